Context: an optimization exercise on an open-source flow, tuned for small area, a short achievable clock period and few clock cycles. The choices shown serve that exercise and are no tape-out recipe. Function was checked by simulation only, so behaviour that the tests miss may differ from the original. Order is by start time. A run may have started before the one above it ended, and the first run may already hold edits. Some runs may be left out. An edit can pass the tests and still lose a function that they never use. No activity file was given, so power comes from the tool's default toggle rates.

[design/flow/run.sh]
#!/bin/bash
# synth_recipe.tcl (not shown) runs the flow's synth.tcl, then flattens the netlist and writes it again
# the make line also repeats each setting of config.mk as NAME=value (left out here)
make -C /OpenROAD-flow-scripts/flow DESIGN_CONFIG=/design/flow/config.mk WORK_HOME=/design/flow/orfs CLKGATE_MAP_FILE= SYNTH_SCRIPT=/design/flow/synth_recipe.tcl finish
[design/flow/config.mk]
export PLATFORM = sky130hd
export DESIGN_NAME = mips
export DESIGN_NICKNAME = mips
export VERILOG_FILES = /design/flow/design.v
export SDC_FILE = /design/flow/constraint.sdc
export NUM_CORES = 4
export LEC_CHECK = 0
export CAP_MARGIN = 20
export CORE_MARGIN = 2
export CORE_UTILIZATION = 30
export PLACE_DENSITY = 0.5
export SLEW_MARGIN = 20
[design/flow/constraint.sdc]
create_clock -name core_clock -period 9.0 [get_ports {clk}]
set_input_delay 1.8000 -clock core_clock [delete_from_list [all_inputs] [get_ports {clk}]]
set_output_delay 1.8000 -clock core_clock [all_outputs]
set_load 0.01 [all_outputs]
[design/flow/design.v]
`timescale 1ns / 1ps
module ctrl(
	 input [5:0] Func, Op,
	 output RegDst,
	 output Branch,   
	 output MtoR,
	 output MW, MR,
	 output [3:0] ALUOp,
	 output Alusel,
	 output RW,
	 output J, Jal, Jr, Jalr,
	 output LB,
	 output addu, subu, ori, lw, sw, beq, lui, j, jal, jr, lb, jalr, rotrv, rotr, blez, bltzal,   clz
    );
	assign addu = (Op == 6'b000000 && Func == 6'b100001),
			 subu = (Op == 6'b000000 && Func == 6'b100011),
			 ori  = (Op == 6'b001101),
			 lw   = (Op == 6'b100011),
			 sw   = (Op == 6'b101011),
			 beq  = (Op == 6'b000100),
			 lui  = (Op == 6'b001111),
			 j    = (Op == 6'b000010),
			 jal  = (Op == 6'b000011),
			 jr   = (Op == 6'b000000 && Func == 6'b001000),
			 jalr = (Op == 6'b000000 && Func == 6'b001001),
			 lb   = (Op == 6'b100000),
			 blez = (Op == 6'b000110),
			 rotrv = (Op == 6'b000000 && Func == 6'b000110),
			 bltzal =(Op == 6'b000001),
			 rotr = (Op == 6'b000000 && Func == 6'b000010),  
			 clz  = (Op == 6'b011100 && Func == 6'b100000);
	assign RegDst = (addu || subu || rotrv || clz),  
			 Branch = beq,
			 MtoR   = lw,
			 MW     = sw,
			 MR     = (lw || lb),
			 ALUOp  = (addu || lw || sw || lb) ? 4'b0001 :
			{
				subu ? 4'b0010 :
				{
					ori ? 4'b0100 :
					{
						lui ? 4'b1000 :
						rotrv ? 4'b1001 : 
						clz ? 4'b1010 : 4'b0000 
					}
				}
			},
			 Alusel = (ori || lw || sw || lui || lb),
			 RW     = (addu || subu || ori || lw || lui || jal || lb || rotrv || bltzal || clz), 
			 J      = j,
			 Jal    = jal,
			 Jalr   = jalr,
			 Jr     = jr,
			 LB     = lb;
endmodule
`timescale 1ns / 1ps
module hazard(
	 output stall_F, stall_D,
	 output [2:0] f_Rs_D, f_Rt_D,
	 output reset_E, 
	 output [2:0] f_jr_D, f_A_E, f_B_E,
	 output [1:0] f_Data_M, f_RD1_D, f_RD2_D,
	 input [31:0] Instr_D, Instr_E, Instr_M, Instr_W
    );
	 wire stall_b, stall_cal_r, stall_cal_i, stall_load, stall_store, stall_jr;
	 reg [5:0] op_D, op_E, op_M, op_W,
				  fun_D, fun_E, fun_M, fun_W;
	 reg [4:0] Rs_D, Rs_E, Rs_M, Rs_W,
				  Rt_D, Rt_E, Rt_M, Rt_W,
				  Rd_D, Rd_E, Rd_M, Rd_W;
	 wire addu_D, addu_E, addu_M, addu_W,
			subu_D, subu_E, subu_M, subu_W,
			ori_D, ori_E, ori_M, ori_W,
			lw_D, lw_E, lw_M, lw_W,
			sw_D, sw_E, sw_M, sw_W,
			beq_D, beq_E, beq_M, beq_W,
			lui_D, lui_E, lui_M, lui_W,
			jr_D, jr_E, jr_M, jr_W,
			jal_D, jal_E, jal_M, jal_W,
			lb_D, lb_E, lb_M, lb_W,
			blez_D, blez_E, blez_M, blez_W,
			rotrv_D, rotrv_E, rotrv_M, rotrv_W,
			bltzal_D, bltzal_E, bltzal_M, bltzal_W,
			clz_D, clz_E, clz_M, clz_W;
ctrl CTRL_D(
	 .Func(fun_D), .Op(op_D), .addu(addu_D), .subu(subu_D), .ori(ori_D), .lw(lw_D), .sw(sw_D), .beq(beq_D), .lui(lui_D), .jr(jr_D), .jal(jal_D), .lb(lb_D), .blez(blez_D), .rotrv(rotrv_D), .bltzal(bltzal_D), .clz(clz_D)
    );
ctrl CTRL_E(
	 .Func(fun_E), .Op(op_E), .addu(addu_E), .subu(subu_E), .ori(ori_E), .lw(lw_E), .sw(sw_E), .beq(beq_E), .lui(lui_E), .jr(jr_E), .jal(jal_E), .lb(lb_E), .blez(blez_E), .rotrv(rotrv_E), .bltzal(bltzal_E), .clz(clz_E)
    );
ctrl CTRL_M(
	 .Func(fun_M), .Op(op_M), .addu(addu_M), .subu(subu_M), .ori(ori_M), .lw(lw_M), .sw(sw_M), .beq(beq_M), .lui(lui_M), .jr(jr_M), .jal(jal_M), .lb(lb_M), .blez(blez_M), .rotrv(rotrv_M), .bltzal(bltzal_M), .clz(clz_M)
    );
ctrl CTRL_W(
	 .Func(fun_W), .Op(op_W), .addu(addu_W), .subu(subu_W), .ori(ori_W), .lw(lw_W), .sw(sw_W), .beq(beq_W), .lui(lui_W), .jr(jr_W), .jal(jal_W), .lb(lb_W), .blez(blez_W), .rotrv(rotrv_W), .bltzal(bltzal_W), .clz(clz_W)
    );
	 wire cal_r_D = addu_D || subu_D || rotrv_D || clz_D, cal_r_E = addu_E || subu_E || rotrv_E || clz_E,
			cal_r_M = addu_M || subu_M || rotrv_M || clz_M, cal_r_W = addu_W || subu_W || rotrv_W || clz_W,
			cal_i_D = lui_D || ori_D, cal_i_E = lui_E || ori_E,
			cal_i_M = lui_M || ori_M, cal_i_W = lui_W || ori_W,
			load_D  = lw_D || lb_D, load_E  = lw_E || lb_E,
			load_M  = lw_M || lb_M, load_W  = lw_W || lb_W,
			store_D = sw_D, store_E = sw_E, store_M = sw_M, store_W = sw_W;
	always @(*) begin
		op_D <= Instr_D[31:26]; op_E <= Instr_E[31:26]; op_M <= Instr_M[31:26]; op_W <= Instr_W[31:26];
		fun_D <= Instr_D[5:0]; fun_E <= Instr_E[5:0]; fun_M <= Instr_M[5:0]; fun_W <= Instr_W[5:0];
	   Rs_D <= Instr_D[25:21]; Rs_E <= Instr_E[25:21]; Rs_M <= Instr_M[25:21]; Rs_W <= Instr_W[25:21];
		Rt_D <= Instr_D[20:16]; Rt_E <= Instr_E[20:16]; Rt_M <= Instr_M[20:16]; Rt_W <= Instr_W[20:16];
		Rd_D <= Instr_D[15:11]; Rd_E <= Instr_E[15:11]; Rd_M <= Instr_M[15:11]; Rd_W <= Instr_W[15:11];
	end
	 assign stall_F = stall_b || stall_cal_r || stall_cal_i || stall_load || stall_store || stall_jr,
			  stall_D = stall_F,
			  reset_E = stall_F,
			  stall_b = beq_D && (
				 (cal_r_E && ((Rd_E == Rs_D && Rs_D != 0) || (Rd_E == Rt_D && Rt_D != 0))) ||
				 (cal_i_E && ((Rt_E == Rs_D && Rs_D != 0) || (Rt_E == Rt_D && Rt_D != 0))) ||
				 (load_E && ((Rt_E == Rt_D && Rt_D != 0) || (Rt_E == Rs_D && Rs_D != 0))) ||
				 (load_M && ((Rt_M == Rt_D && Rt_D != 0) || (Rt_M == Rs_D && Rs_D != 0)))) ||
				 (blez_D || bltzal_D) && (
				 (cal_r_E && Rd_E == Rs_D && Rs_D != 0) ||
				 (cal_i_E && Rt_E == Rs_D && Rs_D != 0) ||
				 (load_E && Rt_E == Rs_D && Rs_D != 0) ||
				 (load_M && Rt_M == Rs_D && Rs_D != 0)),
			  stall_cal_r = load_E && cal_r_D && ((Rt_E == Rs_D && Rs_D != 0) || (Rt_E == Rt_D && Rt_D != 0)),
			  stall_cal_i = load_E && cal_i_D && Rt_E == Rs_D && Rs_D != 0,
			  stall_load = load_E && load_D && Rt_E == Rs_D && Rs_D != 0,
			  stall_store = load_E && store_D && Rt_E == Rs_D && Rs_D != 0,
			  stall_jr = jr_D && Rs_D != 0 && (
					(cal_r_E && Rd_E == Rs_D) ||
					(cal_i_E && Rt_E ==Rs_D) ||
					(load_E && Rt_E == Rs_D) ||
					(load_M && Rt_M == Rs_D)
					),
			  f_RD1_D = (cal_r_D || cal_i_D || load_D || store_D) && cal_r_W && Rs_D == Rd_W && Rd_W != 0 ? 2'b01 :
							(cal_r_D || cal_i_D || load_D || store_D) && cal_i_W && Rs_D == Rt_W && Rt_W != 0 ? 2'b01 :
							(cal_r_D || cal_i_D || load_D || store_D) && load_W && Rs_D == Rt_W && Rt_W != 0 ? 2'b01 :
							(cal_r_D || cal_i_D || load_D || store_D) && (jal_W || bltzal_W) && Rs_D == 5'h1f ? 2'b10 : 2'b00,
			  f_RD2_D = (cal_r_D || store_D) && cal_r_W && Rt_D == Rd_W && Rd_W != 0 ? 2'b01 :
							(cal_r_D || store_D) && cal_i_W && Rt_D == Rt_W && Rt_W != 0 ? 2'b01 :
							(cal_r_D || store_D) && load_W && Rt_D == Rt_W && Rt_W != 0 ? 2'b01 :
							(cal_r_D || store_D) && (jal_W || bltzal_W) && Rt_D == 5'h1f ? 2'b10: 2'b00,
			  f_Rs_D = (beq_D || blez_D || bltzal_D) && (jal_E || bltzal_E) && Rs_D == 5'h1f ? 3'b100 :
						  (beq_D || blez_D || bltzal_D) && (jal_M || bltzal_M) && Rs_D == 5'h1f ? 3'b101 :
						  (beq_D || blez_D || bltzal_D) && cal_r_M && Rs_D == Rd_M && Rd_M != 0 ? 3'b001 :
						  (beq_D || blez_D || bltzal_D) && cal_i_M && Rs_D == Rt_M && Rt_M != 0 ? 3'b001 :
						  (beq_D || blez_D || bltzal_D) && cal_r_W && Rs_D == Rd_W && Rd_W != 0 ? 3'b010 :
						  (beq_D || blez_D || bltzal_D) && cal_i_W && Rs_D == Rt_W && Rt_W != 0 ? 3'b010 :
						  (beq_D || blez_D || bltzal_D) && load_W && Rs_D == Rt_W && Rt_W != 0 ? 3'b011 :
						  (beq_D || blez_D || bltzal_D) && (jal_W || bltzal_W) && Rs_D == 5'h1f ? 3'b110 : 3'b000,
			  f_Rt_D =  beq_D && (jal_E || bltzal_E) && Rt_D == 5'h1f ? 3'b100 :
							beq_D && (jal_M || bltzal_M) && Rt_D == 5'h1f ? 3'b101 :
							beq_D && cal_r_M && Rt_D == Rd_M && Rd_M != 0 ? 3'b001 :
						   beq_D && cal_i_M && Rt_D == Rt_M && Rt_M != 0 ? 3'b001 :
						   beq_D && cal_r_W && Rt_D == Rd_W && Rd_W != 0 ? 3'b010 :
						   beq_D && cal_i_W && Rt_D == Rt_W && Rt_W != 0 ? 3'b010 :
						   beq_D && load_W && Rt_D == Rt_W && Rt_W != 0 ? 3'b011 :
							beq_D && (jal_W || bltzal_W) && Rt_D == 5'h1f ? 3'b110 : 3'b000,
			  f_jr_D = jr_D && (jal_E || bltzal_E) && Rs_D == 5'h1f ? 3'b100 :
						  jr_D && cal_r_M && Rs_D == Rd_M && Rd_M != 0 ? 3'b001 :
						  jr_D && cal_i_M && Rs_D == Rt_M && Rt_M != 0 ? 3'b001 :
						  jr_D && (jal_M || bltzal_M) && Rs_D == 5'h1f ? 3'b101 :
						  jr_D && cal_r_W && Rs_D == Rd_W && Rd_W != 0 ? 3'b010 :
						  jr_D && cal_i_W && Rs_D == Rt_W && Rt_W != 0 ? 3'b010 :
						  jr_D && load_W && Rs_D == Rt_W && Rt_W != 0 ? 3'b011 :
						  jr_D && (jal_W || bltzal_W) && Rs_D == 5'h1f ? 3'b110 : 3'b000,  
			  f_A_E = (cal_r_E || cal_i_E || load_E || store_E) && cal_r_M && Rs_E == Rd_M && Rd_M != 0 ? 3'b010 :
					  	 (cal_r_E || cal_i_E || load_E || store_E) && cal_i_M && Rs_E == Rt_M && Rt_M != 0 ? 3'b010 :
						 (cal_r_E || cal_i_E || load_E || store_E) && (jal_M || bltzal_M) && Rs_E == 5'h1f ? 3'b100 :
					  	 (cal_r_E || cal_i_E || load_E || store_E) && cal_r_W && Rs_E == Rd_W && Rd_W != 0 ? 3'b001 :
						 (cal_r_E || cal_i_E || load_E || store_E) && cal_i_W && Rs_E == Rt_W && Rt_W != 0 ? 3'b001 :
						 (cal_r_E || cal_i_E || load_E || store_E) && load_W && Rs_E == Rt_W && Rt_W != 0 ? 3'b011 :
						 (cal_r_E || cal_i_E || load_E || store_E) && (jal_W || bltzal_W) && Rs_E == 5'h1f ? 3'b101 : 3'b000,
			  f_B_E = (cal_r_E || store_E) && cal_r_M && Rt_E == Rd_M && Rd_M != 0 ? 3'b010 :
						 (cal_r_E || store_E) && cal_i_M && Rt_E == Rt_M && Rt_M != 0 ? 3'b010 :
						 (cal_r_E || store_E) && (jal_M || bltzal_M) && Rt_E == 5'h1f ? 3'b100 :
						 (cal_r_E || store_E) && cal_r_W && Rt_E == Rd_W && Rd_W != 0 ? 3'b001 :
						 (cal_r_E || store_E) && cal_i_W && Rt_E == Rt_W && Rt_W != 0 ? 3'b001 :
						 (cal_r_E || store_E) && load_W && Rt_E == Rt_W && Rt_W != 0 ? 3'b011 :
						 (cal_r_E || store_E) && (jal_W || bltzal_W) && Rt_E == 5'h1f ? 3'b101 :	3'b000,
			  f_Data_M = store_M && load_W && Rt_M == Rt_W && Rt_W !=0 ? 2'b01 :
							 store_M && (jal_W || bltzal_W) && Rt_M == 5'h1f ? 2'b10 : 2'b00;
endmodule
`timescale 1ns / 1ps
module IFU(
    input CLK,
	 input RESET,
	 input PCsrc_D,  
	 input [31:0] IM_D,  
	 input [31:0] NPC, 
	 output [31:0]Instr,
	 output [31:0] PC, PC_,  
	 output reg [31:0] Instr_D,
	 output reg [31:0] PC_D,
	 input stall_D, stall_F
	 );
	always @(posedge CLK) begin  
		if(RESET) begin
			Instr_D <= 0; PC_D <= 0;
		end
		else if(!stall_D) begin
			Instr_D <= Instr; PC_D <= PC;
		end
	end
	reg [31:0] rgt; 
	always @(posedge CLK) begin  
		if(RESET) rgt <= 32'h00003000;  
		else if(!stall_F) rgt <= PC_; 
	end
	assign PC = rgt;
	assign Instr = IM_D;
	assign PC_ = PCsrc_D ? NPC : (PC + 32'h4);
endmodule
`timescale 1ns / 1ps
module GRF(
	 input CLK,
	 input RESET,
	 output PCsrc_D,  
	 input [31:0] PC_D, Instr_D,
	 output reg [31:0] Instr_E,
	 output reg [31:0] PC_E,
	 output reg [31:0] RD1_E, RD2_E,
	 output reg [4:0] Rs_E, Rt_E, Rd_E,
	 output reg [31:0] EXT_E,
	 output [31:0] NPC,
	 input [2:0] f_Rs_D, f_Rt_D, f_jr_D,
	 input [1:0] f_RD1_D ,f_RD2_D,
	 input reset_E,  
	 input [31:0] ALUOut_M, PC_M,
	 input [31:0] RD_W, ALUOut_W, PC_W, RF_WD, Instr_W,
	 input [4:0] WReg_W,
	 output TR_WE,
	 output [4:0] TR_WA,
	 output [31:0] TR_WD, TR_PC
    );
	 wire [3:0] ALUOp_D;
	 wire Branch_D, MtoR_D, MW_D, MR_D, Alusel_D, RW_D, J, Jal, Jr, LB_D, blez_D, rotrv_D, bltzal_D;
	 wire RW_W, LB_W, Jal_W, bltzal_W;
ctrl D_CTRL(
	 .Func(Instr_D[5:0]), .Op(Instr_D[31:26]), .Branch(Branch_D), .MtoR(MtoR_D),
    .MW(MW_D), .MR(MR_D), .RW(RW_D),
    .J(J), .Jal(Jal), .Jr(Jr), .LB(LB_D), .blez(blez_D), .rotrv(rotrv_D), .bltzal(bltzal_D)
    );
ctrl WB_CTRL(
	 .Func(Instr_W[5:0]), .Op(Instr_W[31:26]),
    .RW(RW_W), .Jal(Jal_W), .LB(LB_W), .bltzal(bltzal_W)
    );
	always @(posedge CLK) begin  
		if(RESET || reset_E) begin
			Instr_E <= 32'b0; PC_E <= 32'b0; RD1_E <= 32'b0; RD2_E <= 32'b0;
			Rs_E <= 5'b0; Rt_E <= 5'b0; Rd_E <= 5'b0; EXT_E <= 32'b0;
		end
		else begin
			Instr_E <= Instr_D;
			PC_E <= PC_D;
			RD1_E <= RegRD1;
			RD2_E <= RegRD2;
			Rs_E <= Instr_D[25:21];
			Rt_E <= Instr_D[20:16];
			Rd_E <= Instr_D[15:11];
			EXT_E <= {{16{imm[15]}}, imm};
		end
	end
	wire WE; 
	wire [31:0] WD;
	wire [4:0] WA; 
	wire [4:0] Rs = Instr_D[25:21], Rt = Instr_D[20:16], Rd = Instr_D[15:11];
	wire [4:0] A1 = Rs, A2 = Rt;
	wire [25:0] index = Instr_D[25:0];
	wire [31:0] index_s;
	wire [31:0] WPC;
	wire [31:0] RegRD1 = f_RD1_D == 2'b01 ? RF_WD : f_RD1_D == 2'b10 ? (PC_W + 32'h8) : grf[A1]; 
	wire [31:0] RegRD2 = f_RD2_D == 2'b01 ? RF_WD : f_RD2_D == 2'b10 ? (PC_W + 32'h8) : grf[A2];
	wire [31:0] ext = {{14{imm[15]}}, imm, 2'b0};
	wire [15:0] imm = Instr_D[15:0];
	reg [31:0] grf[0:31];  
	integer i;
	always @(posedge CLK) begin 
		if(RESET)  
			for(i = 0; i <= 31; i = i + 1) grf[i] <= 32'h0;
		else if(WE) begin 
			if(WA != 32'h0) begin
				grf[WA] <= WD;  
			end
		end
	end
	wire [31:0] RD1, RD2;
   reg [2:0] PCsel;
	assign RD1 = f_Rs_D == 3'b001 ? ALUOut_M :
					 f_Rs_D == 3'b010 ? ALUOut_W :
					 f_Rs_D == 3'b011 ? RF_WD :
					 f_Rs_D == 3'b100 ? (PC_E + 32'h8) :
					 f_Rs_D == 3'b101 ? (PC_M + 32'h8) :
					 f_Rs_D == 3'b110 ? (PC_W + 32'h8) : RegRD1,  
			 RD2 = f_Rt_D == 3'b001 ? ALUOut_M :
					 f_Rt_D == 3'b010 ? ALUOut_W :
					 f_Rt_D == 3'b011 ? RF_WD :
					 f_Rt_D == 3'b100 ? (PC_E + 32'h8) :
					 f_Rt_D == 3'b101 ? (PC_M + 32'h8) :
					 f_Rt_D == 3'b110 ? (PC_W + 32'h8) : RegRD2;  
	always @(*) begin
		if($signed(RD1) < 0 && bltzal_D) PCsel <= 3'b000;  
		else if($signed(RD1) == $signed(RD2) && Branch_D) PCsel <= 3'b000;  
		else if($signed(RD1) <= 0 && blez_D) PCsel <= 3'b000;  
		else if(J) PCsel <= 3'b010;
		else if(Jal) PCsel <= 3'b011;
		else if(Jr) PCsel <= 3'b100;
		else PCsel <= 3'b111;
	end
	assign NPC = PCsel == 3'b000 ? (ext + PC_D + 32'h4) :  
					 PCsel == 3'b010 ? index_s :  
					 PCsel == 3'b011 ? index_s :
					 PCsel == 3'b100 ? ra : 0,  
			 PCsrc_D = !(PCsel == 3'b111);
	wire [31:0] ra = f_jr_D == 3'b001 ? ALUOut_M : 
						  f_jr_D == 3'b010 ? ALUOut_W :
						  f_jr_D == 3'b011 ? RF_WD :
						  f_jr_D == 3'b100 ? (PC_E + 32'h8) :
						  f_jr_D == 3'b101 ? (PC_M + 32'h8) :
						  f_jr_D == 3'b110 ? (PC_W + 32'h8) : RegRD1;  
	 assign index_s = {PC_D[31:28], index, 2'b0},  
			  WE = RW_W,
			  WA = (Jal_W || bltzal_W) ? 5'h1f : WReg_W,  
			  WD = (Jal_W || bltzal_W)? (PC_W + 32'h8) : RF_WD,  
			  WPC = PC_W, 
			  TR_WE = WE && (WA != 5'h0),
			  TR_WA = WA,
			  TR_WD = WD,
			  TR_PC = WPC;
endmodule
`timescale 1ns / 1ps
module ALU(
	 input CLK, RESET,
	 input [31:0] Instr_E,
	 input [31:0] PC_E,
	 input [31:0] RD1_E, RD2_E,
	 input [4:0] Rs_E, Rt_E, Rd_E,
	 input [31:0] EXT_E,
	 output reg [31:0] Instr_M, ALUOut_M,
	 output reg [31:0] WData_M,
	 output reg [4:0] WReg_M,
	 output reg [31:0] PC_M,
	 input [2:0] f_A_E, f_B_E,
	 input [1:0] f_Data_M,
	 input [31:0] RF_WD, RD_W, ALUOut_W, PC_W
    );
	 wire RegDst_E, Alusel_E, clz_E;
	 wire [3:0] ALUOp_E;
ctrl E_CTRL(
	 .Func(Instr_E[5:0]), .Op(Instr_E[31:26]), .RegDst(RegDst_E), .ALUOp(ALUOp_E), .Alusel(Alusel_E), .clz(clz_E)
    );
	 always @(posedge CLK) begin
		if(RESET) begin
			Instr_M <= 0;ALUOut_M <= 0;WReg_M <= 0; WData_M <= 0; PC_M <= 0;
		end
		else begin
			Instr_M <= Instr_E;
			ALUOut_M <= Result;
			WReg_M <= RegDst_E ? Rd_E : Rt_E; 
			WData_M <= (f_B_E == 3'b000) ? RD2_E :
						  (f_B_E == 3'b001) ? ALUOut_W :
						  (f_B_E == 3'b010) ? ALUOut_M :
						  (f_B_E == 3'b100) ? (PC_M + 32'h8) :
						  (f_B_E == 3'b101) ? (PC_W + 32'h8) : RF_WD; 
			PC_M <= PC_E;
		end
	 end
	wire [31:0] A, B, HI, OR; 
	wire [31:0] Result;
	assign HI = {B[15:0], 16'b0},  
			 OR = {16'b0, B[15:0]},  
			 A = (f_A_E == 3'b000) ? RD1_E :
				  (f_A_E == 3'b001) ? ALUOut_W :
				  (f_A_E == 3'b010) ? ALUOut_M :
				  (f_A_E == 3'b100) ? (PC_M + 32'h8) :
				  (f_A_E == 3'b101) ? (PC_W + 32'h8) : RF_WD,
			 B = Alusel_E ? EXT_E :
				  (f_B_E == 3'b000) ? RD2_E :
				  (f_B_E == 3'b001) ? ALUOut_W :
				  (f_B_E == 3'b010) ? ALUOut_M :
				  (f_B_E == 3'b100) ? (PC_M + 32'h8) :
				  (f_B_E == 3'b101) ? (PC_W + 32'h8) : RF_WD;
	assign Result = ALUOp_E == 4'b0001 ? (A + B) :
						 ALUOp_E == 4'b0010 ? (A - B) :
						 ALUOp_E == 4'b0100 ? A | OR :
						 ALUOp_E == 4'b1000 ? HI :
						 ALUOp_E == 4'b1001 ? temp :
						 ALUOp_E == 4'b1010 ? {26'b0, count} : 32'h0;
	 wire [4:0] s = A[4:0];
	 wire [31:0] temp = (B >> s) | (B << (6'd32 - {1'b0, s}));  
	 reg [5:0] count;  
	 integer i;
	 always @(*) begin
		count = 6'd32;
		for(i = 0; i <= 31; i = i + 1)
			if(A[i]) count = 6'd31 - i[5:0];
	 end
endmodule
`timescale 1ns / 1ps
module DM(
	 input clk,
    input clr,
	 input [31:0] Instr_M, ALUOut_M, PC_M,
	 input [31:0] WData_M,
	 input [4:0] WReg_M,
	 input [1:0] f_Data_M,
	 output reg [31:0] Instr_W, ALUOut_W, PC_W,
	 output reg [31:0] RD_W,
	 output reg [4:0] WReg_W,
	 output [31:0] RF_WD,
	 output [31:0] MEM_A, MEM_WD,
	 output MEM_WE,
	 input [31:0] MEM_RD
    );
	 wire MtoR_M, MR_M, RW_M, LB_M, Jal_M;
	 wire MtoR_W, LB_W;
ctrl M_CTRL(
	 .Func(Instr_M[5:0]), .Op(Instr_M[31:26]), .MtoR(MtoR_M),
    .MW(MW_M), .MR(MR_M), .RW(RW_M),
    .Jal(Jal_M), .LB(LB_M)
    );
ctrl D_W_CTRL(
	 .Func(Instr_W[5:0]), .Op(Instr_W[31:26]), .MtoR(MtoR_W), .LB(LB_W)
    );
	always @(posedge clk) begin
		if(clr) begin
			PC_W <= 0;Instr_W <= 0;ALUOut_W <= 0;RD_W <= 0;WReg_W <= 0;
		end
		else begin
			PC_W <= PC_M;
			Instr_W <= Instr_M;
			ALUOut_W <= ALUOut_M;
			RD_W <= RD;
			WReg_W <= WReg_M;
		end
	end
	wire [9:0] A;
	wire [31:0] WD;
	wire SD; 
	wire [31:0] PC;  
	wire [31:0] RD;
	wire [1:0] Byte;  
	wire MW_M;
	assign A = ALUOut_M[11:2],
			 WD = f_Data_M == 2'b01 ? RF_WD : f_Data_M == 2'b10 ? (PC_W + 32'h8) : WData_M,  
			 RD = MEM_RD,
			 MEM_A = ALUOut_M,
			 MEM_WD = WD,
			 MEM_WE = SD,
			 PC = PC_M,
			 SD = MW_M,
			 RF_WD = LB_W ? {  
						 (Byte == 2'b11) ? {{24{RD_W[31]}}, RD_W[31:24]} :
						 (Byte == 2'b10) ? {{24{RD_W[23]}}, RD_W[23:16]} :
						 (Byte == 2'b01) ? {{24{RD_W[15]}}, RD_W[15:8]} :
						 {{24{RD_W[7]}}, RD_W[7:0]}
						 } : MtoR_W ? RD_W : ALUOut_W,
			 Byte = ALUOut_W[1:0];
endmodule
`timescale 1ns / 1ps
module mips(
    input clk,
	 input reset,
	 output [31:0] i_addr,
	 input  [31:0] i_data,
	 output [31:0] d_addr,
	 output [31:0] d_wdata,
	 output        d_we,
	 input  [31:0] d_rdata,
	 output        rf_we,
	 output [4:0]  rf_waddr,
	 output [31:0] rf_wdata,
	 output [31:0] rf_wpc
    );
	wire PCsrc_D;  
	wire [31:0] Instr,
		  PC, PC_,  
		  NPC; 
	wire [31:0] Instr_D,
		  PC_D;
	wire r_WE;  
	wire [4:0]A1, A2, r_WA;  
	wire [31:0] r_WD,  
	     RD1, RD2;
	wire [31:0] Instr_E;
	wire [31:0] PC_E,
		  RD1_E, RD2_E;
	wire [4:0] Rs_E, Rt_E, Rd_E;
	wire [31:0] EXT_E;
	wire [31:0] B;  
	wire [3:0] ALUOp;
   wire [31:0] Result;
	wire [31:0] Instr_M, ALUOut_M,
		  WData_M;
	wire [4:0] WReg_M;
	wire [31:0] PC_M;
	wire [31:0] RD_W, Instr_W, ALUOut_W;
	wire [4:0] WReg_W;
	wire [31:0] PC_W, RF_WD;
	wire stall_D, stall_F,
		  reset_E;  
	wire [2:0] f_Rs_D, f_Rt_D, f_jr_D, f_A_E, f_B_E;
	wire [1:0] f_Data_M, f_RD1_D ,f_RD2_D;
IFU F_IFU(
    .CLK(clk), .RESET(reset), .IM_D(i_data),
    .PCsrc_D(PCsrc_D), .NPC(NPC),
    .Instr(Instr), .PC(PC), .PC_(PC_),
	 .Instr_D(Instr_D), .PC_D(PC_D),
	 .stall_D(stall_D), .stall_F(stall_F)
    );
GRF D_GRF(
    .CLK(clk), .RESET(reset),
	 .PCsrc_D(PCsrc_D),
	 .PC_D(PC_D), .Instr_D(Instr_D), .Instr_E(Instr_E), .PC_E(PC_E),
	 .RD1_E(RD1_E), .RD2_E(RD2_E), .Rs_E(Rs_E), .Rt_E(Rt_E), .Rd_E(Rd_E), .EXT_E(EXT_E),
	 .NPC(NPC), .f_Rs_D(f_Rs_D), .f_Rt_D(f_Rt_D), .f_jr_D(f_jr_D),
	 .f_RD1_D(f_RD1_D), .f_RD2_D(f_RD2_D), .reset_E(reset_E), .ALUOut_M(ALUOut_M), .PC_M(PC_M),
	 .RD_W(RD_W), .ALUOut_W(ALUOut_W), .PC_W(PC_W), .RF_WD(RF_WD), .Instr_W(Instr_W),
	 .WReg_W(WReg_W),
	 .TR_WE(rf_we), .TR_WA(rf_waddr), .TR_WD(rf_wdata), .TR_PC(rf_wpc)
    );
ALU E_ALU(
	 .CLK(clk), .RESET(reset),
	 .Instr_E(Instr_E), .PC_E(PC_E),
	 .RD1_E(RD1_E), .RD2_E(RD2_E), .Rs_E(Rs_E), .Rt_E(Rt_E), .Rd_E(Rd_E), .EXT_E(EXT_E),
	 .Instr_M(Instr_M), .ALUOut_M(ALUOut_M), .WData_M(WData_M),
    .WReg_M(WReg_M), .PC_M(PC_M),
    .f_A_E(f_A_E), .f_B_E(f_B_E), .f_Data_M(f_Data_M),
    .RF_WD(RF_WD), .RD_W(RD_W), .ALUOut_W(ALUOut_W), .PC_W(PC_W)
    );
DM M_DM(
	 .clk(clk), .clr(reset),
	 .Instr_M(Instr_M), .ALUOut_M(ALUOut_M), .PC_M(PC_M),
	 .WData_M(WData_M), .WReg_M(WReg_M),
	 .f_Data_M(f_Data_M),
	 .Instr_W(Instr_W), .ALUOut_W(ALUOut_W), .PC_W(PC_W), .RD_W(RD_W), .WReg_W(WReg_W), .RF_WD(RF_WD),
	 .MEM_A(d_addr), .MEM_WD(d_wdata), .MEM_WE(d_we), .MEM_RD(d_rdata)
    );
hazard HAZARD(
	 .stall_F(stall_F), .stall_D(stall_D),
	 .f_Rs_D(f_Rs_D), .f_Rt_D(f_Rt_D), .reset_E(reset_E),  
	 .f_jr_D(f_jr_D), .f_A_E(f_A_E), .f_B_E(f_B_E), .f_Data_M(f_Data_M), .f_RD1_D(f_RD1_D), .f_RD2_D(f_RD2_D),
	 .Instr_D(Instr_D), .Instr_E(Instr_E), .Instr_M(Instr_M), .Instr_W(Instr_W)
	 );
assign i_addr = PC;
endmodule
==> results.py, run 1 <==
metrics = {
    "die": {
        "start_util": 0.302,
        "die_h_um": 561,
        "core_area_um2": 309000,
        "boundaryPins": 233,
        "die_w_um": 561,
        "dieArea_um2": 315000,
        "std_cell_rows": 204,
    },
    "pwr": {
        "p_int_mw": 13.2,
        "swShare": 0.314,
        "seq_power_share": 0.411,
        "p_sw_mw": 6.07,
        "combinationalPowerShare": 0.196,
        "pwr-share-clk": 0.393,
        "p_leak_nw": 38.4,
        "max-vdd-ir-drop_v": 0.000160,
        "p_per_area_nw_per_um2": 177,
    },
    "setup_path": {
        "r2r_slack_ps": 760,
        "r2r_start": "E_ALU.Instr_M[30]$_SDFF_PP0_",
        "worstSetupPathType": "flop to flop",
        "crit_fanout": 7,
        "required_ps": 9750,
        "cp_slowest_cell": "nor4_2",
        "crit_arrival_ps": 9000,
        "cpPeakStageDelay_ps": 580,
        "startpoint": "E_ALU.Instr_M[30]$_SDFF_PP0_",
        "end_kind": "flop",
        "start_kind": "flop",
        "cp_common_cell": "a21oi_1",
    },
    "worst_hold_path": {
        "hp-class": "flop to flop",
        "min-delay-start": "E_ALU.WReg_M[1]$_SDFF_PP0_",
    },
    "timing": {
        "max_freq_mhz": 121,
        "finalCritPeriodShare": 0.916,
        "relSlewSlack": 0.0953,
        "setup_slack_ps": 757,
        "setup_violations": 0,
        "hold_viol": 0,
        "tightest_slew_ps": 1350,
        "fin_setup_tns_ps": 0,
        "fin_skew_ps": 117,
        "finalMaxSlewViolations": 0,
        "rsz0062_at_grt": "no",
        "finalCriticalPeriod_ps": 8240,
    },
    "placed_design": {
        "portBuffers": 232,
        "gp_congestion": 1.09,
        "place_ws_ps": 848,
        "dp_hpwl_mm": 399,
        "dp.cells": 13500,
    },
    "drt": {
        "vias": 87400,
        "ant_nets": 0,
        "drc": 0,
        "drt-wirelength-per-cell_um": 40.3,
        "drtIter0Drc": 13300,
        "first_pass_iters": 9,
        "drt-total-wl_mm": 557,
        "via_per_inst": 6.31,
    },
    "grt": {
        "grt_pass1_wl_mm": 744,
        "grt_pass1_vias": 82800,
        "track_usage": 0.343,
        "grt_overflow": 0,
        "grt_max_degree": 98,
        "antenna_found_initial": 58,
    },
    "final_layout": {
        "finalNetCount": 9759,
        "largest_register": "D_GRF.grf",
        "most-common-layout-cells": "nor2_1 (1677), edfxtp_1 (1024), nand2_1 (660), a21oi_1 (557), buf_4 (519)",
        "drive_above_1_share": 0.166,
        "largest_reg_flops": 1024,
        "syn_to_final_growth_pct": 16.7,
        "stdcell_count": 13800,
        "final_core_util": 0.352,
        "final_common_cell": "nor2_1",
    },
    "clock_tree": {
        "insertion_delay_ps": 940,
        "cts_hold_buf": 0,
        "numCtsBuffers": 187,
        "cts-root-buf": "clkbuf_16",
        "cts_max_level": 4,
        "clock_sinks": 1504,
        "cts_setup_buffers": 0,
        "path_clk_slew_ps": 60,
        "tritoncts": "yes",
        "clockBufferDepth": 4,
        "cts-resized-gates": 0,
    },
    "yosys": {
        "synthFlopType": "edfxtp_1",
        "async_flop_share": 0,
        "syn_area_um2": 93200,
        "syn-instance-count": 9381,
        "ys_seq_area_frac": 0.433,
        "ys_types": 117,
        "syn_avg_cell_area_um2": 9.94,
        "synth_edf_count": 1024,
        "synth-warning-count": 5,
        "synth-seq-cells": 1504,
    },
    "run": {
        "drv_cap": 0,
    },
    "outcome": {
        "outcome": "complete, no violations",
    },
}
worst max-delay path: cells and delay by family, from the launching register on:
family / cells / cell delay (ps)
buffers and inverters: 3 / 530
and+or+nand+nor: 4 / 1640
AOI/OAI and AO/OA: 19 / 5230
adders and majority gates: 1 / 270
xor gates and xnor gates: 1 / 110
DFF: 1 / 350
path summary, 6_finish.rpt:
check / end / depth (start not counted)
min: M_DM.WReg_W[1]$_SDFF_PP0_ / 1
max: E_ALU.ALUOut_M[30]$_SDFF_PP0_ / 28
max reg2reg: E_ALU.ALUOut_M[30]$_SDFF_PP0_ / 28
min reg2reg: M_DM.WReg_W[1]$_SDFF_PP0_ / 1
kinds of logic (layout without fill, tap and decap cells):
| group | count (synthesis) | after routing | share of synthesized area |
|---|---|---|---|
| AND/OR/NAND/NOR | 3430 | 3430 | 0.164 |
| AO/OA/AOI/OAI | 2074 | 2074 | 0.144 |
| flip-flops | 1504 | 1504 | 0.433 |
| buffers and inverters | 983 | 1260 | 0.0427 |
| multiplexers | 967 | 967 | 0.171 |
| XOR/XNOR | 279 | 279 | 0.0262 |
| adder cells (fa/ha/maj) | 143 | 143 | 0.0194 |
| other | 1 | 58 | 0.0000402 |
synthesized netlist by cell type (93+ instances only):
master    instances  area share
o21ai_0         425       0.023
o211ai_1        109      0.0088
inv_1           161      0.0065
mux4_2          495        0.12
nor2b_1         206       0.014
nor3_1          167      0.0090
xor2_1          128       0.012
a21oi_1         601       0.032
buf_2           118      0.0063
ha_1            140       0.019
edfxtp_1       1024        0.33
and3_1          139      0.0093
a211oi_1        144       0.012
nand3_1         191       0.010
nor2_1         1690       0.068
nand2_1         725       0.029
a22oi_1          93      0.0075
xnor2_1         151       0.014
dfxtp_1         480        0.10
mux2i_1         425       0.046
clkbuf_1        595       0.024
cell type report:
cell class | instances | area, um^2
fill | 31000 | 200000
multi-input combinational | 6925 | 50100
sequential | 1504 | 40400
timing repair buffer | 768 | 6560
tap | 4120 | 5150
clock buffer | 249 | 5100
clock inverter | 79 | 790
inverter | 164 | 618
antenna | 26 | 65.1
stage by stage:
stage | total power [mW] | cell area, um^2 | hold WS, ps
final | 19.3 | 109000 | 455
after global routing | 19.7 | 109000 | 468
after CTS | 19.2 | 109000 | 457
after detailed placement | 11.7 | 103000 | 430
after global placement | 11.7 | 103000 | 440
after floorplan | 9.98 | 93300 | 414
per-layer routing:
layer  wire length, um  GRT usage
met5               222          0
met4             42200      0.213
met3             61500     0.0899
met2            240000      0.518
met1            213000      0.436
power by group through the flow:
stage	logic, mW	clock network (mW)	registers [mW]
after floorplan	2.10	0	7.88
after global placement	3.66	0	8.05
after detailed placement	3.65	0	8.06
after CTS	3.66	7.61	7.92
after global routing	3.91	7.87	7.94
final	3.79	7.59	7.93
Testbench counts, summed over its fixed seeds: cycles 173,075.
==> inputs of run 2 (changes only) <==
==> design/flow/design.v (replaced) <==
module mips(
    input         clk,
    input         reset,
    output [31:0] i_addr,
    input  [31:0] i_data,
    output [31:0] d_addr,
    output [31:0] d_wdata,
    output        d_we,
    input  [31:0] d_rdata,
    output        rf_we,
    output [4:0]  rf_waddr,
    output [31:0] rf_wdata,
    output [31:0] rf_wpc
);
    localparam [19:0] PC_HI = 20'h00003;
    reg  [9:0]  pc_f;
    wire        stall;
    wire        redirect;
    wire [9:0]  target;
    wire [9:0]  pc_f1 = pc_f + 10'd1;
    always @(posedge clk) begin
        if (reset)        pc_f <= 10'h000;
        else if (!stall)  pc_f <= redirect ? target : pc_f1;
    end
    assign i_addr = {PC_HI, pc_f, 2'b00};
    reg  [31:0] ir_d;
    reg  [9:0]  pc_d;
    always @(posedge clk) begin
        if (reset) begin
            ir_d[31:26] <= 6'd0;
            ir_d[5:0]   <= 6'd0;
        end else if (!stall) begin
            ir_d[31:26] <= i_data[31:26];
            ir_d[5:0]   <= i_data[5:0];
        end
        if (!stall) begin
            ir_d[25:6] <= i_data[25:6];
            pc_d       <= pc_f;
        end
    end
    wire [5:0]  op = ir_d[31:26], fn = ir_d[5:0];
    wire [4:0]  rs = ir_d[25:21], rt = ir_d[20:16], rd = ir_d[15:11];
    wire [15:0] imm = ir_d[15:0];
    wire sp      = (op == 6'h00);
    wire i_addu  = sp && fn == 6'h21;
    wire i_subu  = sp && fn == 6'h23;
    wire i_rotrv = sp && fn == 6'h06;
    wire i_jr    = sp && fn == 6'h08;
    wire i_clz   = (op == 6'h1c) && fn == 6'h20;
    wire i_ori   = (op == 6'h0d);
    wire i_lui   = (op == 6'h0f);
    wire i_lw    = (op == 6'h23);
    wire i_lb    = (op == 6'h20);
    wire i_sw    = (op == 6'h2b);
    wire i_beq   = (op == 6'h04);
    wire i_blez  = (op == 6'h06);
    wire i_bltzal= (op == 6'h01);
    wire i_j     = (op == 6'h02);
    wire i_jal   = (op == 6'h03);
    wire i_load  = i_lw | i_lb;
    wire i_link  = i_jal | i_bltzal;
    wire i_rtype = i_addu | i_subu | i_rotrv | i_clz;
    wire use_rs  = i_rtype | i_ori | i_load | i_sw;         
    wire use_rt  = i_addu | i_subu | i_rotrv;               
    wire br_rs   = i_beq | i_blez | i_bltzal | i_jr;        
    wire br_rt   = i_beq;                                   
    wire [4:0] dst_d = i_rtype ? rd : (i_ori | i_lui | i_load) ? rt : i_link ? 5'd31 : 5'd0;
    reg  [31:0] rf [1:31];
    reg  [31:0] res_w;
    reg  [4:0]  dst_w;
    integer k;
    always @(posedge clk) begin
        if (reset) begin
            for (k = 1; k < 32; k = k + 1) rf[k] <= 32'd0;
        end else if (dst_w != 5'd0) begin
            rf[dst_w] <= res_w;
        end
    end
    wire [31:0] rf_a = (rs == 5'd0) ? 32'd0 : rf[rs];
    wire [31:0] rf_b = (rt == 5'd0) ? 32'd0 : rf[rt];
    reg  [4:0]  dst_e, dst_m;
    reg         load_e, load_m;
    reg  [31:0] res_m;
    wire a_fm = (rs == dst_m) && !load_m && dst_m != 5'd0;
    wire a_fw = (rs == dst_w) && dst_w != 5'd0;
    wire b_fm = (rt == dst_m) && !load_m && dst_m != 5'd0;
    wire b_fw = (rt == dst_w) && dst_w != 5'd0;
    wire [31:0] va = a_fm ? res_m : a_fw ? res_w : rf_a;
    wire [31:0] vb = b_fm ? res_m : b_fw ? res_w : rf_b;
    wire a_zero = (va == 32'd0);
    wire taken  = (i_beq && va == vb) || (i_blez && (va[31] || a_zero)) || (i_bltzal && va[31]);
    assign redirect = taken | i_j | i_jal | i_jr;
    assign target = (i_j | i_jal) ? ir_d[9:0] : i_jr ? va[11:2] : (pc_f + imm[9:0]);
    wire rs_e = (rs == dst_e) && dst_e != 5'd0;
    wire rt_e = (rt == dst_e) && dst_e != 5'd0;
    wire rs_ml = (rs == dst_m) && load_m && dst_m != 5'd0;
    wire rt_ml = (rt == dst_m) && load_m && dst_m != 5'd0;
    assign stall = (br_rs && (rs_e || rs_ml)) || (br_rt && (rt_e || rt_ml)) ||
                   (load_e && ((use_rs && rs_e) || (use_rt && rt_e)));
    reg  [31:0] a_e, b_e;
    reg  [15:0] imm_e;
    reg  [9:0]  pc_e;
    reg         a_sm, a_sw, b_sm, b_sw, use_imm_e;
    reg         add_e, sub_e, or_e, rot_e, clz_e, lui_e, sext_e;
    reg         lb_e, sw_e, sdw_e;
    wire [31:0] link_d = {PC_HI, pc_f1, 2'b00};
    always @(posedge clk) begin
        if (reset || stall) begin
            dst_e <= 5'd0; load_e <= 1'b0; lb_e <= 1'b0; sw_e <= 1'b0;
        end else begin
            dst_e <= dst_d; load_e <= i_load; lb_e <= i_lb; sw_e <= i_sw;
        end
        a_e   <= i_link ? link_d : va;
        b_e   <= vb;
        imm_e <= imm;
        pc_e  <= pc_d;
        a_sm  <= use_rs && rs_e;
        a_sw  <= use_rs && !rs_e && (rs == dst_m) && dst_m != 5'd0;
        b_sm  <= (use_rt | i_sw) && rt_e;
        b_sw  <= (use_rt | i_sw) && !rt_e && (rt == dst_m) && dst_m != 5'd0;
        sdw_e <= i_sw && rt_e && load_e;
        use_imm_e <= i_ori | i_lui | i_load | i_sw;
        add_e <= i_addu | i_load | i_sw;
        sub_e <= i_subu;
        or_e  <= i_ori | i_lui | i_link;
        rot_e <= i_rotrv;
        clz_e <= i_clz;
        lui_e <= i_lui;
        sext_e <= i_load | i_sw;
    end
    wire [31:0] A  = a_sm ? res_m : a_sw ? res_w : (lui_e ? 32'd0 : a_e);
    wire [31:0] Bf = b_sm ? res_m : b_sw ? res_w : b_e;
    wire [31:0] immx = lui_e ? {imm_e, 16'd0} : {{16{sext_e & imm_e[15]}}, imm_e};
    wire [31:0] B  = use_imm_e ? immx : Bf;
    wire [31:0] sum = A + (sub_e ? ~B : B) + {31'd0, sub_e};
    wire [31:0] orr = A | (or_e & ~use_imm_e ? 32'd0 : B);
    wire [31:0] rot = (B >> A[4:0]) | (B << (6'd32 - {1'b0, A[4:0]}));
    reg  [5:0]  cnt;
    integer i;
    always @(*) begin
        cnt = 6'd32;
        for (i = 0; i < 32; i = i + 1)
            if (A[i]) cnt = 6'd31 - i[5:0];
    end
    wire [31:0] res_e = (add_e | sub_e) ? sum :
                        rot_e ? rot :
                        clz_e ? {26'd0, cnt} : orr;
    reg  [31:0] sd_m;
    reg  [9:0]  pc_m;
    reg         lb_m, sw_m, sdw_m;
    always @(posedge clk) begin
        if (reset) begin
            dst_m <= 5'd0; load_m <= 1'b0; lb_m <= 1'b0; sw_m <= 1'b0;
        end else begin
            dst_m <= dst_e; load_m <= load_e; lb_m <= lb_e; sw_m <= sw_e;
        end
        res_m <= res_e;
        sd_m  <= Bf;
        sdw_m <= sdw_e;
        pc_m  <= pc_e;
    end
    assign d_addr  = res_m;
    assign d_wdata = sdw_m ? res_w : sd_m;
    assign d_we    = sw_m;
    reg [7:0] byte_m;
    always @(*) begin
        case (res_m[1:0])
            2'd0: byte_m = d_rdata[7:0];
            2'd1: byte_m = d_rdata[15:8];
            2'd2: byte_m = d_rdata[23:16];
            default: byte_m = d_rdata[31:24];
        endcase
    end
    wire [31:0] ld_m = lb_m ? {{24{byte_m[7]}}, byte_m} : d_rdata;
    reg [9:0] pc_w;
    always @(posedge clk) begin
        if (reset) dst_w <= 5'd0;
        else       dst_w <= dst_m;
        res_w <= load_m ? ld_m : res_m;
        pc_w  <= pc_m;
    end
    assign rf_we    = (dst_w != 5'd0);
    assign rf_waddr = dst_w;
    assign rf_wdata = res_w;
    assign rf_wpc   = {PC_HI, pc_w, 2'b00};
endmodule
==> run 2 against run 1 <==
- design area fell by 21%
- sequential share of layout area rose by 6.2 points
- synthesized area fell by 20%
- critical path type unchanged
- highest routed layer unchanged
==> results.py, run 2 <==
metrics = {
    "pwr": {
        "pwr-share-clk": 0.352,
        "p_sw_mw": 6.20,
        "p_per_area_nw_per_um2": 214,
        "p_int_mw": 12.2,
        "seq_power_share": 0.404,
        "swShare": 0.337,
        "combinationalPowerShare": 0.244,
        "max-vdd-ir-drop_v": 0.000223,
        "p_leak_nw": 30.7,
        "finalPower_mw": 18.4,
    },
    "yosys": {
        "syn_avg_cell_area_um2": 12.2,
        "synth-warning-count": 1,
        "synth-seq-cells": 1327,
        "synth.area.top_cells": "edfxtp_1 (42%), mux4_2 (15%), dfxtp_1 (7.3%)",
        "post-synth-top-area-cell": "edfxtp_1",
        "yosys.cell_count.top_type": "edfxtp_1",
        "ys_seq_area_frac": 0.498,
        "syn-instance-count": 6086,
        "ys_top_cells_by_count": "edfxtp_1 (1054), and2_1 (725), mux4_2 (493)",
        "ys_types": 93,
        "syn_area_um2": 74500,
        "synth_top_area_frac": 0.425,
        "async_flop_share": 0,
        "synthFlopType": "edfxtp_1",
        "synth_edf_count": 1054,
    },
    "grt": {
        "grt_overflow": 0,
        "grt_pass1_vias": 54200,
        "grt_max_degree": 97,
        "grt_pass1_wl_mm": 452,
        "antenna_found_initial": 24,
        "track_usage": 0.256,
    },
    "placed_design": {
        "gp_congestion": 0.960,
        "dp_hpwl_mm": 218,
        "dp.cells": 9238,
        "portBuffers": 188,
        "place_ws_ps": 2690,
    },
    "timing": {
        "finalMaxSlewViolations": 0,
        "rsz0062_at_grt": "no",
        "setup_violations": 0,
        "fin_setup_tns_ps": 0,
        "fin_skew_ps": 53.6,
        "setup_slack_ps": 2690,
        "hold_viol": 0,
        "relSlewSlack": 0.164,
        "finalCriticalPeriod_ps": 6310,
        "max_freq_mhz": 159,
        "tightest_slew_ps": 1240,
        "finalCritPeriodShare": 0.701,
        "holdWs_ps": 326,
    },
    "final_layout": {
        "syn_to_final_growth_pct": 15.0,
        "largest_register": "rf",
        "multi_input_area_um2": 35200,
        "stdcell_count": 9531,
        "largest_reg_flops": 1024,
        "most-common-layout-cells": "edfxtp_1 (1054), and2_1 (725), mux4_2 (493), nor3_1 (368), mux2i_1 (333)",
        "final_common_cell": "edfxtp_1",
        "seqCellArea_um2": 37200,
        "nFillCells": 24200,
        "finalNetCount": 6193,
        "drive_above_1_share": 0.193,
    },
    "clock_tree": {
        "cts_setup_buffers": 0,
        "clock_sinks": 1327,
        "path_clk_slew_ps": 70,
        "cts-root-buf": "clkbuf_16",
        "tritoncts": "yes",
        "insertion_delay_ps": 850,
        "cts_hold_buf": 0,
        "cts-resized-gates": 0,
        "clockBufferDepth": 3,
        "numCtsBuffers": 154,
        "cts_max_level": 4,
    },
    "worst_hold_path": {
        "hp-class": "flop to flop",
        "min-delay-start": "pc_e[9]$_DFF_P_",
    },
    "run": {
        "drv_cap": 0,
    },
    "outcome": {
        "outcome": "complete, no violations",
    },
    "setup_path": {
        "crit_arrival_ps": 7060,
        "start_kind": "flop",
        "end_kind": "flop",
        "cpPeakStageDelay_ps": 980,
        "r2r_start": "dst_w[3]$_SDFF_PP0_",
        "path_buf_inv": 0,
        "startpoint": "dst_w[3]$_SDFF_PP0_",
        "worstSetupPathType": "flop to flop",
        "crit_fanout": 38,
        "crit_family": "compound AO/OA/AOI/OAI gates",
        "cp_slowest_cell": "or3_2",
        "path_cells": "or3_2, o311a_1, a211o_2, a211o_1, a31oi_1, xnor2_1, nand2_1, nor4_1, a41oi_4, or4_1, o2111ai_1",
        "required_ps": 9750,
    },
    "drt": {
        "drc": 0,
        "drtIter0Drc": 7427,
        "first_pass_iters": 6,
        "ant_nets": 0,
        "drt-wirelength-per-cell_um": 34.6,
        "drt-total-wl_mm": 330,
        "vias": 55900,
        "via_per_inst": 5.86,
    },
    "die": {
        "std_cell_rows": 182,
        "dieArea_um2": 252000,
        "core_area_um2": 246000,
        "start_util": 0.302,
        "die_w_um": 502,
        "boundaryPins": 233,
        "die_h_um": 502,
    },
}
==> run 2: area by class of cell <==
type | count | share of cell area
sequential | 1327 | 0.434
multi-input combinational | 4101 | 0.410
tap | 3312 | 0.0484
clock buffer | 184 | 0.0475
timing repair buffer | 419 | 0.0442
clock inverter | 98 | 0.0122
inverter | 79 | 0.00352
antenna | 11 | 0.000321
==> run 2: power groups by stage <==
| stage | sequential [mW] | combinational (mW) | clock (mW) |
|---|---|---|---|
| after detailed placement | 7.53 | 4.37 | 0 |
| after global routing | 7.44 | 4.63 | 6.74 |
| final | 7.42 | 4.49 | 6.46 |
| after floorplan | 7.32 | 2.42 | 0 |
| after CTS | 7.41 | 4.39 | 6.53 |
| after global placement | 7.52 | 4.39 | 0 |
==> run 2: path summary, 6_finish.rpt <==
path	endpoint	slack, ps	depth (start not counted)
worst max-delay path	pc_f[4]$_SDFFE_PP0N_	2690	11
worst min-delay path	pc_m[9]$_DFF_P_	330	0
worst max register to register	pc_f[4]$_SDFFE_PP0N_	2690	11
worst min register to register	pc_m[9]$_DFF_P_	330	0
==> run 2: cells by family (layout without fill, tap and decap cells) <==
kind of cell | Yosys count | in the layout | share of synthesized area
and+or+nand+nor | 1999 | 1999 | 0.142
xor gates and xnor gates | 133 | 133 | 0.0156
muxes | 916 | 916 | 0.207
AOI/OAI and AO/OA | 932 | 932 | 0.0860
buffers and inverters | 732 | 780 | 0.0433
adders and majority gates | 45 | 45 | 0.00776
DFF | 1327 | 1327 | 0.498
other | 2 | 87 | 0.000101
==> run 2: per-layer routing <==
layer	routed length (um)	part of all wire	track usage
met1	130000	0.39	0.332
met2	152000	0.46	0.406
met3	29400	0.089	0.0502
met4	18800	0.057	0.129
met5	23	0.000070	0
==> run 2: through the flow <==
stage               cell area, um^2  utilization
CTS                           85600        0.348
finish                        85700        0.348
global placement              80500        0.327
detailed placement            80500        0.327
floorplan                     74800            -
global route                  85700        0.348
Testbench counts for the RTL of run 2, summed over its fixed seeds: cycles 173,019.
==> inputs of run 3 (changes only) <==
--- a/design/flow/config.mk
+++ b/design/flow/config.mk
@@ -6,7 +6,9 @@
 export NUM_CORES = 4
 export LEC_CHECK = 0
+export ABC_CLOCK_PERIOD_IN_PS = 3500
 export CAP_MARGIN = 20
 export CORE_MARGIN = 2
 export CORE_UTILIZATION = 30
 export PLACE_DENSITY = 0.5
+export SETUP_SLACK_MARGIN = 5
 export SLEW_MARGIN = 20
==> run 3 against run 2 <==
- sequential power up 0.7%
- synthesized cell count is the same
- design area up 5.2%
- clock power fell by 2%
- routed wire length increased by 5.7%
- largest power group unchanged
- combinational power grew 12%
- sequential share of layout area is 2.1 points lower
- worst setup slack improved by 1800 ps
- count of clock-buffer cells in the layout is 9 higher
- via count grew 4.1%
==> results.py, run 3 <==
metrics = {
    "timing": {
        "finalCriticalPeriod_ps": 4500,
        "fin_skew_ps": 56.7,
        "hold_viol": 0,
        "setup_violations": 0,
        "rsz0062_at_grt": "yes",
        "tightest_slew_ps": 1190,
        "fin_setup_tns_ps": 0,
        "setup_slack_ps": 4500,
        "finalMaxSlewViolations": 0,
        "max_freq_mhz": 222,
        "relSlewSlack": 0.208,
        "finalCritPeriodShare": 0.500,
    },
    "grt": {
        "grt_max_degree": 68,
        "grt_overflow": 0,
        "gr-usage-met2": 0.420,
        "grt_most_used_layer": "met2",
        "use_met1": 0.344,
        "antenna_found_initial": 34,
        "grt_pass1_wl_mm": 474,
        "track_usage": 0.269,
        "use_met3": 0.0636,
        "grt_pass1_vias": 55600,
    },
    "setup_path": {
        "crit_fanout": 19,
        "r2r_cells": 14,
        "required_ps": 9700,
        "end_kind": "flop",
        "reg2reg_to": "pc_f[6]$_SDFFE_PP0N_",
        "r2r_slack_ps": 4500,
        "crit_arrival_ps": 5200,
        "start_kind": "flop",
        "worstSetupPathType": "flop to flop",
    },
    "yosys": {
        "syn-instance-count": 6086,
        "ys_seq_area_frac": 0.498,
        "syn_area_um2": 74500,
        "synth_top_area_frac": 0.425,
        "synth.area.top_cells": "edfxtp_1 (42%), mux4_2 (15%), dfxtp_1 (7.3%)",
        "synth_edf_count": 1054,
        "synth-seq-cells": 1327,
        "synth-warning-count": 1,
        "yosys.cell_count.top_type": "edfxtp_1",
        "async_flop_share": 0,
        "synthFlopType": "edfxtp_1",
        "ys_top_cells_by_count": "edfxtp_1 (1054), and2_1 (725), mux4_2 (493)",
        "post-synth-top-area-cell": "edfxtp_1",
        "ys_types": 93,
        "syn_avg_cell_area_um2": 12.2,
    },
    "worst_hold_path": {
        "min-delay-start": "pc_m[5]$_DFF_P_",
        "whs_path_depth": 0,
        "min_to": "pc_w[5]$_DFF_P_",
        "hp-class": "flop to flop",
    },
    "clock_tree": {
        "path_clk_slew_ps": 60,
        "cts_max_level": 4,
        "insertion_delay_ps": 860,
        "cts-root-buf": "clkbuf_16",
        "tritoncts": "yes",
        "numCtsBuffers": 151,
        "clockBufferDepth": 3,
        "clock_sinks": 1327,
    },
    "final_layout": {
        "postLayoutCellArea_um2": 90200,
        "stdcell_count": 9714,
        "final_common_cell": "edfxtp_1",
        "most-common-layout-cells": "edfxtp_1 (1054), and2_1 (723), mux4_2 (493), nor3_1 (363), nand2_1 (318)",
        "multi_input_area_um2": 36600,
        "finalNetCount": 6381,
        "largest_reg_flops": 1024,
        "largest_register": "rf",
        "syn_to_final_growth_pct": 21.1,
        "seqCellArea_um2": 37300,
        "drive_above_1_share": 0.256,
        "nFillCells": 23700,
    },
    "die": {
        "core_area_um2": 246000,
        "dieArea_um2": 252000,
        "boundaryPins": 233,
        "start_util": 0.302,
        "die_w_um": 502,
        "die_h_um": 502,
        "std_cell_rows": 182,
    },
    "drt": {
        "drc": 0,
        "ant_nets": 0,
        "drt-wirelength-per-cell_um": 35.9,
        "drtIter0Drc": 8329,
        "vias": 58200,
        "drt-total-wl_mm": 349,
        "first_pass_iters": 8,
        "via_per_inst": 5.99,
    },
    "pwr": {
        "p_per_area_nw_per_um2": 208,
        "max-vdd-ir-drop_v": 0.000227,
        "p_leak_nw": 32.6,
    },
    "placed_design": {
        "dp.cells": 9227,
        "gp_congestion": 0.973,
        "dp_hpwl_mm": 216,
        "place_area_um2": 80400,
        "place_ws_ps": 3130,
        "portBuffers": 188,
    },
    "outcome": {
        "outcome": "complete, no violations",
    },
    "run": {
        "drv_cap": 0,
    },
}
[run 3: cell counts after synthesis]
No cell type changed its count.
[run 3: how the worst max path moves through the flow]
stage                     cells after the start  slack (ps)                      end           startpoint
after floorplan                               4        4540  rf[12][0]$_SDFFCE_PN0P_                reset
after global placement                       12        2880     pc_f[4]$_SDFFE_PP0N_  dst_w[2]$_SDFF_PP0_
after detailed placement                     12        3130     pc_f[4]$_SDFFE_PP0N_                 flop
after CTS                                    15        4700     pc_f[3]$_SDFFE_PP0N_                 flop
after global routing                         14        4570     pc_f[3]$_SDFFE_PP0N_                 flop
final                                        14        4500     pc_f[6]$_SDFFE_PP0N_                 flop
[run 3: per-stage QoR]
| stage | hold slack, ps | utilization | power (mW) |
|---|---|---|---|
| after floorplan | 310 | - | 9.74 |
| after global routing | 324 | 0.366 | 19.2 |
| final | 311 | 0.366 | 18.8 |
| after global placement | 310 | 0.326 | 11.9 |
| after CTS | 317 | 0.362 | 18.6 |
| after detailed placement | 312 | 0.326 | 11.8 |
[run 3: kinds of logic after synthesis]
logic type	after synthesis	share of synthesized area
DFF	1327	0.498
muxes	916	0.207
and+or+nand+nor	1999	0.142
buffers and inverters	732	0.0433
AOI/OAI and AO/OA	932	0.0860
xor gates and xnor gates	133	0.0156
adders and majority gates	45	0.00776
other	2	0.000101
[run 3: critical path: stages, from the launching register on]
cell and delay, ps:
dfxtp_4 480, clkbuf_4 280, bufbuf_16 380, mux4_2 320
mux2_2 280, o22ai_2 280, a211oi_1 120, a221o_1 450
xnor2_1 200, nand4_1 240, nor3_4 230, buf_12 180
a41oi_4 260, buf_6 230, o311ai_2 370
[run 3: cell type report]
type | instances | share of cell area
tap | 3312 | 0.0459
clock inverter | 87 | 0.00920
inverter | 79 | 0.00422
timing repair buffer | 605 | 0.0763
multi-input combinational | 4106 | 0.405
clock buffer | 193 | 0.0457
sequential | 1327 | 0.413
antenna | 5 | 0.000139
[run 3: where the power goes]
part           leakage, nW  internal, mW  switching, mW
clock network         2.44          3.48           2.82
logic                 17.0          1.84           3.18
registers             13.2          7.00          0.470
total                 32.6          12.3           6.47
[run 3: repair_timing]
action | 4_1_cts | 5_1_grt
hold buffers | 0 | 0
resized for setup | 494 | 107
pin swaps | 71 | 47
setup endpoints to repair | 416 | 140
cloned | 37 | 1
setup buffers | 112 | 51
[run 3: routing by layer]
metal	wire length [um]	share of wire
met2	157000	0.45
met4	22800	0.065
met5	134	0.00038
met1	133000	0.38
met3	35700	0.10
==> inputs of run 4 (changes only) <==
--- a/design/flow/design.v
+++ b/design/flow/design.v
@@ -69,23 +69,28 @@
     reg  [31:0] res_w;
     reg  [4:0]  dst_w;
-    integer k;
-    always @(posedge clk) begin
-        if (reset) begin
-            for (k = 1; k < 32; k = k + 1) rf[k] <= 32'd0;
-        end else if (dst_w != 5'd0) begin
-            rf[dst_w] <= res_w;
-        end
-    end
-    wire [31:0] rf_a = (rs == 5'd0) ? 32'd0 : rf[rs];
-    wire [31:0] rf_b = (rt == 5'd0) ? 32'd0 : rf[rt];
+    reg         we_w;
+    wire [31:0] wd = res_w & {32{~reset}};
+    genvar g;
+    generate for (g = 1; g < 32; g = g + 1) begin : rfw
+        always @(posedge clk)
+            if (reset || (we_w && dst_w == g)) rf[g] <= wd;
+    end endgenerate
+    wire [4:0]  rs_f = i_data[25:21], rt_f = i_data[20:16];
+    wire [31:0] rf_a = (rs_f == 5'd0) ? 32'd0 : (we_w && rs_f == dst_w) ? res_w : rf[rs_f];
+    wire [31:0] rf_b = (rt_f == 5'd0) ? 32'd0 : (we_w && rt_f == dst_w) ? res_w : rf[rt_f];
+    reg  [31:0] a_d, b_d;
     reg  [4:0]  dst_e, dst_m;
     reg         load_e, load_m;
     reg  [31:0] res_m;
     wire a_fm = (rs == dst_m) && !load_m && dst_m != 5'd0;
-    wire a_fw = (rs == dst_w) && dst_w != 5'd0;
+    wire a_fw = (rs == dst_w) && we_w;
     wire b_fm = (rt == dst_m) && !load_m && dst_m != 5'd0;
-    wire b_fw = (rt == dst_w) && dst_w != 5'd0;
-    wire [31:0] va = a_fm ? res_m : a_fw ? res_w : rf_a;
-    wire [31:0] vb = b_fm ? res_m : b_fw ? res_w : rf_b;
+    wire b_fw = (rt == dst_w) && we_w;
+    wire [31:0] va = a_fm ? res_m : a_fw ? res_w : a_d;
+    wire [31:0] vb = b_fm ? res_m : b_fw ? res_w : b_d;
+    always @(posedge clk) begin
+        a_d <= stall ? va : rf_a;
+        b_d <= stall ? vb : rf_b;
+    end
     wire a_zero = (va == 32'd0);
     wire taken  = (i_beq && va == vb) || (i_blez && (va[31] || a_zero)) || (i_bltzal && va[31]);
@@ -103,5 +108,5 @@
     reg         a_sm, a_sw, b_sm, b_sw, use_imm_e;
     reg         add_e, sub_e, or_e, rot_e, clz_e, lui_e, sext_e;
-    reg         lb_e, sw_e, sdw_e;
+    reg         lb_e, sw_e, sdl_e;
     wire [31:0] link_d = {PC_HI, pc_f1, 2'b00};
     always @(posedge clk) begin
@@ -119,5 +124,5 @@
         b_sm  <= (use_rt | i_sw) && rt_e;
         b_sw  <= (use_rt | i_sw) && !rt_e && (rt == dst_m) && dst_m != 5'd0;
-        sdw_e <= i_sw && rt_e && load_e;
+        sdl_e <= i_sw && rt_e && load_e;
         use_imm_e <= i_ori | i_lui | i_load | i_sw;
         add_e <= i_addu | i_load | i_sw;
@@ -148,19 +153,5 @@
     reg  [31:0] sd_m;
     reg  [9:0]  pc_m;
-    reg         lb_m, sw_m, sdw_m;
-    always @(posedge clk) begin
-        if (reset) begin
-            dst_m <= 5'd0; load_m <= 1'b0; lb_m <= 1'b0; sw_m <= 1'b0;
-        end else begin
-            dst_m <= dst_e; load_m <= load_e; lb_m <= lb_e; sw_m <= sw_e;
-        end
-        res_m <= res_e;
-        sd_m  <= Bf;
-        sdw_m <= sdw_e;
-        pc_m  <= pc_e;
-    end
-    assign d_addr  = res_m;
-    assign d_wdata = sdw_m ? res_w : sd_m;
-    assign d_we    = sw_m;
+    reg         lb_m, sw_m;
     reg [7:0] byte_m;
     always @(*) begin
@@ -173,12 +164,26 @@
     end
     wire [31:0] ld_m = lb_m ? {{24{byte_m[7]}}, byte_m} : d_rdata;
+    always @(posedge clk) begin
+        if (reset) begin
+            dst_m <= 5'd0; load_m <= 1'b0; lb_m <= 1'b0; sw_m <= 1'b0;
+        end else begin
+            dst_m <= dst_e; load_m <= load_e; lb_m <= lb_e; sw_m <= sw_e;
+        end
+        res_m <= res_e;
+        sd_m  <= sdl_e ? ld_m : Bf;
+        pc_m  <= pc_e;
+    end
+    assign d_addr  = res_m;
+    assign d_wdata = sd_m;
+    assign d_we    = sw_m;
     reg [9:0] pc_w;
     always @(posedge clk) begin
-        if (reset) dst_w <= 5'd0;
-        else       dst_w <= dst_m;
+        if (reset) we_w <= 1'b0;
+        else       we_w <= (dst_m != 5'd0);
+        dst_w <= dst_m;
         res_w <= load_m ? ld_m : res_m;
         pc_w  <= pc_m;
     end
-    assign rf_we    = (dst_w != 5'd0);
+    assign rf_we    = we_w;
     assign rf_waddr = dst_w;
     assign rf_wdata = res_w;
--- a/design/flow/config.mk
+++ b/design/flow/config.mk
@@ -6,5 +6,4 @@
 export NUM_CORES = 4
 export LEC_CHECK = 0
-export ABC_CLOCK_PERIOD_IN_PS = 3500
 export CAP_MARGIN = 20
 export CORE_MARGIN = 2
==> run 4 against run 3 <==
- still clean
- flip-flop and latch count increased by 22
- sequential share of layout area up 5.8 points
- core utilization grew 0.79 points
- power is 10% higher
- worst setup slack got worse by 11 ps
- register-to-register slack about the same
- synthesized area fell by 14%
- via count up 4.0%
- design area is 12% lower
- combinational power up 7.8%
- hold slack better by 14 ps
- critical path type unchanged
- highest routed layer unchanged
==> results.py, run 4 <==
metrics = {
    "yosys": {
        "synth-xor-area-share": 0.0187,
        "synth_compound_area_frac": 0.207,
        "syn_area_um2": 63900,
        "synth-adder-area-share": 0.00905,
        "synth_simple_gate_area_frac": 0.108,
        "synth_edf_count": 1022,
        "synth_top_family_by_area": "compound AO/OA/AOI/OAI gates",
        "synthMuxAreaShare": 0.0400,
        "ys_seq_area_frac": 0.583,
        "ys_top_cells_by_count": "edfxtp_1 (1022), a22oi_1 (543), clkbuf_1 (362)",
        "synthFlopType": "edfxtp_1",
        "synth-warning-count": 34,
        "synth.area.top_cells": "edfxtp_1 (48%), dfxtp_1 (10%), a22oi_1 (6.4%)",
        "syn-instance-count": 5571,
        "synth-seq-cells": 1349,
        "ys_types": 90,
        "syn_avg_cell_area_um2": 11.5,
        "post-synth-top-area-cell": "edfxtp_1",
        "synth_top_area_frac": 0.481,
        "yosys.cell_count.top_type": "edfxtp_1",
        "async_flop_share": 0,
    },
    "die": {
        "die_h_um": 465,
        "std_cell_rows": 169,
        "boundaryPins": 233,
        "die_w_um": 465,
        "core_area_um2": 212000,
        "start_util": 0.301,
        "dieArea_um2": 217000,
    },
    "timing": {
        "tightest_slew_ps": 1340,
        "finalCriticalPeriod_ps": 4510,
        "setup_slack_ps": 4490,
        "finalCritPeriodShare": 0.501,
        "hold_viol": 0,
        "relSlewSlack": 0.107,
        "rsz0062_at_grt": "yes",
        "max_freq_mhz": 222,
        "fin_skew_ps": 37.6,
        "fin_setup_tns_ps": 0,
        "setup_violations": 0,
        "holdWs_ps": 325,
        "finalMaxSlewViolations": 0,
    },
    "drt": {
        "drt-wirelength-per-cell_um": 41.2,
        "first_pass_iters": 12,
        "drtIter0Drc": 12800,
        "vias": 60500,
        "drc": 0,
        "drt-total-wl_mm": 366,
        "ant_nets": 0,
        "via_per_inst": 6.81,
    },
    "pwr": {
        "max-vdd-ir-drop_v": 0.000195,
        "p_leak_nw": 27.8,
        "swShare": 0.349,
        "seq_power_share": 0.434,
        "combinationalPowerShare": 0.261,
        "pwr-share-clk": 0.305,
        "p_per_area_nw_per_um2": 261,
        "p_int_mw": 13.5,
        "p_sw_mw": 7.23,
    },
    "setup_path": {
        "r2r_slack_ps": 4490,
        "required_ps": 9730,
        "worstSetupPathType": "flop to flop",
        "crit_fanout": 14,
        "reg2reg_to": "pc_f[7]$_SDFFE_PP0N_",
        "r2r_cells": 14,
        "end_kind": "flop",
        "start_kind": "flop",
        "r2r_start": "ir_d[22]$_DFFE_PN_",
        "crit_arrival_ps": 5240,
    },
    "worst_hold_path": {
        "hp-class": "flop to flop",
        "min-delay-start": "pc_e[2]$_DFF_P_",
        "whs_path_depth": 0,
        "min_to": "pc_m[2]$_DFF_P_",
    },
    "outcome": {
        "outcome": "complete, no violations",
    },
    "clock_tree": {
        "cts_max_level": 4,
        "path_clk_slew_ps": 60,
        "clock_sinks": 1349,
        "tritoncts": "yes",
        "clockBufferDepth": 3,
        "insertion_delay_ps": 830,
        "numCtsBuffers": 142,
        "cts-root-buf": "clkbuf_16",
    },
    "grt": {
        "grt_pass1_vias": 55400,
        "grt_max_degree": 61,
        "antenna_found_initial": 22,
        "grt_pass1_wl_mm": 483,
        "grt_overflow": 0,
        "track_usage": 0.321,
    },
    "final_layout": {
        "syn_to_final_growth_pct": 24.1,
        "drive_above_1_share": 0.194,
        "postLayoutCellArea_um2": 79200,
        "final_common_cell": "edfxtp_1",
        "largest_reg_flops": 992,
        "largest_register": "rf",
        "finalNetCount": 6034,
        "most-common-layout-cells": "edfxtp_1 (1022), a22oi_1 (539), nand2_1 (337), buf_4 (332), dfxtp_1 (285)",
        "nFillCells": 20300,
        "stdcell_count": 8875,
    },
    "run": {
        "drv_cap": 0,
    },
    "placed_design": {
        "portBuffers": 188,
        "dp_hpwl_mm": 212,
        "place_ws_ps": 3040,
        "gp_congestion": 0.967,
        "dp.cells": 8387,
        "place_area_um2": 70100,
    },
}
[run 4: cell count changes after synthesis, moves of 76 or more]
cell	previous run	this run
a22o_1	8	160
a22oi_1	48	543
nor3_1	368	132
a21oi_1	207	302
clkbuf_1	438	362
o21ai_0	163	276
mux2i_1	333	165
a221oi_1	69	169
and2_1	725	14
mux4_2	493	17
nand3_1	62	151
nand4_1	18	170
[run 4: repair_timing]
item                       CTS  global route
buffers inserted           138            53
pin swaps                   82            68
gates resized for setup    355           157
hold buffers                 0             0
setup endpoints to repair  185           105
hold endpoints to repair     0             0
cloned                      14             6
[run 4: critical path, cell delays in order (launching register included)]
cell and delay (ps):
edfxtp_1 510, xor2_2 280, or4_4 540, buf_4 230
nor4_1 490, a31oi_4 80, buf_4 200, nor4_1 450
nand4_1 160, or4_4 580, o211ai_1 140, buf_4 170
a21oi_4 60, mux2_4 340, a211oi_2 200
[run 4: logic make-up after synthesis]
group                      count (synthesis)
DFF                                     1349
and+or+nand+nor                         1412
AOI/OAI and AO/OA                       1870
other                                      2
xor gates and xnor gates                 136
buffers and inverters                    529
muxes                                    228
adders and majority gates                 45
[run 4: per-stage QoR]
step	total power [mW]	utilization
after floorplan	11.0	-
after global placement	13.6	0.331
after detailed placement	13.6	0.331
after CTS	20.1	0.368
after global routing	21.1	0.374
final	20.7	0.374
[run 4: final cells by class]
cell class / instances / area [um^2] / share of cell area
Antenna cell: 13 / 32.5 / 0.000411
Clock buffer: 186 / 3970 / 0.0500
Clock inverter: 76 / 920 / 0.0116
Inverter: 54 / 279 / 0.00352
Multi-Input combinational cell: 3740 / 26900 / 0.339
Sequential cell: 1349 / 37300 / 0.471
Tap cell: 2821 / 3530 / 0.0446
Timing Repair Buffer: 636 / 6300 / 0.0796
[run 4: power groups by stage]
stage / combinational, mW / sequential, mW / clock, mW
finish: 5.41 / 8.99 / 6.31
detailed placement: 4.66 / 8.97 / 0
global placement: 4.66 / 8.99 / 0
floorplan: 2.47 / 8.54 / 0
CTS: 4.96 / 8.88 / 6.31
global route: 5.55 / 8.99 / 6.55
[run 4: how the worst max path moves through the flow]
stage | startpoint | end | slack (ps) | depth (start not counted)
after detailed placement | i_data[22] | a_d[29]$_DFF_P_ | 3040 | 12
after CTS | ir_d[25]$_DFFE_PN_ | pc_f[1]$_SDFFE_PP0N_ | 4570 | 13
final | ir_d[22]$_DFFE_PN_ | pc_f[7]$_SDFFE_PP0N_ | 4490 | 14
after global placement | i_data[22] | a_d[29]$_DFF_P_ | 3070 | 12
after global routing | ir_d[25]$_DFFE_PN_ | pc_f[7]$_SDFFE_PP0N_ | 4520 | 13
after floorplan | reset | rf[12][0]$_DFFE_PP_ | 4850 | 4
[run 4: layer usage]
metal	global-route usage	routed length, um	up-vias
met5	0.00461	291	-
met4	0.209	32600	20
met3	0.142	58000	1945
met2	0.462	148000	6275
met1	0.388	127000	29400
li1	-	-	22800
Testbench counts for the RTL of run 4, summed over its fixed seeds: cycles 173,019.
==> inputs of run 5 (changes only) <==
==> design/flow/design.v (replaced) <==
module mips(
    input         clk,
    input         reset,
    output [31:0] i_addr,
    input  [31:0] i_data,
    output [31:0] d_addr,
    output [31:0] d_wdata,
    output        d_we,
    input  [31:0] d_rdata,
    output        rf_we,
    output [4:0]  rf_waddr,
    output [31:0] rf_wdata,
    output [31:0] rf_wpc
);
    localparam [19:0] PC_HI = 20'h00003;
    reg  [9:0]  pc_f;
    wire        stall;
    wire        redirect;      
    wire [9:0]  target;        
    wire [9:0]  pc_f1 = pc_f + 10'd1;
    wire [9:0]  pc_f2 = pc_f + 10'd2;
    always @(posedge clk) begin
        if (reset)          pc_f <= 10'h000;
        else if (!stall)    pc_f <= redirect ? target : pc_f1;
    end
    assign i_addr = {PC_HI, pc_f, 2'b00};
    wire [5:0]  op = i_data[31:26], fn = i_data[5:0];
    wire [4:0]  rs = i_data[25:21], rt = i_data[20:16], rd = i_data[15:11];
    wire [15:0] imm = i_data[15:0];
    wire sp      = (op == 6'h00);
    wire i_addu  = sp && fn == 6'h21;
    wire i_subu  = sp && fn == 6'h23;
    wire i_rotrv = sp && fn == 6'h06;
    wire i_jr    = sp && fn == 6'h08;
    wire i_clz   = (op == 6'h1c) && fn == 6'h20;
    wire i_ori   = (op == 6'h0d);
    wire i_lui   = (op == 6'h0f);
    wire i_lw    = (op == 6'h23);
    wire i_lb    = (op == 6'h20);
    wire i_sw    = (op == 6'h2b);
    wire i_beq   = (op == 6'h04);
    wire i_blez  = (op == 6'h06);
    wire i_bltzal= (op == 6'h01);
    wire i_j     = (op == 6'h02);
    wire i_jal   = (op == 6'h03);
    wire i_load  = i_lw | i_lb;
    wire i_link  = i_jal | i_bltzal;
    wire i_rtype = i_addu | i_subu | i_rotrv | i_clz;
    wire i_cbr   = i_beq | i_blez | i_bltzal;
    wire use_rs  = i_rtype | i_ori | i_load | i_sw | i_cbr | i_jr;    
    wire use_rt  = i_addu | i_subu | i_rotrv | i_beq;                 
    wire use_imm = i_ori | i_lui | i_load | i_sw | i_link;            
    wire [4:0] dst_f = i_rtype ? rd : (i_ori | i_lui | i_load) ? rt : i_link ? 5'd31 : 5'd0;
    reg  [4:0]  dst_e, dst_m, dst_w;    
    reg         load_e, load_m;
    reg  [31:0] res_m;
    wire [31:0] res_e;                  
    wire [31:0] wr_m;                   
    reg  [31:0] rf [1:31];
    wire [31:0] wd = wr_m & {32{~reset}};
    genvar g;
    generate for (g = 1; g < 32; g = g + 1) begin : rfw
        always @(posedge clk)
            if (reset || dst_m == g) rf[g] <= wd;
    end endgenerate
    wire [31:0] rf_a = (rs == 5'd0) ? 32'd0 : rf[rs];
    wire [31:0] rf_b = (rt == 5'd0) ? 32'd0 : rf[rt];
    wire ma_e = dst_e != 5'd0 && rs == dst_e;
    wire mb_e = dst_e != 5'd0 && rt == dst_e;
    wire ma_m = dst_m != 5'd0 && rs == dst_m;
    wire mb_m = dst_m != 5'd0 && rt == dst_m;
    wire [31:0] va_m = ma_m ? wr_m : rf_a;
    wire [31:0] vb_m = mb_m ? wr_m : rf_b;
    wire [31:0] va = ma_e ? res_e : va_m;
    wire [31:0] vb = mb_e ? res_e : vb_m;
    assign stall = load_e && ((use_rs && ma_e) || (use_rt && mb_e));
    wire [31:0] immx = i_link ? {PC_HI, pc_f2, 2'b00} :
                       i_lui  ? {imm, 16'd0} :
                       {{16{(i_load | i_sw) & imm[15]}}, imm};
    reg  [31:0] a_e, b_e, sd_e;
    reg  [9:0]  pc_e, tgt_e;
    reg         arith_e, sub_e, rot_e, clz_e, zra_e;
    reg         lb_e, sw_e, sdl_e;
    reg         jmp_e, jr_e, beq_e, blez_e, bltz_e;
    always @(posedge clk) begin
        if (reset || stall) begin
            dst_e <= 5'd0; load_e <= 1'b0; lb_e <= 1'b0; sw_e <= 1'b0;
            jmp_e <= 1'b0; jr_e <= 1'b0; beq_e <= 1'b0; blez_e <= 1'b0; bltz_e <= 1'b0;
        end else begin
            dst_e <= dst_f; load_e <= i_load; lb_e <= i_lb; sw_e <= i_sw;
            jmp_e <= i_j | i_jal; jr_e <= i_jr; beq_e <= i_beq; blez_e <= i_blez; bltz_e <= i_bltzal;
        end
        a_e     <= va;
        b_e     <= i_blez ? 32'd0 : use_imm ? immx : vb;
        sd_e    <= vb;
        sdl_e   <= i_sw && mb_e && load_e;
        pc_e    <= pc_f;
        tgt_e   <= (i_j | i_jal) ? i_data[9:0] : pc_f1 + imm[9:0];
        arith_e <= i_addu | i_subu | i_load | i_sw;
        sub_e   <= i_subu;
        rot_e   <= i_rotrv;
        clz_e   <= i_clz;
        zra_e   <= i_lui | i_link;
    end
    wire [31:0] A = a_e;
    wire [31:0] B = b_e;
    wire eq_e = (A == B);
    assign redirect = jmp_e | jr_e | (beq_e & eq_e) | (blez_e & (A[31] | eq_e)) | (bltz_e & A[31]);
    assign target   = jr_e ? A[11:2] : tgt_e;
    wire [31:0] sum = A + (sub_e ? ~B : B) + {31'd0, sub_e};
    wire [31:0] orr = (zra_e ? 32'd0 : A) | B;
    wire [31:0] rot = (B >> A[4:0]) | (B << (6'd32 - {1'b0, A[4:0]}));
    reg  [5:0]  cnt;
    integer i;
    always @(*) begin
        cnt = 6'd32;
        for (i = 0; i < 32; i = i + 1)
            if (A[i]) cnt = 6'd31 - i[5:0];
    end
    wire [31:0] oth = rot_e ? rot : clz_e ? {26'd0, cnt} : orr;
    assign res_e = arith_e ? sum : oth;
    reg  [31:0] sd_m;
    reg  [9:0]  pc_m;
    reg         lb_m, sw_m;
    reg  [7:0]  byte_m;
    always @(*) begin
        case (res_m[1:0])
            2'd0: byte_m = d_rdata[7:0];
            2'd1: byte_m = d_rdata[15:8];
            2'd2: byte_m = d_rdata[23:16];
            default: byte_m = d_rdata[31:24];
        endcase
    end
    wire [31:0] ld_m = lb_m ? {{24{byte_m[7]}}, byte_m} : d_rdata;
    assign wr_m = load_m ? ld_m : res_m;
    always @(posedge clk) begin
        if (reset) begin
            dst_m <= 5'd0; load_m <= 1'b0; lb_m <= 1'b0; sw_m <= 1'b0;
        end else begin
            dst_m <= dst_e; load_m <= load_e; lb_m <= lb_e; sw_m <= sw_e;
        end
        res_m <= res_e;
        sd_m  <= sdl_e ? ld_m : sd_e;
        pc_m  <= pc_e;
    end
    assign d_addr  = res_m;
    assign d_wdata = sd_m;
    assign d_we    = sw_m;
    reg        we_w;
    reg [31:0] res_w;
    reg [9:0]  pc_w;
    always @(posedge clk) begin
        if (reset) we_w <= 1'b0;
        else       we_w <= (dst_m != 5'd0);
        dst_w <= dst_m;
        res_w <= wr_m;
        pc_w  <= pc_m;
    end
    assign rf_we    = we_w;
    assign rf_waddr = dst_w;
    assign rf_wdata = res_w;
    assign rf_wpc   = {PC_HI, pc_w, 2'b00};
endmodule
==> design/flow/flow/run.sh (new file) <==
#!/bin/bash
set -euo pipefail
M=${MARGIN:-5.4}
sed -e "s/SETUP_SLACK_MARGIN=[0-9.]*/SETUP_SLACK_MARGIN=$M/" standard.sh > standard_margin.sh
grep -q "SETUP_SLACK_MARGIN=$M" standard_margin.sh
bash standard_margin.sh > standard.log 2>&1
==> design/flow/standard.sh (new file) <==
#!/bin/bash
# synth_recipe.tcl (not shown) runs the flow's synth.tcl, then flattens the netlist and writes it again
# the make line also repeats each setting of config.mk as NAME=value (left out here)
make -C /OpenROAD-flow-scripts/flow DESIGN_CONFIG=/design/flow/config.mk WORK_HOME=/design/flow/orfs CLKGATE_MAP_FILE= SYNTH_SCRIPT=/design/flow/synth_recipe.tcl "${@:-finish}"
--- a/design/flow/config.mk
+++ b/design/flow/config.mk
@@ -8,6 +8,8 @@
 export CAP_MARGIN = 20
 export CORE_MARGIN = 2
-export CORE_UTILIZATION = 30
-export PLACE_DENSITY = 0.5
+export CORE_UTILIZATION = 45
+export CTS_CLUSTER_DIAMETER = 80
+export CTS_CLUSTER_SIZE = 30
+export PLACE_DENSITY = 0.6
 export SETUP_SLACK_MARGIN = 5
 export SLEW_MARGIN = 20
removed: design/flow/run.sh
==> run 5 against run 4 <==
- still clean
- flip-flop and latch count fell by 82
- via count decreased by 7.1%
- sequential share of layout area rose by 1.0 points
- worst setup slack improved by 630 ps
- sequential power is 7.3% lower
- combinational power fell by 1%
- design area down 7.2%
- critical path depth up 1
- clock skew is 17 ps higher
- largest cell class unchanged
- largest power group unchanged
==> results.py, run 5 <==
metrics = {
    "outcome": {
        "outcome": "complete, no violations",
    },
    "placed_design": {
        "gp_congestion": 1.01,
        "place_area_um2": 64600,
        "place_ws_ps": 2270,
        "portBuffers": 188,
        "dp_hpwl_mm": 189,
    },
    "pwr": {
        "swShare": 0.367,
        "seq_power_share": 0.482,
        "p_per_area_nw_per_um2": 235,
        "pwr-share-clk": 0.210,
        "p_leak_nw": 26.4,
        "p_int_mw": 10.9,
        "p_sw_mw": 6.34,
        "max-vdd-ir-drop_v": 0.000186,
        "combinationalPowerShare": 0.308,
    },
    "yosys": {
        "ys_seq_area_frac": 0.589,
        "synthMuxAreaShare": 0.0454,
        "post-synth-top-area-cell": "edfxtp_1",
        "async_flop_share": 0,
        "synth_edf_count": 992,
        "synth-adder-area-share": 0.0103,
        "synth-xor-area-share": 0.0180,
        "synth.area.top_cells": "edfxtp_1 (50%), a22oi_1 (9.6%), dfxtp_1 (9.2%)",
        "yosys.cell_count.top_type": "edfxtp_1",
        "syn_area_um2": 59900,
        "synthFlopType": "edfxtp_1",
        "synth_simple_gate_area_frac": 0.0945,
        "synth_compound_area_frac": 0.204,
        "ys_top_cells_by_count": "edfxtp_1 (992), a22oi_1 (770), nor2_1 (324)",
        "synth_top_area_frac": 0.497,
        "syn-instance-count": 5006,
        "synth-warning-count": 34,
        "synth_top_family_by_area": "compound AO/OA/AOI/OAI gates",
        "synth-seq-cells": 1267,
        "syn_avg_cell_area_um2": 12.0,
        "ys_types": 107,
    },
    "timing": {
        "setup_violations": 0,
        "relSlewSlack": 0.201,
        "fin_setup_tns_ps": 0,
        "hold_viol": 0,
        "fin_skew_ps": 54.8,
        "finalCritPeriodShare": 0.432,
        "finalCriticalPeriod_ps": 3890,
        "tightest_slew_ps": 1200,
        "setup_slack_ps": 5110,
        "rsz0062_at_grt": "yes",
        "max_freq_mhz": 257,
        "finalMaxSlewViolations": 0,
    },
    "setup_path": {
        "reg2reg_to": "rf[1][3]$_DFFE_PP_",
        "worstSetupPathType": "input port to flop",
        "r2r_slack_ps": 5320,
        "r2r_cells": 6,
        "end_kind": "flop",
        "crit_arrival_ps": 4610,
        "r2r_start": "lb_m$_SDFF_PP0_",
        "start_kind": "input port",
        "required_ps": 9730,
        "crit_fanout": 16,
        "startpoint": "i_data[19]",
    },
    "grt": {
        "grt_max_degree": 58,
        "grt_pass1_vias": 50800,
        "grt_overflow": 0,
        "grt_pass1_wl_mm": 432,
        "antenna_found_initial": 11,
        "track_usage": 0.462,
    },
    "clock_tree": {
        "cts_max_level": 2,
        "cts-root-buf": "clkbuf_16",
        "path_clk_slew_ps": 110,
        "clock_sinks": 1267,
        "insertion_delay_ps": 790,
        "tritoncts": "yes",
        "clockBufferDepth": 3,
        "numCtsBuffers": 61,
    },
    "drt": {
        "vias": 56100,
        "drt-wirelength-per-cell_um": 45.9,
        "ant_nets": 0,
        "via_per_inst": 7.78,
        "first_pass_iters": 17,
        "drc": 0,
        "drtIter0Drc": 13800,
        "drt-total-wl_mm": 331,
    },
    "worst_hold_path": {
        "min-delay-start": "pc_m[3]$_DFF_P_",
        "min_to": "pc_w[3]$_DFF_P_",
        "whs_path_depth": 0,
        "hp-class": "flop to flop",
    },
    "final_layout": {
        "drive_above_1_share": 0.233,
        "final_core_util": 0.558,
        "nFillCells": 10900,
        "most-common-layout-cells": "edfxtp_1 (992), a22oi_1 (750), buf_4 (336), nor2_1 (266), a21oi_1 (264)",
        "final_common_cell": "edfxtp_1",
        "postLayoutCellArea_um2": 73500,
        "largest_register": "rf",
        "finalNetCount": 5510,
        "largest_reg_flops": 992,
        "syn_to_final_growth_pct": 22.7,
    },
    "die": {
        "die_h_um": 369,
        "dieArea_um2": 136000,
        "start_util": 0.455,
        "core_area_um2": 132000,
        "die_w_um": 369,
        "std_cell_rows": 133,
        "boundaryPins": 233,
    },
    "run": {
        "drv_cap": 0,
    },
}
-- run 5: cell types whose count changed after synthesis, moves of 58 or more --
cell,before,now
nand2_1,358,265
buf_2,20,78
a22oi_1,543,770
clkbuf_1,362,251
a221oi_1,169,59
nand3_1,151,87
nor3_1,132,68
o21ai_0,276,131
mux2i_1,165,93
a22o_1,160,55
-- run 5: worst max-delay path: stages --
cell and delay, ps:
buf_12 140, nand3b_1 220, buf_4 180, nor2_4 310, buf_6 160, buf_8 100
buf_12 110, buf_16 170, buf_4 140, a22oi_1 70, nand2_1 120, nor3_1 60
a211o_1 460, a2bb2oi_2 330, a21bo_2 170
-- run 5: power by group through the flow --
| stage | combinational (mW) | clock [mW] | sequential (mW) |
|---|---|---|---|
| 6_report | 5.33 | 3.62 | 8.33 |
| 3_5_place_dp | 4.31 | 0 | 8.39 |
| 4_1_cts | 4.81 | 3.59 | 8.24 |
| 2_1_floorplan | 2.47 | 0 | 8.02 |
| 5_1_grt | 5.40 | 3.80 | 8.35 |
| 3_3_place_gp | 4.32 | 0 | 8.42 |
-- run 5: layout make-up --
class / count / area [um^2] / area share
clock buffers: 68 / 1630 / 0.0221
multi-input cells: 3292 / 25700 / 0.350
flip-flops and latches: 1267 / 35400 / 0.481
clock inverters: 43 / 573 / 0.00780
repair buffers: 712 / 7720 / 0.105
well taps: 1755 / 2200 / 0.0299
inverters: 61 / 244 / 0.00332
diodes: 17 / 42.5 / 0.000579
repair inverters: 1 / 5.00 / 0.0000681
-- run 5: what timing repair did --
action,CTS,global route
cloned,32,14
pin swaps,109,123
setup buffers,207,101
setup endpoints to repair,1341,795
hold buffers,0,0
resized for setup,536,268
-- run 5: per-stage QoR --
step                      hold slack, ps  power [mW]  instances
after global routing                 338        17.6       7202
final                                335        17.3       7216
after global placement               310        12.7       6734
after detailed placement             312        12.7       6734
after CTS                            336        16.6       7084
after floorplan                      310        10.5       5048
-- run 5: worst max path at each step --
stage,endpoint,slack (ps),cells after the start
floorplan,b_e[24]$_SDFF_PP0_,5150,11
detailed placement,a_e[27]$_DFF_P_,2270,11
CTS,b_e[4]$_SDFF_PP0_,5090,11
finish,b_e[23]$_SDFF_PP0_,5110,15
global route,b_e[21]$_SDFF_PP0_,5180,15
global placement,a_e[27]$_DFF_P_,2310,11
-- run 5: metal layers --
layer,track usage,up-vias,share of wire
met2,0.651,6403,0.40
met5,0.0146,-,0.0016
met1,0.549,27000,0.32
met4,0.346,18,0.11
met3,0.211,2101,0.17
li1,-,20600,-
-- run 5: cell families after synthesis --
logic type                 count (synthesis)
and+or+nand+nor                         1149
muxes                                    196
DFF                                     1267
xor gates and xnor gates                 123
adders and majority gates                 48
AOI/OAI and AO/OA                       1706
other                                      2
buffers and inverters                    515
Testbench counts for the RTL of run 5, summed over its fixed seeds: cycles 159,802.
==> inputs of run 6 (changes only) <==
==> design/flow/run.sh (new file) <==
#!/bin/bash
# synth_recipe.tcl (not shown) runs the flow's synth.tcl, then flattens the netlist and writes it again
# the make line also repeats each setting of config.mk as NAME=value (left out here)
make -C /OpenROAD-flow-scripts/flow DESIGN_CONFIG=/design/flow/config.mk WORK_HOME=/design/flow/orfs CLKGATE_MAP_FILE= SYNTH_SCRIPT=/design/flow/synth_recipe.tcl finish
--- a/design/flow/config.mk
+++ b/design/flow/config.mk
@@ -8,8 +8,8 @@
 export CAP_MARGIN = 20
 export CORE_MARGIN = 2
-export CORE_UTILIZATION = 45
+export CORE_UTILIZATION = 35
 export CTS_CLUSTER_DIAMETER = 80
 export CTS_CLUSTER_SIZE = 30
-export PLACE_DENSITY = 0.6
+export PLACE_DENSITY = 0.5
 export SETUP_SLACK_MARGIN = 5
 export SLEW_MARGIN = 20
removed: design/flow/flow/run.sh
removed: design/flow/standard.sh
==> run 6 against run 5 <==
- still clean on timing, DRC and antenna
- power increased by 0.10%
- fmax decreased by 6.8%
- sequential power increased by 0.6%
- clock power increased by 12%
- non-clock buffer count decreased by 178
==> results.py, run 6 <==
metrics = {
    "drt": {
        "drt-total-wl_mm": 336,
        "drt-wirelength-per-cell_um": 44.8,
        "ant_nets": 0,
        "via_per_inst": 7.13,
        "first_pass_iters": 11,
        "drc": 0,
        "vias": 53500,
        "drtIter0Drc": 12000,
    },
    "setup_path": {
        "end_kind": "flop",
        "r2r_slack_ps": 4930,
        "cp_common_cell": "a21oi_1",
        "cpPeakStageDelay_ps": 590,
        "reg2reg_to": "a_e[19]$_DFF_P_",
        "required_ps": 9620,
        "crit_arrival_ps": 4790,
        "path_buf_inv": 2,
        "worstSetupPathType": "input port to flop",
        "crit_fanout": 21,
        "path_cells": "buf_4, or3_4, nor2_4, buf_6, a22oi_1, nand3_1, nor3_1, a21oi_1, a211oi_1, a21oi_1",
        "cp_slowest_cell": "nor2_4",
        "r2r_start": "a_e[3]$_DFF_P_",
        "start_kind": "input port",
        "r2r_cells": 11,
        "crit_family": "simple AND/OR/NAND/NOR gates",
    },
    "yosys": {
        "yosys.cell_count.top_type": "edfxtp_1",
        "ys_types": 107,
        "syn-instance-count": 5006,
        "syn_avg_cell_area_um2": 12.0,
        "async_flop_share": 0,
        "ys_top_cells_by_count": "edfxtp_1 (992), a22oi_1 (770), nor2_1 (324)",
        "post-synth-top-area-cell": "edfxtp_1",
        "synth_edf_count": 992,
        "synth.area.top_cells": "edfxtp_1 (50%), a22oi_1 (9.6%), dfxtp_1 (9.2%)",
        "synthFlopType": "edfxtp_1",
        "synth-warning-count": 34,
        "ys_seq_area_frac": 0.589,
        "syn_area_um2": 59900,
        "synth-seq-cells": 1267,
        "synth_top_area_frac": 0.497,
    },
    "outcome": {
        "outcome": "complete, no violations",
    },
    "final_layout": {
        "nFillCells": 15900,
        "most-common-layout-cells": "edfxtp_1 (992), a22oi_1 (768), a21oi_1 (300), nor2_1 (274), buf_4 (263)",
        "largest_reg_flops": 992,
        "drive_above_1_share": 0.170,
        "multi_input_area_um2": 24200,
        "finalNetCount": 5328,
        "stdcell_count": 7497,
        "largest_register": "rf",
        "final_common_cell": "edfxtp_1",
        "final_core_util": 0.415,
        "syn_to_final_growth_pct": 17.4,
        "seqCellArea_um2": 35300,
    },
    "clock_tree": {
        "cts_max_level": 3,
        "clockBufferDepth": 3,
        "clock_sinks": 1267,
        "cts-root-buf": "clkbuf_16",
        "insertion_delay_ps": 780,
        "numCtsBuffers": 71,
        "path_clk_slew_ps": 90,
        "tritoncts": "yes",
    },
    "die": {
        "dieArea_um2": 175000,
        "die_h_um": 418,
        "core_area_um2": 170000,
        "start_util": 0.353,
        "die_w_um": 418,
        "boundaryPins": 233,
        "std_cell_rows": 151,
    },
    "timing": {
        "hold_viol": 0,
        "finalCriticalPeriod_ps": 4170,
        "fin_skew_ps": 102,
        "rsz0062_at_grt": "yes",
        "setup_violations": 0,
        "max_freq_mhz": 240,
        "relSlewSlack": 0.153,
        "finalMaxSlewViolations": 0,
        "tightest_slew_ps": 1260,
        "fin_setup_tns_ps": 0,
        "holdWs_ps": 334,
        "finalCritPeriodShare": 0.463,
    },
    "pwr": {
        "p_per_area_nw_per_um2": 246,
        "max-vdd-ir-drop_v": 0.000135,
        "p_leak_nw": 25.0,
    },
    "run": {
        "drv_cap": 0,
    },
    "grt": {
        "grt_pass1_vias": 49600,
        "antenna_found_initial": 20,
        "grt_overflow": 0,
        "track_usage": 0.370,
        "grt_max_degree": 58,
        "grt_pass1_wl_mm": 441,
    },
    "worst_hold_path": {
        "whs_path_depth": 0,
        "min-delay-start": "pc_m[0]$_DFF_P_",
        "hp-class": "flop to flop",
        "min_to": "pc_w[0]$_DFF_P_",
    },
    "placed_design": {
        "dp_hpwl_mm": 205,
        "gp_congestion": 0.979,
        "dp.cells": 7218,
        "portBuffers": 188,
    },
}
run 6: cell counts after synthesis:
No cell type changed its count.
run 6: cell families (layout without fill, tap and decap cells):
logic type / after synthesis / after routing / synth area share
simple gates: 1149 / 1161 / 0.0945
fa+ha+maj: 48 / 48 / 0.0103
mux: 196 / 196 / 0.0454
compound gates: 1706 / 1706 / 0.204
xor+xnor: 123 / 123 / 0.0180
other cells: 2 / 53 / 0.000125
buf+inv: 515 / 725 / 0.0385
flops: 1267 / 1267 / 0.589
run 6: per-stage QoR:
stage / setup slack, ps / area [um^2] / total power [mW]
floorplan: 5010 / 60100 / 10.4
global placement: 2370 / 65100 / 12.9
detailed placement: 2300 / 65100 / 12.8
CTS: 4890 / 69800 / 17.0
global route: 4940 / 70400 / 17.6
finish: 4830 / 70400 / 17.3
run 6: report_power, final:
group | switching [mW] | internal [mW] | leakage, nW
Clock | 2.33 | 1.73 | 1.25
Combinational | 3.16 | 1.70 | 11.4
Sequential | 0.879 | 7.50 | 12.4
run 6: per-layer routing:
layer  vias up  part of all wire  global-route usage
li1      20200                 -                   -
met1     26200              0.35               0.450
met2      5504              0.42               0.542
met3      1580              0.14               0.132
met4        20             0.092               0.268
met5         -            0.0011             0.00889
run 6: worst reg2reg max path: stages (launching register included):
cell and delay [ps]:
dfxtp_1 320, buf_4 430, ha_1 420, o21ai_0 360, a211oi_1 220, a21o_1 250
a31oi_1 580, o21ai_0 200, xnor2_1 190, o22ai_2 400, nand2_1 430, o21ai_0 220
run 6: what timing repair did:
item,in CTS,in global routing
hold buffers,0,0
gates cloned,8,9
setup endpoints to repair,860,403
pin swaps,49,16
setup buffers,100,24
gates resized for setup,284,68
run 6: area by class of cell:
| class | instances | area share |
|---|---|---|
| Clock inverter | 55 | 0.0115 |
| Timing Repair Buffer | 534 | 0.0739 |
| Inverter | 61 | 0.00343 |
| Timing Repair inverter | 1 | 0.0000711 |
| Antenna cell | 9 | 0.000320 |
| Sequential cell | 1267 | 0.502 |
| Multi-Input combinational cell | 3278 | 0.344 |
| Clock buffer | 74 | 0.0254 |
| Tap cell | 2218 | 0.0394 |
run 6: how the worst max path moves through the flow:
stage | from | end | slack, ps | cells after the start
after floorplan | i_data[17] | b_e[24]$_SDFF_PP0_ | 5010 | 11
after global placement | i_data[25] | a_e[26]$_DFF_P_ | 2370 | 11
after detailed placement | i_data[25] | a_e[26]$_DFF_P_ | 2300 | 10
after CTS | i_data[21] | a_e[26]$_DFF_P_ | 4890 | 12
after global routing | d_rdata[7] | b_e[11]$_SDFF_PP0_ | 4940 | 9
final | i_data[21] | a_e[13]$_DFF_P_ | 4830 | 10
==> inputs of run 7 (changes only) <==
==> design/flow/flow/run.sh (new file) <==
#!/bin/bash
set -euo pipefail
M=${MARGIN:-5.6}
sed -e "s/SETUP_SLACK_MARGIN=[0-9.]*/SETUP_SLACK_MARGIN=$M 'BUFFER_PORTS_ARGS=-buffer_cell sky130_fd_sc_hd__buf_2'/" standard.sh > standard_custom.sh
grep -q "SETUP_SLACK_MARGIN=$M 'BUFFER_PORTS_ARGS" standard_custom.sh
bash standard_custom.sh > standard.log 2>&1
==> design/flow/standard.sh (new file) <==
#!/bin/bash
# synth_recipe.tcl (not shown) runs the flow's synth.tcl, then flattens the netlist and writes it again
# the make line also repeats each setting of config.mk as NAME=value (left out here)
make -C /OpenROAD-flow-scripts/flow DESIGN_CONFIG=/design/flow/config.mk WORK_HOME=/design/flow/orfs CLKGATE_MAP_FILE= SYNTH_SCRIPT=/design/flow/synth_recipe.tcl "${@:-finish}"
--- a/design/flow/config.mk
+++ b/design/flow/config.mk
@@ -8,8 +8,8 @@
 export CAP_MARGIN = 20
 export CORE_MARGIN = 2
-export CORE_UTILIZATION = 35
+export CORE_UTILIZATION = 40
 export CTS_CLUSTER_DIAMETER = 80
 export CTS_CLUSTER_SIZE = 30
-export PLACE_DENSITY = 0.5
+export PLACE_DENSITY = 0.55
 export SETUP_SLACK_MARGIN = 5
 export SLEW_MARGIN = 20
removed: design/flow/run.sh
==> run 7 against run 6 <==
- critical path depth grew 5
- count of clock-buffer cells in the layout increased by 2
- synthesized area did not move
- critical path type unchanged
- critical endpoint is now a_e[20]$_DFF_P_
- largest cell class unchanged
==> results.py, run 7 <==
metrics = {
    "final_layout": {
        "seqCellArea_um2": 35300,
        "multi_input_area_um2": 27000,
        "drive_above_1_share": 0.317,
        "most-common-layout-cells": "edfxtp_1 (992), a22oi_1 (692), buf_4 (388), nor2_1 (258), nand2_1 (254)",
        "postLayoutCellArea_um2": 77400,
        "nFillCells": 12600,
        "syn_to_final_growth_pct": 29.1,
        "largest_register": "rf",
        "final_common_cell": "edfxtp_1",
        "finalNetCount": 5691,
        "largest_reg_flops": 992,
    },
    "clock_tree": {
        "cts_max_level": 3,
        "clock_sinks": 1267,
        "path_clk_slew_ps": 110,
        "clockBufferDepth": 3,
        "tritoncts": "yes",
        "insertion_delay_ps": 770,
        "numCtsBuffers": 68,
        "cts_hold_buf": 0,
        "cts-root-buf": "clkbuf_16",
    },
    "yosys": {
        "post-synth-top-area-cell": "edfxtp_1",
        "yosys.cell_count.top_type": "edfxtp_1",
        "async_flop_share": 0,
        "syn_area_um2": 59900,
        "synth_edf_count": 992,
        "synthFlopType": "edfxtp_1",
        "synth-seq-cells": 1267,
        "synth.area.top_cells": "edfxtp_1 (50%), a22oi_1 (9.6%), dfxtp_1 (9.2%)",
        "synth_top_area_frac": 0.497,
        "ys_top_cells_by_count": "edfxtp_1 (992), a22oi_1 (770), nor2_1 (324)",
        "ys_seq_area_frac": 0.589,
        "syn-instance-count": 5006,
        "ys_types": 107,
        "syn_avg_cell_area_um2": 12.0,
        "synth-warning-count": 34,
    },
    "setup_path": {
        "start_kind": "input port",
        "crit_arrival_ps": 4480,
        "crit_fanout": 6,
        "required_ps": 9620,
        "path_cells": "buf_16, or3b_4, nor2_4, buf_8, buf_12, buf_6, buf_6, buf_12, a22oi_2, nand2_1, a221oi_2, nand4b_1, a2111oi_4, a2bb2oi_1, o21ai_1",
        "r2r_slack_ps": 5420,
        "end_kind": "flop",
        "cp_slowest_cell": "a2111oi_4",
        "worstSetupPathType": "input port to flop",
        "startpoint": "i_data[23]",
        "path_buf_inv": 6,
        "r2r_start": "sub_e$_DFF_P_",
        "cpPeakStageDelay_ps": 620,
        "crit_family": "compound AO/OA/AOI/OAI gates",
    },
    "drt": {
        "first_pass_iters": 13,
        "drc": 0,
        "vias": 58300,
        "drt-wirelength-per-cell_um": 46.6,
        "drt-total-wl_mm": 354,
        "drtIter0Drc": 14100,
        "ant_nets": 0,
        "via_per_inst": 7.68,
    },
    "timing": {
        "finalMaxSlewViolations": 0,
        "fin_setup_tns_ps": 0,
        "finalCritPeriodShare": 0.430,
        "hold_viol": 0,
        "setup_violations": 0,
        "holdWs_ps": 330,
        "rsz0062_at_grt": "yes",
        "tightest_slew_ps": 1210,
        "relSlewSlack": 0.194,
        "finalCriticalPeriod_ps": 3870,
        "fin_skew_ps": 79.7,
        "max_freq_mhz": 258,
    },
    "worst_hold_path": {
        "hp-class": "flop to flop",
        "min-delay-start": "pc_e[8]$_DFF_P_",
    },
    "die": {
        "boundaryPins": 233,
        "core_area_um2": 149000,
        "dieArea_um2": 153000,
        "die_w_um": 391,
        "start_util": 0.402,
        "die_h_um": 391,
        "std_cell_rows": 142,
    },
    "placed_design": {
        "dp_hpwl_mm": 193,
        "gp_congestion": 1.02,
        "place_area_um2": 64400,
        "portBuffers": 188,
    },
    "pwr": {
        "p_per_area_nw_per_um2": 229,
        "max-vdd-ir-drop_v": 0.000146,
        "p_leak_nw": 28.2,
    },
    "grt": {
        "grt_pass1_vias": 51700,
        "antenna_found_initial": 25,
        "track_usage": 0.429,
        "grt_overflow": 0,
        "grt_max_degree": 55,
        "grt_pass1_wl_mm": 448,
    },
    "run": {
        "drv_cap": 0,
    },
    "outcome": {
        "outcome": "complete, no violations",
    },
}
==> run 7: cell counts after synthesis <==
No cell type changed its count.
==> run 7: timing repair <==
item	CTS	global route
cloned	39	32
pin swaps	237	251
endpoints found under the setup margin	935	447
setup buffers	310	163
resized for setup	660	330
==> run 7: cells by family (layout without fill, tap and decap cells) <==
kind of cell / after synthesis / after routing / share of synthesized area
AO/OA/AOI/OAI: 1706 / 1706 / 0.204
XOR/XNOR: 123 / 123 / 0.0180
adder cells (fa/ha/maj): 48 / 48 / 0.0103
buffers and inverters: 515 / 1067 / 0.0385
flip-flops: 1267 / 1267 / 0.589
multiplexers: 196 / 196 / 0.0454
other: 2 / 67 / 0.000125
AND/OR/NAND/NOR: 1149 / 1173 / 0.0945
==> run 7: area by class of cell <==
class,instances,share of cell area
sequential,1267,0.457
multi-input combinational,3290,0.350
timing repair buffer,888,0.127
tap,1944,0.0314
clock buffer,76,0.0227
clock inverter,41,0.00801
inverter,61,0.00327
antenna,23,0.000744
timing repair inverter,1,0.0000647
==> run 7: worst paths after layout <==
kind	end	depth (start not counted)
max	a_e[20]$_DFF_P_	15
min	pc_m[8]$_DFF_P_	0
max reg2reg	b_e[16]$_SDFF_PP0_	13
min reg2reg	pc_m[8]$_DFF_P_	0
==> run 7: metal layers <==
layer  share of wire  GRT usage  up-vias
met5          0.0035     0.0303        -
met1            0.32      0.501    28000
met3            0.17      0.206     2354
met2            0.39      0.595     6877
met4            0.12      0.339       37
li1                -          -    21000
==> run 7: power breakdown <==
| group | internal, mW | switching, mW |
|---|---|---|
| combinational | 1.97 | 3.46 |
| sequential | 7.50 | 0.890 |
| clock | 1.62 | 2.25 |
| total | 11.1 | 6.60 |
==> run 7: metrics by stage <==
step	worst slack (ps)	instances	power, mW	utilization
after global routing	5170	7572	17.9	0.518
after global placement	3060	6904	12.6	0.431
after CTS	5390	7372	16.9	0.492
after floorplan	5150	5048	10.5	-
after detailed placement	3100	6906	12.6	0.431
final	5130	7591	17.7	0.518

## re-timing with driven ports
The results above use ideal ports. As a check the final layouts listed here were re-extracted and re-timed, cells and wires unchanged.
Step 1, drivers: a clkbuf_16 drives clk and a buf_2 each remaining input, both assumed.
Step 2 times the ports against the registers' clock, not the clock port: input delays grow and output delays shrink by t, the midpoint of the rising clock arrivals with the driver on.
Slacks: ideal / step 1 / step 2; pairs: ideal / step 1.
run	shift t [ns]	setup slack, ns	hold slack, ns	worst data-port slew with drivers (ns)	pins driven straight from the clock port
run 1	0.994	0.757 / 0.757 / 0.757	0.455 / 0.455 / 0.455	0.09	1
run 2	0.926	2.691 / 2.691 / 2.691	0.326 / 0.326 / 0.326	0.09	1
run 3	0.934	4.498 / 4.498 / 4.134	0.311 / 0.311 / 0.311	0.10	1
run 4	0.899	4.487 / 4.487 / 4.075	0.325 / 0.325 / 0.325	0.06	1
run 5	0.833	5.114 / 5.137 / 4.304	0.335 / 0.335 / 0.335	0.09	1
run 6	0.812	4.832 / 4.893 / 4.081	0.334 / 0.334 / 0.334	0.13	1
run 7	0.805	5.131 / 5.052 / 4.246	0.330 / 0.330 / 0.330	0.25	1
After both steps setup and hold are still met in every run listed. The setup slack of run 7, which loses most, moves by -0.079 ns with the drivers and by -0.885 ns with both steps.
